What follows belongs to an exercise in optimizing a design on an open flow for a short achievable clock period and few clock cycles; a production flow would make more cautious choices. The RTL was checked by simulation tests, not by an equivalence proof against the original design. The runs stand in the order in which they began. Some may have run side by side, so a run need not build on the results above it, and the first need not be the original design. Not every run is shown, and edits may drop behaviour that the tests do not exercise. Power is estimated from default activity; no workload was simulated.

## flow/run.sh

```bash
#!/bin/bash
# synth_recipe.tcl (not shown) runs the flow's synth.tcl, then flattens the netlist and writes it again
# the make line also repeats each setting of config.mk as NAME=value (left out here)
make -C /OpenROAD-flow-scripts/flow DESIGN_CONFIG=/design/flow/config.mk WORK_HOME=/design/flow/orfs CLKGATE_MAP_FILE= SYNTH_SCRIPT=/design/flow/synth_recipe.tcl finish
```

## flow/config.mk

```make
export PLATFORM = sky130hd
export DESIGN_NAME = main
export DESIGN_NICKNAME = main
export VERILOG_FILES = /design/flow/design.v
export SDC_FILE = /design/flow/constraint.sdc
export NUM_CORES = 4
export LEC_CHECK = 0
export CAP_MARGIN = 20
export CORE_MARGIN = 2
export CORE_UTILIZATION = 40
export PLACE_DENSITY = 0.6
export SETUP_SLACK_MARGIN = 0.2
export SLEW_MARGIN = 20
```

## flow/constraint.sdc

```tcl
create_clock -name core_clock -period 11.0 [get_ports {Clock}]
set_input_delay 2.2000 -clock core_clock [delete_from_list [all_inputs] [get_ports {Clock}]]
set_output_delay 2.2000 -clock core_clock [all_outputs]
set_load 0.01 [all_outputs]
```

## flow/design.v

```verilog
module ADD (a,b,sum);
    input[31:0] a,b;
    output [31:0] sum;
    assign sum = a+b;
endmodule
module ALU (a,b,ctrl,out,zero);
	input[width-1:0] a,b;
	input[3-1:0] ctrl;
	output reg[width-1:0] out;
	output reg zero;
	parameter width=32;
	always @(a or b or ctrl) begin
		case(ctrl)
			3'b000: out=a&b;
			3'b001: out=a|b;
			3'b010: out=a^b;
            3'b111: out=~(a|b);
			3'b100: out=a+b;
            3'b110: out=a-b;
			3'b011: begin
				if (a<b)
					out=1;
				else
					out=0;
			end
			default: out=~a; 
		endcase
		if (out==0)
			zero=1;
		else
			zero=0;
	end
endmodule
module ALUCU(inst,aluop,ctrl,opcode);
	input[5:0] inst;
	input[1:0] aluop;
    input[5:0] opcode;
	output reg[3-1:0] ctrl;
    always @(*) begin
        ctrl = 3'b100;
        casex(aluop) 
            2'b00: ctrl = 3'b100;
            2'b01: ctrl = 3'b110;
            2'b10: begin
                case (inst)
                    6'b100000: ctrl = 3'b100; 
                    6'b100001: ctrl = 3'b101; 
                    6'b100010: ctrl = 3'b110; 
                    6'b100100: ctrl = 3'b000; 
                    6'b100101: ctrl = 3'b001; 
                    6'b101010: ctrl = 3'b011; 
                    6'b100110: ctrl = 3'b010; 
                    6'b100111: ctrl = 3'b111; 
                    default:   ctrl = 3'b100;
                endcase
            end
            2'b11: begin
                case(opcode)
                    6'b001100: ctrl = 3'b000; 
                    6'b001101: ctrl = 3'b001; 
                    6'b001010: ctrl = 3'b011; 
                    6'b001110: ctrl = 3'b010; 
                    default:   ctrl = 3'b100;
                endcase
            end
        endcase
    end
endmodule
module AND(br,aluz,mc);
input br,aluz;
output mc;
assign mc = br & aluz;
endmodule
module CU(op_code, RegDst, regw, alusrc, memr, memw, memtoreg, branch, jump, aluop,branch2);
input [5:0] op_code;
output reg RegDst, regw, alusrc, memr, memw, memtoreg, branch, jump, branch2;
output reg [1:0] aluop;
parameter R_type =  6'b000000,
          lw =      6'b100011,
          sw =      6'b101011,
          beq =     6'b000100,
          j =       6'b000010,
          addiu =   6'b001001,
          andi =    6'b001100,
          ori =     6'b001101,
          slti =    6'b001010,
          bne =     6'b000101;
always @(*) begin
    case(op_code)
        R_type:{RegDst, regw, alusrc, memr, memw, memtoreg, branch, jump, aluop,branch2} =  11'b11000000100;
        lw:{RegDst, regw, alusrc, memr, memw, memtoreg, branch, jump, aluop,branch2} =      11'b01110100000;
        sw:{RegDst, regw, alusrc, memr, memw, memtoreg, branch, jump, aluop,branch2} =      11'b00101000000;
        beq:{RegDst, regw, alusrc, memr, memw, memtoreg, branch, jump, aluop,branch2} =     11'b00000010010;
        j:{RegDst, regw, alusrc, memr, memw, memtoreg, branch, jump, aluop,branch2} =       11'b00000001000;
        addiu:{RegDst, regw, alusrc, memr, memw, memtoreg, branch, jump, aluop,branch2} =   11'b01100000000;
        andi:{RegDst, regw, alusrc, memr, memw, memtoreg, branch, jump, aluop,branch2} =    11'b01100000110;
        ori:{RegDst, regw, alusrc, memr, memw, memtoreg, branch, jump, aluop,branch2} =     11'b01100000110;
        slti:{RegDst, regw, alusrc, memr, memw, memtoreg, branch, jump, aluop,branch2} =    11'b01100000110;
        bne:{RegDst, regw, alusrc, memr, memw, memtoreg, branch, jump, aluop,branch2} =     11'b00000000011;
        default:{RegDst, regw, alusrc, memr, memw, memtoreg, branch, jump, aluop,branch2} = 11'b00000000000;
    endcase
end
endmodule
module DM(R,W,Addr,W_data,R_data,clk);
	input clk;
	input R,W;
	input[addr_width-1:0] Addr;
	input[data_width-1:0] W_data;
	output[data_width-1:0] R_data;
	parameter addr_width=5;
	parameter data_width=32;
	reg[data_width-1:0] mem[(1<<addr_width)-1:0];
	assign R_data=mem[Addr];
	always @(posedge clk) begin
		if (W) begin
			mem[Addr]<=W_data;
		end
	end
endmodule
module MUXTWO (I0,I1,ctrl,out);
	input[width-1:0] I0,I1;
	input ctrl;
	output reg[width-1:0] out;
	parameter width=32;
	always @(I0 or I1 or ctrl) begin
		if (ctrl==0)
			out=I0;
		else
			out=I1;
	end
endmodule
module OR(oa,ob,oc);
input oa,ob;
output oc;
assign oc = oa|ob;
endmodule
module PC(Clock,Reset,Address_in,Pc_reg);
    input Clock;
    input Reset;
    input [31:0] Address_in;
    output reg[31:0] Pc_reg;
    always@(posedge Clock or posedge Reset)
    begin
        if (Reset)
        begin  
            Pc_reg <= 0;  
        end  
        else   
        begin
            Pc_reg <= Address_in;  
        end
    end
endmodule
module RF(wd,rr1,rr2,wr,rd1,rd2,clk,regwr);
    input[31:0]wd;
    input[4:0] rr1,rr2,wr;
    input clk,regwr;
    output[31:0] rd1,rd2;
    reg [31:0]RFReg[31:0];
    assign rd1 = RFReg[rr1];
    assign rd2 = RFReg[rr2];
    always @(posedge clk)begin
        if (regwr)
            RFReg[wr] <= wd;
    end
endmodule
module SHL2(src,dst);
    input [31:0]src;
    output [31:0]dst;
    parameter s2 = 2'b00;
    assign dst = {src[29:0], s2};
endmodule
module SIG16_32(in,sext,out);
	input[16-1:0] in;
	input sext;
	output[32-1:0] out;
	assign out={{16{sext & in[15]}},in};
endmodule
module main(Clock,Reset,imem_addr,imem_data,dmem_we,dmem_addr,dmem_wdata);
    input Clock,Reset;
    output [31:0] imem_addr;
    input  [31:0] imem_data;
    output dmem_we;
    output [31:0] dmem_addr,dmem_wdata;
    wire RegDst,Jump,RegWr,Branch,MemtoReg,MemWr,MemRd,ALUSrc,Branch2,And2Out,MuxNewCtrl;
    wire AluZ,MuxCtrl,SExt;
    wire [1:0] ALUOp;
    wire [2:0]AluCtrl;
    wire [4:0]WRi;
    wire [31:0]ShlOut;
    wire [31:0]PcI,PcAddr,Inst,Add1C,TransAddr;
    wire [31:0]Data,RdO,AluC,WdI,AluA,AluB,Sig32,Add2B,Add2C,MuxOut;
    assign Inst=imem_data;
    assign imem_addr=PcAddr;
    assign dmem_we=MemWr;
    assign dmem_addr=AluC;
    assign dmem_wdata=Data;
    assign TransAddr={Add1C[31:28],ShlOut[27:0]};
    assign SExt=~(Inst[31:28]==4'b0011);
    PC Pc(Clock,Reset,PcI,PcAddr);
    CU Cu(Inst[31:26],RegDst, RegWr, ALUSrc, MemRd, MemWr, MemtoReg, Branch, Jump, ALUOp, Branch2);
    ALUCU Alucu(.inst(Inst[5:0]),.aluop(ALUOp),.ctrl(AluCtrl),.opcode(Inst[31:26]));
    MUXTWO #(5) Mt1(Inst[20:16],Inst[15:11],RegDst,WRi);
    MUXTWO Mt2(Data,Sig32,ALUSrc,AluB);
    MUXTWO MT3(AluC,RdO,MemtoReg,WdI);
    MUXTWO MT4(Add1C,Add2C,MuxNewCtrl,MuxOut);
    MUXTWO MT5(MuxOut,TransAddr,Jump,PcI);
    SHL2 Shl21({6'b0,Inst[25:0]},ShlOut);
    SHL2 SHl22(Sig32,Add2B);
    AND And(Branch,AluZ,MuxCtrl);
    AND And2(Branch2,~AluZ,And2Out);
    OR Or(And2Out,MuxCtrl,MuxNewCtrl);
    SIG16_32 Sig1632(Inst[15:0],SExt,Sig32);
    ADD Add1(.a(32'h4),.b(PcAddr),.sum(Add1C));
    ADD Add2(.a(Add1C),.b(Add2B),.sum(Add2C));
    ALU Alu(AluA,AluB,AluCtrl,AluC,AluZ);
    DM Dm(MemRd,MemWr,AluC[4:0],Data,RdO,Clock);
    RF Rf(WdI,Inst[25:21],Inst[20:16],WRi,AluA,Data,Clock,RegWr);
endmodule
```

==> results of run 1 <==
## routing by layer
layer  track usage  up-vias
li1              -    25600
met1         0.344    31900
met2         0.406     2961
met3        0.0373      547
met4        0.0951        0
met5             0        -
## cell type report
| type | count | area share |
|---|---|---|
| flip-flops and latches | 2078 | 0.554 |
| repair buffers | 510 | 0.0471 |
| inverters | 150 | 0.00519 |
| well taps | 3202 | 0.0357 |
| clock inverters | 120 | 0.00948 |
| clock buffers | 269 | 0.0501 |
| multi-input cells | 3613 | 0.298 |
| diodes | 5 | 0.000111 |
## kinds of logic after synthesis
logic type | Yosys count | synth area share
xor gates and xnor gates | 72 | 0.00648
adders and majority gates | 142 | 0.0185
AOI/OAI and AO/OA | 847 | 0.0617
other | 1 | 0.0000385
DFF | 2078 | 0.640
muxes | 859 | 0.170
buffers and inverters | 572 | 0.0246
and+or+nand+nor | 1691 | 0.0788
## path summary, 6_finish.rpt
check                           slack (ns)          endpoint  cells past startpoint
worst max-delay path                  0.30     dmem_addr[26]                     19
worst max register to register        3.05  Rf.RFReg[19][23]                     28
worst min register to register        0.63      Pc.Pc_reg[2]                      1
min in group asynchronous             1.71      Pc.Pc_reg[6]                      3
max in group asynchronous             9.00     Pc.Pc_reg[29]                      3
worst min-delay path                  0.63      Pc.Pc_reg[2]                      1
## cell usage after synthesis, types with 39 or more instances
| cell | number | area, um2 |
|---|---|---|
| edfxtp_1 | 2048 | 61500 |
| nand2_1 | 895 | 3360 |
| mux4_2 | 634 | 14300 |
| clkbuf_1 | 266 | 998 |
| nand3_1 | 242 | 1210 |
| nor2_1 | 204 | 766 |
| mux2i_1 | 194 | 1940 |
| a21oi_1 | 146 | 731 |
| inv_1 | 145 | 544 |
| ha_1 | 139 | 1740 |
| a32oi_1 | 122 | 1070 |
| a31oi_1 | 118 | 738 |
| a211oi_1 | 105 | 788 |
| o21ai_0 | 91 | 455 |
| and2_1 | 84 | 526 |
| buf_2 | 71 | 355 |
| buf_1 | 51 | 191 |
| xnor2_1 | 46 | 403 |
| nor3_1 | 43 | 215 |
| and3_1 | 39 | 244 |
## power breakdown
group	total, mW	switching, mW	leakage (nW)	internal (mW)
Clock	7.02	3.09	3.24	3.93
Combinational	6.02	3.93	15.2	2.09
Sequential	9.46	0.0759	18.8	9.38
Total	22.5	7.10	37.2	15.4
## placed cells by master (no fill, tap or decap), drive strengths merged, types with 88 or more instances in the layout
master	count
edfxtp	2048
nand2	895
mux4	634
buf	393
clkbuf	269
nand3	244
nor2	204
mux2i	194
inv	160
a21oi	147
ha	139
a32oi	122
a31oi	118
clkdlybuf4s50	116
a211oi	106
and2	98
o21ai	98
clkinv	88
## what timing repair did
item	in CTS	in global routing
setup endpoints to repair	0	6
resized for setup	0	12
setup buffers	0	0
hold buffers	0	0
==> summary.md, run 1 <==
| Metric | Value |
|---|---|
| Final Max Slew Viols | `0` |
| 1st-iter DRT viols | `7,544` |
| Slew HR | `0.255` |
| CP Buf/Inv Count | `3` |
| Reg-to-Reg Start | `Rf.RFReg[7][0]` |
| Fin crit share | `0.973` |
| WL per Instance | `31.7 um` |
| Vias in the first global route | `59,500` |
| Data arrival, critical path | `8.50 ns` |
| Synth-to-Final Area Change | `15.3%` |
| # setup viols final | `0` |
| DIE AREA | `0.247 mm2` |
| Yosys warnings | `8` |
| Crit end category | `primary output` |
| H-tree level count | `4` |
| Pwr Total | `22.5 mW` |
| Post-route DRC violation count | `0` |
| Port bufs | `128` |
| Startpoint Class | `primary input` |
| Final worst slack | `0.302 ns` |
| CP Cell Sequence | `clkdlybuf4s50_1 > inv_6 > mux4_2 > nand2_1 > nand2_1 > mux2_2 > ha_1 > fa_1 > a21oi_1 > o22ai_1 > or3_1 > and2_1 > o211ai_1 > a311oi_1 > or3b_2 > a21o_1 > o21a_1 > a21oi_1 > clkdlybuf4s50_1` |
| TritonCTS Sinks | `2,078` |
| GRT overflow | `0` |
| Nets | `6,743` |
| Slowest CP cell | `clkdlybuf4s50_1` |
| EDFF count, synth | `2,048` |
| Hold Path Origin | `Pc.Pc_reg[2]` |
| Clock-pin slew on the worst setup and hold paths | `0.06 ns` |
| Slew at the pin closest to its max-slew limit | `1.12 ns` |
| Synth Cell Area | `0.0973 mm2` |
| Area after DPL | `0.106 mm2` |
| Static leakage | `37.2 nW` |
| CP Data Required Time | `8.80 ns` |
| Critical path's top delay family | `compound AO/OA/AOI/OAI gates` |
| Async S/R FF share, synth | `0.0144` |
| CTS tree | `done` |
| First-pass GRT wire length | `448 mm` |
| Final non-filler cell total | `9,947` |
| Synth Instances | `6,262` |
| Final min period | `10.70 ns` |
| Skew-Pair Late Insertion Delay | `0.89 ns` |
| Cts bufs inserted | `214` |
| Pin count of the biggest net entering global routing | `160` |
| Die Height | `497 um` |
| Core Util, Final | `0.463` |
| Final Wtd Congestion | `0.955` |
| Clock skew | `0.0362 ns` |
| Netlist cell types | `102` |
| Initial antenna violation count | `5` |
| Final Cell Area | `0.112 mm2` |
| Tightest Hold Check Type | `reg -> reg` |
| Critical path origin | `imem_data[18]` |
| I/O pin count | `131` |
| Ys flop type | `edfxtp_1` |
| Total track usage | `0.251` |
| Placed insts | `9,552` |
| Total core area | `0.243 mm2` |
| Cell Pwr Density | `200 mW/mm2` |
| Syn Area/Cell | `15.5 um2` |
| Register Area | `0.0622 mm2` |
| WL final | `315 mm` |
| Cell Rows | `181` |
| Drt via density | `6.13` |
| Top Metal Used | `met4` |
| Worst Setup Slack post-DPL | `0.313 ns` |
| Layout fillers | `20,700` |
| Multi-input logic area | `0.0334 mm2` |
| F_max | `93.5 MHz` |
| Largest stage delay, worst path | `0.64 ns` |
| Kind of critical path | `in -> out` |
| Hpwl dp | `192 mm` |
| Initial Util | `0.401` |
| Via count | `61,000` |
| Max Cap Viol | `0` |
| Share of layout cells above drive strength 1 | `0.223` |
| Drt first pass iters | `6` |
| Post-DRT Antenna Nets | `0` |
| Outcome | `no timing/DRC/antenna violations` |
| Final hold vios | `0` |
| CTS root buffer | `clkbuf_16` |
| #FFs+latches synth | `2,078` |
| WL met2 | `151 mm` |
| Met3 Wirelength | `25.1 mm` |
| Met1 WL | `126 mm` |
| Maximum clock path buffer count | `3` |
| Final setup TNS | `0 ns` |
| Sequential area share after synthesis | `0.640` |
| Crit Path Max Fanout | `13` |
| RSZ-0062 raised after global routing | `yes` |
| Die width | `497 um` |
| WHS | `0.632 ns` |
| Worst vdd ir | `0.160 mV` |
Testbench counts, summed over its fixed seeds: cycles 13,533.
==> inputs of run 2 (changes only) <==
==> flow/design.v (replaced) <==
module main(Clock,Reset,imem_addr,imem_data,dmem_we,dmem_addr,dmem_wdata);
    input Clock,Reset;
    output [31:0] imem_addr;
    input  [31:0] imem_data;
    output dmem_we;
    output [31:0] dmem_addr,dmem_wdata;
    reg [31:0] RFReg [0:31];
    reg [31:0] mem   [0:31];
    reg  [29:0] pc;                       
    wire [29:0] pc4 = pc + 30'd1;
    wire [31:0] ins = imem_data;
    wire [5:0] op = ins[31:26];
    wire [4:0] rs = ins[25:21];
    wire [4:0] rt = ins[20:16];
    wire [4:0] rd = ins[15:11];
    wire [5:0] fn = ins[5:0];
    wire [15:0] imm = ins[15:0];
    wire f_r     = (op == 6'h00);
    wire f_addiu = (op == 6'h09);
    wire f_andi  = (op == 6'h0C);
    wire f_ori   = (op == 6'h0D);
    wire f_slti  = (op == 6'h0A);
    wire f_lw    = (op == 6'h23);
    wire f_sw    = (op == 6'h2B);
    wire f_beq   = (op == 6'h04);
    wire f_bne   = (op == 6'h05);
    wire f_j     = (op == 6'h02);
    wire r_add = f_r & ~(fn == 6'h21 | fn == 6'h22 | fn == 6'h24 | fn == 6'h25 |
                         fn == 6'h26 | fn == 6'h27 | fn == 6'h2A);
    wire r_not = f_r & (fn == 6'h21);
    wire r_sub = f_r & (fn == 6'h22);
    wire r_and = f_r & (fn == 6'h24);
    wire r_or  = f_r & (fn == 6'h25);
    wire r_xor = f_r & (fn == 6'h26);
    wire r_nor = f_r & (fn == 6'h27);
    wire r_slt = f_r & (fn == 6'h2A);
    wire        f_zext = f_andi | f_ori;
    wire [31:0] f_imm  = {{16{imm[15] & ~f_zext}}, imm};
    wire        f_we   = f_r | f_addiu | f_andi | f_ori | f_slti | f_lw;
    wire [4:0]  f_dst  = f_r ? rd : rt;
    wire        same   = (rs == rt);
    wire        f_predt = (f_beq & same) | (f_bne & ~same);
    wire [10:0] tlow   = {1'b0, pc4[9:0]} + {1'b0, imm[9:0]};
    wire        f_exact = tlow[10] ? (imm[15:10] == 6'h3F) : (imm[15:10] == 6'h00);
    wire        f_imm0 = (imm == 16'd0);
    reg         x_valid;
    reg  [31:0] x_a, x_b, x_imm;
    reg         x_fa, x_fb;
    reg         x_useimm;
    reg         x_add, x_sub, x_and, x_or, x_xor, x_nor, x_not, x_slt, x_lw;
    reg         x_sw, x_beq, x_bne, x_we;
    reg  [4:0]  x_dst;
    reg         x_predt, x_exact, x_imm0;
    reg  [29:0] x_pc4;
    reg  [31:0] last_res;
    wire [31:0] a  = x_fa ? last_res : x_a;
    wire [31:0] bv = x_fb ? last_res : x_b;
    wire [31:0] b  = x_useimm ? x_imm : bv;
    wire [31:0] sum  = a + b;
    wire [32:0] diff = {1'b0, a} - {1'b0, b};
    wire        ltu  = diff[32];
    wire [4:0]  didx = a[4:0] + x_imm[4:0];
    wire [31:0] ld   = mem[didx];
    wire [31:0] res = ({32{x_add}} & sum)
                    | ({32{x_sub}} & diff[31:0])
                    | ({32{x_and}} & (a & b))
                    | ({32{x_or}}  & (a | b))
                    | ({32{x_xor}} & (a ^ b))
                    | ({32{x_nor}} & ~(a | b))
                    | ({32{x_not}} & ~a)
                    | {31'd0, x_slt & ltu}
                    | ({32{x_lw}}  & ld);
    wire eq    = (a == bv);
    wire taken = (x_beq & eq) | (x_bne & ~eq);
    wire okt   = x_predt ? x_exact : x_imm0;
    wire oknt  = ~x_predt | x_imm0;
    wire mispredict = x_valid & (x_beq | x_bne) & (taken ? ~okt : ~oknt);
    wire [29:0] btgt  = x_pc4 + {{14{x_imm[15]}}, x_imm[15:0]};
    wire [29:0] fixpc = taken ? btgt : x_pc4;
    always @(posedge Clock or posedge Reset) begin
        if (Reset)
            pc <= 30'd0;
        else if (mispredict)
            pc <= fixpc;
        else if (f_j)
            pc <= {pc4[29:26], ins[25:0]};
        else if (f_predt)
            pc <= {pc4[29:10], tlow[9:0]};
        else
            pc <= pc4;
    end
    assign imem_addr = {pc, 2'b00};
    reg dwe;
    always @(posedge Clock or posedge Reset) begin
        if (Reset) begin
            x_valid <= 1'b0;
            dwe     <= 1'b0;
        end else begin
            x_valid <= ~mispredict;
            dwe     <= x_valid & x_sw;
        end
    end
    always @(posedge Clock) begin
        x_a      <= RFReg[rs];
        x_b      <= RFReg[rt];
        x_imm    <= f_imm;
        x_fa     <= x_valid & x_we & (x_dst == rs);
        x_fb     <= x_valid & x_we & (x_dst == rt);
        x_useimm <= ~f_r;
        x_add    <= r_add | f_addiu | f_sw;
        x_sub    <= r_sub;
        x_and    <= r_and | f_andi;
        x_or     <= r_or | f_ori;
        x_xor    <= r_xor;
        x_nor    <= r_nor;
        x_not    <= r_not;
        x_slt    <= r_slt | f_slti;
        x_lw     <= f_lw;
        x_sw     <= f_sw;
        x_beq    <= f_beq;
        x_bne    <= f_bne;
        x_we     <= f_we;
        x_dst    <= f_dst;
        x_predt  <= f_predt;
        x_exact  <= f_exact;
        x_imm0   <= f_imm0;
        x_pc4    <= pc4;
    end
    reg [31:0] daddr, dwdata;
    always @(posedge Clock) begin
        last_res <= res;
        daddr    <= sum;
        dwdata   <= bv;
        if (x_valid & x_we)
            RFReg[x_dst] <= res;
        if (x_valid & x_sw)
            mem[didx] <= bv;
    end
    assign dmem_we    = dwe;
    assign dmem_addr  = daddr;
    assign dmem_wdata = dwdata;
endmodule
==> run 2 against run 1 <==
Net effect: clock power is 17% higher; critical path depth decreased by 1; flip-flop and latch count is 233 higher; critical path type is now reg -> reg.
==> summary.md, run 2 <==
| Metric | Value |
|---|---|
| Synth Instances | `5,581 (-11%)` |
| Synth cell count leaders | `edfxtp_1 (2,048), mux4_2 (905), nand2_1 (239)` |
| Maximum clock path buffer count | `3 (unchanged)` |
| WL final | `308 mm (-2.2%)` |
| Drt first pass iters | `6 (unchanged)` |
| CP Data Required Time | `11.64 ns (+2.84 ns)` |
| Reg2reg path depth | `18 (-36%)` |
| Cells taking the most area after synthesis | `edfxtp_1 (60%), mux4_2 (20%), dfxtp_1 (4.5%)` |
| EDFF count, synth | `2,048 (unchanged)` |
| Cell Rows | `185 (+2.2%)` |
| Synth-to-Final Area Change | `13.8%` |
| Total core area | `0.254 mm2 (+4.9%)` |
| Area after DPL | `0.108 mm2 (+2.8%)` |
| Vias in the first global route | `57,700 (-3.1%)` |
| Commonest non-fill, non-tap cell in the layout | `edfxtp_1` |
| Busiest grt layer | `met2` |
| Data arrival, critical path | `7.72 ns (-0.78 ns)` |
| Final Cell Area | `0.117 mm2 (+3.8%)` |
| Post-Synth Simple-Gate Area | `0.0322 (-0.0466)` |
| Top-count cell post-synth | `edfxtp_1` |
| Top cell type's share of synthesized area | `0.601 (-0.0311)` |
| Crit end category | `flop` |
| First-pass GRT wire length | `436 mm (-2.6%)` |
| Ys flop type | `edfxtp_1` |
| Post-route DRC violation count | `0 (unchanged)` |
| Max Cap Viol | `0 (unchanged)` |
| Startpoint Class | `flop` |
| I/O pin count | `131 (unchanged)` |
| Crit Path Max Fanout | `39 (+26)` |
| Resize count post-CTS | `0 (unchanged)` |
| Final Max Slew Viols | `0 (unchanged)` |
| Skew-Pair Late Insertion Delay | `0.92 ns (+0.03 ns)` |
| 1st-iter DRT viols | `6,937 (-8.0%)` |
| WL per Instance | `33.0 um (+4.0%)` |
| # setup viols final | `0 (unchanged)` |
| Post-CTS Setup Inserts | `0 (unchanged)` |
| Port bufs | `128 (unchanged)` |
| Outcome | `no timing/DRC/antenna violations` |
| Post-Synth XOR/XNOR Area | `0.0181 (+0.0116)` |
| Cell Pwr Density | `192 mW/mm2 (-4.4%)` |
| Placed insts | `8,879 (-7.0%)` |
| Met3 usage | `0.0357 (-0.00164)` |
| Sequential area share after synthesis | `0.654 (+0.0142)` |
| Share of layout cells above drive strength 1 | `0.284 (+0.0611)` |
| Layout fillers | `21,400 (+3.3%)` |
| Static leakage | `37.7 nW (+1.2%)` |
| Drt via density | `6.13 (about the same)` |
| Initial Util | `0.402 (+0.00112)` |
| Slew HR | `0.178 (-0.0767)` |
| Nets | `5,933 (-12%)` |
| Final worst slack | `3.92 ns (+3.62 ns)` |
| Worst Setup Slack post-DPL | `4.02 ns (+3.70 ns)` |
| Synth Cell Area | `0.102 mm2 (+5.2%)` |
| Post-DRT Antenna Nets | `0 (unchanged)` |
| Clock skew | `0.0658 ns (+0.0296 ns)` |
| Met2 Use GR | `0.389 (-0.0169)` |
| Tightest Hold Check Type | `reg -> reg` |
| Hold buffer count at cts | `0 (unchanged)` |
| Compound-Gate Fraction of Synth Area | `0.0383 (-0.0234)` |
| Kind of critical path | `reg -> reg` |
| #FFs+latches synth | `2,311 (+11%)` |
| CTS tree | `done` |
| Final non-filler cell total | `9,351 (-6.0%)` |
| DIE AREA | `0.260 mm2 (+5.1%)` |
| Hpwl dp | `182 mm (-5.3%)` |
| Yosys warnings | `1 (-7)` |
| RSZ-0062 raised after global routing | `no` |
| GRT overflow | `0 (unchanged)` |
| Final Wtd Congestion | `0.921 (-3.6%)` |
| Die Height | `510 um (+2.5%)` |
| Commonest non-fill, non-tap cells in the layout | `edfxtp_1 (2,048), mux4_2 (905), clkbuf_16 (239), nand2_1 (238), dfxtp_1 (227)` |
| Initial antenna violation count | `17 (+12)` |
| Clock-pin slew on the worst setup and hold paths | `0.06 ns (about the same)` |
| Final min period | `7.08 ns (-3.62 ns)` |
| TritonCTS Sinks | `2,311 (+11%)` |
| Netlist cell types | `79 (-23%)` |
| CTS root buffer | `clkbuf_16` |
| Pin count of the biggest net entering global routing | `135 (-16%)` |
| Met1 Use GR | `0.319 (-0.0252)` |
| Cts bufs inserted | `239 (+12%)` |
| Die width | `510 um (+2.5%)` |
| Final hold vios | `0 (unchanged)` |
| Worst vdd ir | `0.152 mV (-4.7%)` |
| F_max | `141 MHz (+51%)` |
| Largest family of logic cells by synthesized area | `multiplexers` |
| Async S/R FF share, synth | `0.0138 (-0.000590)` |
| H-tree level count | `4 (unchanged)` |
| Total track usage | `0.236 (-0.0148)` |
| Via count | `57,300 (-6.1%)` |
| Post-synthesis adder-cell area fraction | `0.0181 (-0.000396)` |
| Biggest area consumer among synthesized cells | `edfxtp_1` |
| Core Util, Final | `0.458 (-0.00483)` |
| Slew at the pin closest to its max-slew limit | `1.23 ns (+0.118 ns)` |
| Final setup TNS | `0 ns (unchanged)` |
| Fin crit share | `0.644 (-0.329)` |
| Hold Path Depth | `2 (+1)` |
| Mux cell area share after synthesis | `0.221 (+0.0511)` |
| Syn Area/Cell | `18.3 um2 (+18%)` |
[run 2: cell types whose count changed in the layout (fill, tap and decap cells not counted), moves of 79 or more]
cell | previous run | this run
a211oi_1 | 105 | 15
a31oi_1 | 118 | 38
a32oi_1 | 122 | 2
and2_1 | 84 | 2
buf_12 | 87 | 8
buf_4 | 297 | 147
dfxtp_1 | 0 | 227
mux2_2 | 28 | 114
mux2i_1 | 191 | 97
mux4_2 | 634 | 905
nand2_1 | 895 | 238
nand3_1 | 242 | 52
xnor2_1 | 46 | 133
[run 2: path summary, 6_finish.rpt]
| path | startpoint | endpoint | slack (ns) |
|---|---|---|---|
| worst min register to register | x_pc4[29] | pc[29] | 0.48 |
| worst max register to register | x_fa | RFReg[19][24] | 3.92 |
| worst min-delay path | x_pc4[29] | pc[29] | 0.48 |
| max in group asynchronous | Reset | pc[10] | 8.90 |
| worst max-delay path | x_fa | RFReg[19][24] | 3.92 |
| min in group asynchronous | Reset | pc[6] | 1.72 |
[run 2: area by class of cell]
| type | instances | area, um2 | share of cell area |
|---|---|---|---|
| timing repair buffer | 283 | 2560 | 0.0220 |
| tap | 3366 | 4210 | 0.0361 |
| clock buffer | 313 | 6500 | 0.0558 |
| sequential | 2311 | 66900 | 0.574 |
| antenna | 16 | 40.0 | 0.000344 |
| multi-input combinational | 2804 | 34300 | 0.294 |
| clock inverter | 143 | 1540 | 0.0132 |
| inverter | 115 | 432 | 0.00370 |
[run 2: per-stage QoR]
| stage | power, mW | hold WS [ns] |
|---|---|---|
| floorplan | 12.7 | 0.447 |
| global placement | 14.2 | 0.481 |
| detailed placement | 14.2 | 0.473 |
| CTS | 22.4 | 0.482 |
| global route | 23.0 | 0.506 |
| finish | 22.3 | 0.481 |
[run 2: logic make-up (layout without fill, tap and decap cells)]
| group | after synthesis | after routing |
|---|---|---|
| fa+ha+maj | 145 | 145 |
| buf+inv | 467 | 854 |
| xor+xnor | 210 | 210 |
| other cells | 1 | 18 |
| simple gates | 734 | 734 |
| compound gates | 595 | 595 |
| flops | 2311 | 2311 |
| mux | 1118 | 1118 |
[run 2: metal layers]
layer / share of wire / up-vias / routed length, um
met2: 0.49 / 2637 / 152000
met1: 0.39 / 30800 / 121000
met5: 0.000042 / - / 13
met4: 0.038 / 2 / 11800
met3: 0.076 / 468 / 23300
li1: - / 23300 / -
[run 2: power by group]
part,internal [mW],leakage [nW],switching [mW]
registers,9.93,20.9,0.215
clock network,4.68,3.92,3.56
logic,1.51,12.9,2.42
[run 2: critical path, stage by stage, from the launching register on]
cell      delay, ns
dfxtp_2        0.31
buf_4          0.51
mux2i_1        0.57
inv_1          0.19
ha_4           0.21
fa_4           0.54
a21o_1         0.19
a21oi_1        0.62
xnor2_4        0.17
buf_4          0.36
buf_4          0.52
nand3_1        0.57
o21ai_0        0.36
a31oi_1        0.11
a221o_1        0.38
a211oi_1       0.39
mux2_2         0.24
o22ai_2        0.22
buf_6          0.26
Testbench counts for the RTL of run 2, summed over its fixed seeds: cycles 13,711.
==> inputs of run 3 (changes only) <==
==> flow/design.v (replaced) <==
module main(Clock,Reset,imem_addr,imem_data,dmem_we,dmem_addr,dmem_wdata);
    input Clock,Reset;
    output [31:0] imem_addr;
    input  [31:0] imem_data;
    output dmem_we;
    output [31:0] dmem_addr,dmem_wdata;
    reg         d_valid;
    reg  [31:0] d_ins;
    reg  [29:0] d_pc4;
    reg  [31:0] d_rs_oh, d_rt_oh;         
    reg         d_predt, d_exact;
    reg         x_valid;
    reg  [31:0] x_a, x_b, x_bi;
    reg  [15:0] x_imm;
    reg  [31:0] x_doh;                    
    reg         x_add, x_sub, x_and, x_or, x_xor, x_nor, x_not, x_slt, x_lw;
    reg         x_sw, x_beq, x_bne, x_we;
    reg  [4:0]  x_dst;
    reg         x_predt, x_exact, x_imm0;
    reg  [29:0] x_pc4;
    wire [31:0] res;
    wire        rf_we = x_valid & x_we;
    wire        dm_we = x_valid & x_sw;
    reg  [31:0] rf [0:31];
    reg  [31:0] dm [0:31];
    wire [31:0] rs_oh, rt_oh;
    reg  [31:0] rf_a, rf_b, ld;
    integer k;
    genvar gi;
    generate
        for (gi = 0; gi < 32; gi = gi + 1) begin : regs
            always @(posedge Clock) begin
                if (rf_we && x_dst == gi)
                    rf[gi] <= res;
                if (dm_we && x_doh[gi])
                    dm[gi] <= x_b;
            end
        end
    endgenerate
    always @(*) begin
        rf_a = 32'd0;
        rf_b = 32'd0;
        ld   = 32'd0;
        for (k = 0; k < 32; k = k + 1) begin
            rf_a = rf_a | ({32{rs_oh[k]}} & rf[k]);
            rf_b = rf_b | ({32{rt_oh[k]}} & rf[k]);
            ld   = ld   | ({32{x_doh[k]}} & dm[k]);
        end
    end
    reg  [29:0] pc;                       
    reg  [29:0] pc_o;                     
    wire [29:0] pc4 = pc + 30'd1;
    wire [31:0] ins = imem_data;
    wire [5:0]  f_op = ins[31:26];
    wire        f_beq = (f_op == 6'h04);
    wire        f_bne = (f_op == 6'h05);
    wire        f_j   = (f_op == 6'h02);
    wire        same    = (ins[25:21] == ins[20:16]);
    wire        f_predt = (f_beq & same) | (f_bne & ~same);
    wire [10:0] tlow;
    wire [9:0]  tg0 = pc4[9:0] & ins[9:0];
    wire [9:0]  tp0 = pc4[9:0] ^ ins[9:0];
    wire [9:0]  tg1, tp1, tg2, tp2, tg3, tp3, tg4;
    genvar ti;
    generate
        for (ti = 0; ti < 10; ti = ti + 1) begin : tks
            if (ti >= 1) begin : l1
                assign tg1[ti] = tg0[ti] | (tp0[ti] & tg0[ti-1]);
                assign tp1[ti] = tp0[ti] & tp0[ti-1];
            end else begin : l1z
                assign tg1[ti] = tg0[ti];
                assign tp1[ti] = tp0[ti];
            end
            if (ti >= 2) begin : l2
                assign tg2[ti] = tg1[ti] | (tp1[ti] & tg1[ti-2]);
                assign tp2[ti] = tp1[ti] & tp1[ti-2];
            end else begin : l2z
                assign tg2[ti] = tg1[ti];
                assign tp2[ti] = tp1[ti];
            end
            if (ti >= 4) begin : l3
                assign tg3[ti] = tg2[ti] | (tp2[ti] & tg2[ti-4]);
                assign tp3[ti] = tp2[ti] & tp2[ti-4];
            end else begin : l3z
                assign tg3[ti] = tg2[ti];
                assign tp3[ti] = tp2[ti];
            end
            if (ti >= 8) begin : l4
                assign tg4[ti] = tg3[ti] | (tp3[ti] & tg3[ti-8]);
            end else begin : l4z
                assign tg4[ti] = tg3[ti];
            end
        end
    endgenerate
    assign tlow = {tg4[9], tp0 ^ {tg4[8:0], 1'b0}};
    wire        f_exact = tlow[10] ? (ins[15:10] == 6'h3F) : (ins[15:10] == 6'h00);
    wire [5:0]  op  = d_ins[31:26];
    wire [4:0]  rs  = d_ins[25:21];
    wire [4:0]  rt  = d_ins[20:16];
    wire [4:0]  rd  = d_ins[15:11];
    wire [5:0]  fn  = d_ins[5:0];
    wire [15:0] imm = d_ins[15:0];
    assign rs_oh = d_rs_oh;
    assign rt_oh = d_rt_oh;
    wire i_r     = (op == 6'h00);
    wire i_addiu = (op == 6'h09);
    wire i_andi  = (op == 6'h0C);
    wire i_ori   = (op == 6'h0D);
    wire i_slti  = (op == 6'h0A);
    wire i_lw    = (op == 6'h23);
    wire i_sw    = (op == 6'h2B);
    wire i_beq   = (op == 6'h04);
    wire i_bne   = (op == 6'h05);
    wire r_add = i_r & ~(fn == 6'h21 | fn == 6'h22 | fn == 6'h24 | fn == 6'h25 |
                         fn == 6'h26 | fn == 6'h27 | fn == 6'h2A);
    wire r_not = i_r & (fn == 6'h21);
    wire r_sub = i_r & (fn == 6'h22);
    wire r_and = i_r & (fn == 6'h24);
    wire r_or  = i_r & (fn == 6'h25);
    wire r_xor = i_r & (fn == 6'h26);
    wire r_nor = i_r & (fn == 6'h27);
    wire r_slt = i_r & (fn == 6'h2A);
    wire        i_zext = i_andi | i_ori;
    wire [31:0] i_imm  = {{16{imm[15] & ~i_zext}}, imm};
    wire        i_we   = i_r | i_addiu | i_andi | i_ori | i_slti | i_lw;
    wire [4:0]  i_dst  = i_r ? rd : rt;
    wire        fwa  = rf_we & (x_dst == rs);
    wire        fwb  = rf_we & (x_dst == rt);
    wire [31:0] opa  = fwa ? res : rf_a;
    wire [31:0] opb  = fwb ? res : rf_b;
    wire [31:0] bi_early = ~i_r ? i_imm : rf_b;
    wire        bi_fwd   = i_r & fwb;
    wire [31:0] base_oh = 32'd1 << rf_a[4:0];
    wire [31:0] rot0 = imm[0] ? {base_oh[30:0], base_oh[31]}    : base_oh;
    wire [31:0] rot1 = imm[1] ? {rot0[29:0], rot0[31:30]}       : rot0;
    wire [31:0] rot2 = imm[2] ? {rot1[27:0], rot1[31:28]}       : rot1;
    wire [31:0] rot3 = imm[3] ? {rot2[23:0], rot2[31:24]}       : rot2;
    wire [31:0] didx_oh = imm[4] ? {rot3[15:0], rot3[31:16]}    : rot3;
    wire        stall = d_valid & (i_lw | i_sw) & fwa;
    wire [31:0] a  = x_a;
    wire [31:0] bv = x_b;                 
    wire [31:0] b  = x_bi;                
    function [32:0] ks_add;
        input [31:0] x, y;
        input        cin;
        reg   [31:0] g, p, p0;
        begin
            p0 = x ^ y;
            g  = x & y;
            g[0] = g[0] | (p0[0] & cin);
            p  = p0;
            g = g | (p & (g << 1));  p = p & ((p << 1) | 32'h1);
            g = g | (p & (g << 2));  p = p & ((p << 2) | 32'h3);
            g = g | (p & (g << 4));  p = p & ((p << 4) | 32'hF);
            g = g | (p & (g << 8));  p = p & ((p << 8) | 32'hFF);
            g = g | (p & (g << 16));
            ks_add = {g[31], p0 ^ {g[30:0], cin}};
        end
    endfunction
    wire [32:0] sumc = ks_add(a, b, 1'b0);
    wire [32:0] difc = ks_add(a, ~b, 1'b1);
    wire [31:0] sum  = sumc[31:0];
    wire [31:0] diff = difc[31:0];
    wire        ltu  = ~difc[32];             
    assign res = ({32{x_add}} & sum)
               | ({32{x_sub}} & diff[31:0])
               | ({32{x_and}} & (a & b))
               | ({32{x_or}}  & (a | b))
               | ({32{x_xor}} & (a ^ b))
               | ({32{x_nor}} & ~(a | b))
               | ({32{x_not}} & ~a)
               | {31'd0, x_slt & ltu}
               | ({32{x_lw}}  & ld);
    wire eq    = (a == bv);
    wire taken = (x_beq & eq) | (x_bne & ~eq);
    wire okt   = x_predt ? x_exact : x_imm0;
    wire oknt  = ~x_predt | x_imm0;
    wire mispredict = x_valid & (x_beq | x_bne) & (taken ? ~okt : ~oknt);
    wire [29:0] btgt  = x_pc4 + {{14{x_imm[15]}}, x_imm[15:0]};
    wire [29:0] fixpc = taken ? btgt : x_pc4;
    wire [29:0] pred_pc  = stall   ? pc :
                           f_j     ? {pc4[29:26], ins[25:0]} :
                           f_predt ? {pc4[29:10], tlow[9:0]} :
                                     pc4;
    wire [29:0] pc_next  = mispredict ? fixpc : pred_pc;
    always @(posedge Clock or posedge Reset) begin
        if (Reset)
            pc <= 30'd0;
        else
            pc <= pc_next;
    end
    always @(posedge Clock)
        pc_o <= Reset ? 30'd0 : pc_next;
    assign imem_addr = {pc_o, 2'b00};
    always @(posedge Clock or posedge Reset) begin
        if (Reset) begin
            d_valid <= 1'b0;
            x_valid <= 1'b0;
        end else begin
            d_valid <= mispredict ? 1'b0 : stall ? d_valid : 1'b1;
            x_valid <= d_valid & ~mispredict & ~stall;
        end
    end
    always @(posedge Clock) begin
        if (~stall) begin    
            d_ins   <= ins;
            d_rs_oh <= 32'd1 << ins[25:21];
            d_rt_oh <= 32'd1 << ins[20:16];
            d_pc4   <= pc4;
            d_predt <= f_predt;
            d_exact <= f_exact;
        end
    end
    always @(posedge Clock) begin
        x_a      <= opa;
        x_b      <= opb;
        x_bi     <= bi_fwd ? res : bi_early;
        x_imm    <= imm;
        x_doh    <= didx_oh;
        x_add    <= r_add | i_addiu | i_sw;
        x_sub    <= r_sub;
        x_and    <= r_and | i_andi;
        x_or     <= r_or | i_ori;
        x_xor    <= r_xor;
        x_nor    <= r_nor;
        x_not    <= r_not;
        x_slt    <= r_slt | i_slti;
        x_lw     <= i_lw;
        x_sw     <= i_sw;
        x_beq    <= i_beq;
        x_bne    <= i_bne;
        x_we     <= i_we;
        x_dst    <= i_dst;
        x_predt  <= d_predt;
        x_exact  <= d_exact;
        x_imm0   <= (imm == 16'd0);
        x_pc4    <= d_pc4;
    end
    reg        dwe;
    reg [31:0] daddr, dwdata;
    always @(posedge Clock) begin
        dwe    <= dm_we;
        daddr  <= sum;
        dwdata <= x_b;
    end
    assign dmem_we    = dwe;
    assign dmem_addr  = daddr;
    assign dmem_wdata = dwdata;
endmodule
==> flow/flow/run.sh (new file) <==
#!/bin/bash
# The standard layout (standard.sh: the standard synthesis and the ORFS
# steps, unchanged) run in two parts with a larger setup-repair margin, so
# that repair_timing keeps improving paths well past the 11 ns clock. The SDC
# and the clock period are the design's.
#  1. synthesis to clock tree synthesis, with the full repair after CTS;
#  2. global route to the end, with the post-global-route repair limited to
#     the worst 5% of endpoints (with this margin every endpoint is below it,
#     and a full repair there only iterates without gain).
# Each part's output goes to its own log here; ORFS keeps its per-step logs
# under orfs/logs.
set -euo pipefail
bash standard.sh SETUP_SLACK_MARGIN=8 cts > flow_1_to_cts.log 2>&1
bash standard.sh SETUP_SLACK_MARGIN=8 TNS_END_PERCENT=5 finish > flow_2_to_finish.log 2>&1
==> flow/standard.sh (new file) <==
#!/bin/bash
# synth_recipe.tcl (not shown) runs the flow's synth.tcl, then flattens the netlist and writes it again
# the make line also repeats each setting of config.mk as NAME=value (left out here)
make -C /OpenROAD-flow-scripts/flow DESIGN_CONFIG=/design/flow/config.mk WORK_HOME=/design/flow/orfs CLKGATE_MAP_FILE= SYNTH_SCRIPT=/design/flow/synth_recipe.tcl "${@:-finish}"
--- a/flow/config.mk
+++ b/flow/config.mk
@@ -7,7 +7,7 @@
 export LEC_CHECK = 0
 export CAP_MARGIN = 20
 export CORE_MARGIN = 2
-export CORE_UTILIZATION = 40
-export PLACE_DENSITY = 0.6
+export CORE_UTILIZATION = 60
+export PLACE_DENSITY = 0.72
 export SETUP_SLACK_MARGIN = 0.2
 export SLEW_MARGIN = 20
removed: flow/run.sh
==> run 3 against run 2 <==
Net effect: via count is 44% higher; routed wire length up 43%; die area is 34% lower; critical path type is now in -> reg; highest routed layer unchanged.
==> summary.md, run 3 <==
| Metric | Value |
|---|---|
| 1st-iter DRT viols | `20,100 (+190%)` |
| Commonest non-fill, non-tap cell in the layout | `edfxtp_1` |
| Synth Cell Area | `0.102 mm2 (-0.71%)` |
| Pin count of the biggest net entering global routing | `65 (-52%)` |
| Final Max Slew Viols | `0 (unchanged)` |
| Syn Area/Cell | `14.7 um2 (-20%)` |
| CP Cell Sequence | `buf_8 > ha_4 > fa_2 > a21o_1 > a21oi_2 > o21bai_2 > a2111oi_4 > nor3_2 > xor2_1 > mux2i_1 > a211oi_2 > a211oi_1 > a21oi_1 > and2_1` |
| Synth Instances | `6,906 (+24%)` |
| Fin crit share | `0.341 (-0.303)` |
| # setup viols final | `0 (unchanged)` |
| Final hold vios | `0 (unchanged)` |
| Biggest area consumer among synthesized cells | `edfxtp_1` |
| Final min period | `3.75 ns (-3.33 ns)` |
| Initial Util | `0.602 (+0.199)` |
| Drt first pass iters | `15 (+9)` |
| WL per Instance | `44.5 um (+35%)` |
| DIE AREA | `0.173 mm2 (-34%)` |
| F_max | `267 MHz (+89%)` |
| Synth cell count leaders | `edfxtp_1 (2,176), a22oi_1 (991), clkbuf_1 (349)` |
| Data arrival, critical path | `4.54 ns (-3.18 ns)` |
| Ys flop type | `edfxtp_1` |
| Cell Rows | `151 (-18%)` |
| Crit end category | `flop` |
| RSZ-0062 raised after global routing | `yes` |
| CP Data Required Time | `11.79 ns (+0.15 ns)` |
| #FFs+latches synth | `2,498 (+8.1%)` |
| H-tree level count | `4 (unchanged)` |
| Cts bufs inserted | `234 (-2.1%)` |
| Largest stage delay, worst path | `0.36 ns (-0.26 ns)` |
| Final Wtd Congestion | `0.993 (+7.9%)` |
| Worst Setup Slack post-DPL | `5.76 ns (+1.74 ns)` |
| Skew-Pair Late Insertion Delay | `0.92 ns (about the same)` |
| Drt via density | `8.29 (+35%)` |
| Critical path's top delay family | `compound AO/OA/AOI/OAI gates` |
| Cell Pwr Density | `189 mW/mm2 (-1.1%)` |
| GRT overflow | `0 (unchanged)` |
| Slew HR | `0.0593 (-0.119)` |
| Total core area | `0.169 mm2 (-34%)` |
| Slowest CP cell | `fa_2` |
| Final worst slack | `7.25 ns (+3.33 ns)` |
| Post-DRT Antenna Nets | `0 (unchanged)` |
| WL final | `442 mm (+43%)` |
| Total track usage | `0.495 (+0.259)` |
| CTS tree | `done` |
| WHS | `0.340 ns (-0.141 ns)` |
| Netlist cell types | `100 (+27%)` |
| CP Buf/Inv Count | `1 (-4)` |
| Commonest non-fill, non-tap cells in the layout | `edfxtp_1 (2,176), a22oi_1 (970), buf_4 (383), a221oi_1 (281), a22o_1 (279)` |
| Startpoint Class | `primary input` |
| Die Height | `416 um (-18%)` |
| Tightest Hold Check Type | `reg -> reg` |
| Hpwl dp | `215 mm (+18%)` |
| Vias in the first global route | `76,600 (+33%)` |
| Worst vdd ir | `0.194 mV (+27%)` |
| Nets | `7,637 (+29%)` |
| Async S/R FF share, synth | `0.0128 (-0.00104)` |
| Outcome | `no timing/DRC/antenna violations` |
| Pwr Total | `23.3 mW (+4.4%)` |
| Via count | `82,300 (+44%)` |
| EDFF count, synth | `2,176 (+6.3%)` |
| Synth-to-Final Area Change | `20.9%` |
| Post-route DRC violation count | `0 (unchanged)` |
| Final setup TNS | `0 ns (unchanged)` |
| Clock-pin slew on the worst setup and hold paths | `0.06 ns (about the same)` |
| I/O pin count | `131 (unchanged)` |
| CTS root buffer | `clkbuf_16` |
| Share of layout cells above drive strength 1 | `0.238 (-0.0456)` |
| Yosys warnings | `3 (+2)` |
| Cells taking the most area after synthesis | `edfxtp_1 (64%), a22oi_1 (7.3%), dfxtp_1 (5.7%)` |
| Static leakage | `41.9 nW (+11%)` |
| Crit Path Max Fanout | `2 (-95%)` |
| Sequential area share after synthesis | `0.708 (+0.0541)` |
| Core Util, Final | `0.728 (+0.270)` |
| Kind of critical path | `in -> reg` |
| Initial antenna violation count | `34 (+17)` |
| Die width | `416 um (-18%)` |
| Maximum clock path buffer count | `3 (unchanged)` |
| Max Cap Viol | `0 (unchanged)` |
| Top cell type's share of synthesized area | `0.643 (+0.0421)` |
| Port bufs | `128 (unchanged)` |
| Top-count cell post-synth | `edfxtp_1` |
| TritonCTS Sinks | `2,498 (+8.1%)` |
| Clock skew | `0.0471 ns (-0.0186 ns)` |
| First-pass GRT wire length | `592 mm (+36%)` |
| Slew at the pin closest to its max-slew limit | `1.40 ns (+0.165 ns)` |
## run 3: final timing paths
check                        startpoint    endpoint  slack [ns]  cells after the start
setup reg to reg                 x_a[8]  rf[15][19]        7.41                     16
max in group asynchronous         Reset       pc[3]        8.26                      3
min in group asynchronous         Reset      pc[28]        1.88                      2
hold / removal                d_pc4[24]   x_pc4[24]        0.34                      0
hold reg to reg               d_pc4[24]   x_pc4[24]        0.34                      0
setup / recovery           imem_data[0]     pc_o[8]        7.25                     14
## run 3: kinds of logic after synthesis
| kind of cell | after synthesis | synth area share |
|---|---|---|
| AO/OA/AOI/OAI | 2151 | 0.162 |
| multiplexers | 126 | 0.0134 |
| AND/OR/NAND/NOR | 1255 | 0.0645 |
| buffers and inverters | 584 | 0.0219 |
| adder cells (fa/ha/maj) | 140 | 0.0175 |
| XOR/XNOR | 151 | 0.0130 |
| flip-flops | 2498 | 0.708 |
| other | 1 | 0.0000369 |
## run 3: area by class of cell
class                      count  area (um2)
sequential                  2498       72400
tap                         2218        2780
timing repair buffer         729        8180
timing repair inverter        13        97.6
clock inverter               142        1330
multi-input combinational   3850       31200
clock buffer                 297        6230
fill                       10300       46000
antenna                       44         110
inverter                     137         638
## run 3: timing repair
action	4_1_cts	5_1_grt
hold buffers	0	0
pin swaps	232	32
setup buffers	291	42
resized for setup	1524	48
endpoints found under the setup margin	1504	1501
cloned	79	7
## run 3: stage by stage
stage | cell area, um2 | instances
2_1_floorplan | 102000 | 6907
3_3_place_gp | 106000 | 9025
3_5_place_dp | 106000 | 9025
4_1_cts | 122000 | 9834
5_1_grt | 123000 | 9902
6_report | 123000 | 9928
## run 3: power breakdown
part           switching, mW  total [mW]  internal [mW]
Combinational           2.33        3.86           1.53
Clock                   3.69        8.17           4.48
Sequential             0.418        11.3           10.8
## run 3: metal layers
metal | part of all wire | vias up | GRT usage
met2 | 0.41 | 10100 | 0.697
met3 | 0.18 | 3424 | 0.243
met5 | 0.0030 | - | 0.0583
met4 | 0.11 | 52 | 0.381
li1 | - | 29600 | -
met1 | 0.30 | 39100 | 0.575
## run 3: worst reg2reg max path, stage by stage (launching register included)
cell and delay, ns:
dfxtp_4 0.35, inv_1 0.11, ha_4 0.23, a21o_1 0.16, a211o_1 0.34, o21bai_4 0.20
o211ai_4 0.14, buf_6 0.15, buf_6 0.09, o21bai_4 0.07, a221o_1 0.40, mux2i_1 0.16
nor4_2 0.22, o211ai_1 0.18, buf_6 0.22, buf_12 0.17, clkbuf_16 0.14
Testbench counts for the RTL of run 3, summed over its fixed seeds: cycles 13,933.
==> inputs of run 4 (changes only) <==
--- a/flow/design.v
+++ b/flow/design.v
@@ -48,7 +48,6 @@
         end
     end
     reg  [29:0] pc;                       
-    reg  [29:0] pc_o;                     
     wire [29:0] pc4 = pc + 30'd1;
     wire [31:0] ins = imem_data;
     wire [5:0]  f_op = ins[31:26];
@@ -57,42 +56,11 @@
     wire        f_j   = (f_op == 6'h02);
     wire        same    = (ins[25:21] == ins[20:16]);
     wire        f_predt = (f_beq & same) | (f_bne & ~same);
-    wire [10:0] tlow;
-    wire [9:0]  tg0 = pc4[9:0] & ins[9:0];
-    wire [9:0]  tp0 = pc4[9:0] ^ ins[9:0];
-    wire [9:0]  tg1, tp1, tg2, tp2, tg3, tp3, tg4;
-    genvar ti;
-    generate
-        for (ti = 0; ti < 10; ti = ti + 1) begin : tks
-            if (ti >= 1) begin : l1
-                assign tg1[ti] = tg0[ti] | (tp0[ti] & tg0[ti-1]);
-                assign tp1[ti] = tp0[ti] & tp0[ti-1];
-            end else begin : l1z
-                assign tg1[ti] = tg0[ti];
-                assign tp1[ti] = tp0[ti];
-            end
-            if (ti >= 2) begin : l2
-                assign tg2[ti] = tg1[ti] | (tp1[ti] & tg1[ti-2]);
-                assign tp2[ti] = tp1[ti] & tp1[ti-2];
-            end else begin : l2z
-                assign tg2[ti] = tg1[ti];
-                assign tp2[ti] = tp1[ti];
-            end
-            if (ti >= 4) begin : l3
-                assign tg3[ti] = tg2[ti] | (tp2[ti] & tg2[ti-4]);
-                assign tp3[ti] = tp2[ti] & tp2[ti-4];
-            end else begin : l3z
-                assign tg3[ti] = tg2[ti];
-                assign tp3[ti] = tp2[ti];
-            end
-            if (ti >= 8) begin : l4
-                assign tg4[ti] = tg3[ti] | (tp3[ti] & tg3[ti-8]);
-            end else begin : l4z
-                assign tg4[ti] = tg3[ti];
-            end
-        end
-    endgenerate
-    assign tlow = {tg4[9], tp0 ^ {tg4[8:0], 1'b0}};
+    wire [5:0]  tlo  = {1'b0, pc4[4:0]} + {1'b0, ins[4:0]};
+    wire [5:0]  thi0 = {1'b0, pc4[9:5]} + {1'b0, ins[9:5]};
+    wire [5:0]  thi1 = {1'b0, pc4[9:5]} + {1'b0, ins[9:5]} + 6'd1;
+    wire [5:0]  thi  = tlo[5] ? thi1 : thi0;
+    wire [10:0] tlow = {thi, tlo[4:0]};
     wire        f_exact = tlow[10] ? (ins[15:10] == 6'h3F) : (ins[15:10] == 6'h00);
     wire [5:0]  op  = d_ins[31:26];
     wire [4:0]  rs  = d_ins[25:21];
@@ -189,9 +157,7 @@
         else
             pc <= pc_next;
     end
-    always @(posedge Clock)
-        pc_o <= Reset ? 30'd0 : pc_next;
-    assign imem_addr = {pc_o, 2'b00};
+    assign imem_addr = {pc, 2'b00};
     always @(posedge Clock or posedge Reset) begin
         if (Reset) begin
             d_valid <= 1'b0;
--- a/flow/config.mk
+++ b/flow/config.mk
@@ -7,7 +7,7 @@
 export LEC_CHECK = 0
 export CAP_MARGIN = 20
 export CORE_MARGIN = 2
-export CORE_UTILIZATION = 60
-export PLACE_DENSITY = 0.72
+export CORE_UTILIZATION = 50
+export PLACE_DENSITY = 0.65
 export SETUP_SLACK_MARGIN = 0.2
 export SLEW_MARGIN = 20
==> run 4 against run 3 <==
Net effect: still clean; synthesized cell count down 0.56%; via count up 1.9%; sequential power about the same; global-route usage down 3.2 points; fmax about the same; critical path depth down 13; die area up 19%; synthesized area down 0.73%; register-to-register slack worse by 0.08 ns; non-clock buffer count up 263; cell count up 6.8%.
==> summary.md, run 4 <==
| Metric | Value |
|---|---|
| Largest stage delay, worst path | `0.46 ns (+0.10 ns)` |
| Crit end category | `primary output` |
| CP Cell Sequence | `buf_6` |
| Biggest area consumer among synthesized cells | `edfxtp_1` |
| Vias in the first global route | `77,700 (+1.5%)` |
| Maximum clock path buffer count | `3 (unchanged)` |
| Hold buffer count at cts | `0 (unchanged)` |
| Cell Rows | `164 (+8.6%)` |
| Die Height | `453 um (+9.1%)` |
| First-pass GRT wire length | `648 mm (+9.4%)` |
| Kind of critical path | `reg -> out` |
| Sequential area share after synthesis | `0.707 (-0.000712)` |
| Initial antenna violation count | `43 (+26%)` |
| Startpoint Class | `flop` |
| Port bufs | `128 (unchanged)` |
| Synth Cell Area | `0.101 mm2 (-0.73%)` |
| Top-count cell post-synth | `edfxtp_1` |
| Fin crit share | `0.341 (about the same)` |
| Syn Area/Cell | `14.7 um2 (-0.17%)` |
| Critical path's top delay family | `flip-flops` |
| Drt via density | `7.91 (-4.5%)` |
| Core Util, Final | `0.640 (-0.0880)` |
| Slew HR | `0.132 (+0.0731)` |
| Share of layout cells above drive strength 1 | `0.271 (+0.0333)` |
| Max Cap Viol | `0 (unchanged)` |
| Ys flop type | `edfxtp_1` |
| Hpwl dp | `241 mm (+12%)` |
| WL per Instance | `45.7 um (+2.7%)` |
| Total core area | `0.200 mm2 (+18%)` |
| Final hold vios | `0 (unchanged)` |
| F_max | `267 MHz (about the same)` |
| Reg-to-Reg Start | `d_rt_oh[15]` |
| Initial Util | `0.504 (-0.0975)` |
| Seq pwr share | `0.457 (-0.026)` |
| H-tree level count | `4 (unchanged)` |
| Commonest non-fill, non-tap cells in the layout | `edfxtp_1 (2,176), a22oi_1 (1,087), buf_4 (475), clkbuf_16 (245), nand4_1 (239)` |
| Cells taking the most area after synthesis | `edfxtp_1 (65%), a22oi_1 (8.3%), dfxtp_1 (5.2%)` |
| 1st-iter DRT viols | `19,700 (-1.9%)` |
| Synth Instances | `6,867 (-0.56%)` |
| DIE AREA | `0.205 mm2 (+19%)` |
| Cts bufs inserted | `240 (+2.6%)` |
| Commonest non-fill, non-tap cell in the layout | `edfxtp_1` |
| EDFF count, synth | `2,176 (unchanged)` |
| #FFs+latches synth | `2,468 (-1.2%)` |
| Drt first pass iters | `15 (unchanged)` |
| # setup viols final | `0 (unchanged)` |
| Total track usage | `0.463 (-0.0321)` |
| Final min period | `3.75 ns (-0.00291 ns)` |
| Tightest Hold Check Type | `reg -> reg` |
| CP Data Required Time | `8.80 ns (-2.99 ns)` |
| Final Wtd Congestion | `0.994 (about the same)` |
| Data arrival, critical path | `1.55 ns (-2.99 ns)` |
| Netlist cell types | `100 (unchanged)` |
| Final Max Slew Viols | `0 (unchanged)` |
| WL final | `485 mm (+9.7%)` |
| CTS root buffer | `clkbuf_16` |
| Synth-to-Final Area Change | `26.9%` |
| Die width | `453 um (+9.1%)` |
| CP Buf/Inv Count | `1 (unchanged)` |
| Layout fillers | `14,000 (+35%)` |
| Slowest CP cell | `dfrtp_2` |
| Clock-pin slew on the worst setup and hold paths | `0.07 ns (about the same)` |
| Clock skew | `0.117 ns (+0.0703 ns)` |
| Synth cell count leaders | `edfxtp_1 (2,176), a22oi_1 (1,109), clkbuf_1 (327)` |
| Clock power frac | `0.351 (about the same)` |
| Critical path origin | `pc[9]` |
| Post-route DRC violation count | `0 (unchanged)` |
| TritonCTS Sinks | `2,468 (-1.2%)` |
| Slew at the pin closest to its max-slew limit | `1.29 ns (-0.107 ns)` |
| Final setup TNS | `0 ns (unchanged)` |
| GRT overflow | `0 (unchanged)` |
| Pin count of the biggest net entering global routing | `60 (-7.7%)` |
| Async S/R FF share, synth | `0.0130 (+0.000156)` |
| Static leakage | `43.7 nW (+4.4%)` |
| Worst vdd ir | `0.167 mV (-13%)` |
| Skew-Pair Late Insertion Delay | `0.98 ns (+0.06 ns)` |
| Via count | `83,900 (+1.9%)` |
| Hold Path Origin | `d_pc4[22]` |
| Cell Pwr Density | `189 mW/mm2 (-0.38%)` |
| Top cell type's share of synthesized area | `0.648 (+0.00476)` |
| P_sw | `6.84 mW (+6.3%)` |
| I/O pin count | `131 (unchanged)` |
| Post-DRT Antenna Nets | `0 (unchanged)` |
| CTS tree | `done` |
| Outcome | `no timing/DRC/antenna violations` |
| Nets | `7,873 (+3.1%)` |
| Int Power | `17.3 mW (+2.7%)` |
| Combinational share of power | `0.192 (+0.026)` |
| Yosys warnings | `3 (unchanged)` |
| Crit Path Max Fanout | `2 (unchanged)` |
| Switching Share | `0.283 (+0.00691)` |
| RSZ-0062 raised after global routing | `yes` |
==> run 4: cell count changes after synthesis, sizes merged, moves of 30 or more <==
| cell | change |
|---|---|
| a22o | -59 |
| a221oi | -58 |
| dfxtp | -30 |
| nand3 | +56 |
| a22oi | +118 |
==> run 4: what timing repair did <==
action                     4_1_cts  5_1_grt
setup buffers                  508       21
pin swaps                      304       21
cloned                         101        0
resized for setup             1896       11
setup endpoints to repair     1920     1460
==> run 4: final cells by class <==
| class | count | area, um2 | area share |
|---|---|---|---|
| tap | 2656 | 3320 | 0.0260 |
| antenna | 32 | 80.1 | 0.000626 |
| multi-input combinational | 3848 | 32100 | 0.251 |
| clock buffer | 319 | 6530 | 0.0510 |
| sequential | 2468 | 71800 | 0.561 |
| clock inverter | 138 | 1470 | 0.0115 |
| inverter | 138 | 602 | 0.00470 |
| timing repair buffer | 992 | 12100 | 0.0945 |
| timing repair inverter | 9 | 78.8 | 0.000616 |
==> run 4: path summary, 6_finish.rpt <==
check / slack (ns) / cells past startpoint / to
setup / recovery: 7.25 / 1 / imem_addr[11]
hold / removal: 0.33 / 0 / x_pc4[22]
setup reg to reg: 7.33 / 6 / x_bi[27]
hold reg to reg: 0.33 / 0 / x_pc4[22]
max in group asynchronous: 8.91 / 3 / pc[13]
min in group asynchronous: 1.69 / 3 / pc[24]
==> run 4: power by group through the flow <==
stage / combinational [mW] / clock, mW / sequential (mW)
final: 4.64 / 8.47 / 11.1
after global placement: 2.82 / 0 / 11.3
after global routing: 4.72 / 8.76 / 11.1
after CTS: 4.33 / 8.39 / 11.0
after detailed placement: 2.84 / 0 / 11.3
after floorplan: 1.63 / 0 / 11.2
==> run 4: cell families after synthesis <==
group	count (synthesis)	share of synthesized area
flip-flops	2468	0.707
AO/OA/AOI/OAI	2161	0.163
AND/OR/NAND/NOR	1251	0.0644
buffers and inverters	577	0.0218
XOR/XNOR	151	0.0131
adder cells (fa/ha/maj)	142	0.0180
multiplexers	116	0.0124
other	1	0.0000372
==> run 4: layer usage <==
layer  share of wire  wire (um)  track usage
met3            0.19      90500        0.231
met1            0.30     147000        0.547
met4            0.11      53800        0.366
met5         0.00079        381      0.00233
met2            0.40     193000        0.637
==> run 4: per-stage QoR <==
step / setup slack [ns] / area, um2 / power [mW] / hold slack (ns) / cells
2_1_floorplan: 6.94 / 102000 / 12.8 / 0.323 / 6868
5_1_grt: 7.24 / 128000 / 24.5 / 0.342 / 10600
3_3_place_gp: 4.91 / 107000 / 14.1 / 0.325 / 9476
6_report: 7.25 / 128000 / 24.2 / 0.333 / 10600
3_5_place_dp: 4.89 / 107000 / 14.2 / 0.327 / 9477
4_1_cts: 7.22 / 128000 / 23.7 / 0.319 / 10500
Testbench counts for the RTL of run 4, summed over its fixed seeds: cycles 13,933.
==> inputs of run 5 (changes only) <==
--- a/flow/design.v
+++ b/flow/design.v
@@ -48,6 +48,7 @@
         end
     end
     reg  [29:0] pc;                       
+    reg  [29:0] pc_o;                     
     wire [29:0] pc4 = pc + 30'd1;
     wire [31:0] ins = imem_data;
     wire [5:0]  f_op = ins[31:26];
@@ -146,7 +147,7 @@
     wire mispredict = x_valid & (x_beq | x_bne) & (taken ? ~okt : ~oknt);
     wire [29:0] btgt  = x_pc4 + {{14{x_imm[15]}}, x_imm[15:0]};
     wire [29:0] fixpc = taken ? btgt : x_pc4;
-    wire [29:0] pred_pc  = stall   ? pc :
+    wire [29:0] pred_pc  = (stall | Reset) ? pc :
                            f_j     ? {pc4[29:26], ins[25:0]} :
                            f_predt ? {pc4[29:10], tlow[9:0]} :
                                      pc4;
@@ -157,7 +158,9 @@
         else
             pc <= pc_next;
     end
-    assign imem_addr = {pc, 2'b00};
+    always @(posedge Clock)
+        pc_o <= pc_next;
+    assign imem_addr = {pc_o, 2'b00};
     always @(posedge Clock or posedge Reset) begin
         if (Reset) begin
             d_valid <= 1'b0;
--- a/flow/config.mk
+++ b/flow/config.mk
@@ -5,9 +5,9 @@
 export SDC_FILE = /design/flow/constraint.sdc
 export NUM_CORES = 4
 export LEC_CHECK = 0
-export CAP_MARGIN = 20
+export CAP_MARGIN = 40
 export CORE_MARGIN = 2
 export CORE_UTILIZATION = 50
 export PLACE_DENSITY = 0.65
 export SETUP_SLACK_MARGIN = 0.2
-export SLEW_MARGIN = 20
+export SLEW_MARGIN = 30
==> run 5 against run 4 <==
Net effect: total power decreased by 1.3%; register-to-register slack lost 0.22 ns; non-clock buffer count down 141; clock skew down 0.048 ns; sequential share of layout area grew 1.2 points; largest cell class unchanged; final area is 1.3% lower; clock power increased by 5.9%; fmax down 3.6%; routed wire length decreased by 3.0%; global-route usage fell by 1.5 points; highest routed layer unchanged; sequential power about the same; clock-buffer cell count up 33.
==> summary.md, run 5 <==
| Metric | Value |
|---|---|
| # setup viols final | `0 (unchanged)` |
| Port bufs | `128 (unchanged)` |
| DIE AREA | `0.206 mm2 (+0.38%)` |
| Cell Rows | `165 (+0.61%)` |
| Outcome | `no timing/DRC/antenna violations` |
| Crit Path Max Fanout | `9 (+7)` |
| Top-count cell post-synth | `edfxtp_1` |
| Post-Synth Simple-Gate Area | `0.0620 (-0.00242)` |
| Vias in the first global route | `76,600 (-1.5%)` |
| Die width | `454 um (+0.19%)` |
| TritonCTS Sinks | `2,498 (+1.2%)` |
| Reg-to-Reg Start | `x_a[0]` |
| Post-route DRC violation count | `0 (unchanged)` |
| Cts bufs inserted | `275 (+15%)` |
| Post-DRT Antenna Nets | `0 (unchanged)` |
| Hpwl dp | `243 mm (+0.79%)` |
| Pin count of the biggest net entering global routing | `84 (+40%)` |
| Netlist cell types | `102 (+2.0%)` |
| Drt first pass iters | `14 (-1)` |
| Slowest CP cell | `and2_4` |
| Synth Instances | `6,839 (-0.41%)` |
| WL final | `470 mm (-3.0%)` |
| Total track usage | `0.448 (-0.0147)` |
| EDFF count, synth | `2,176 (unchanged)` |
| Compound-Gate Fraction of Synth Area | `0.160 (-0.00285)` |
| Maximum clock path buffer count | `4 (+1)` |
| Biggest area consumer among synthesized cells | `edfxtp_1` |
| Tightest Hold Check Type | `reg -> reg` |
| Post-synthesis adder-cell area fraction | `0.0179 (-0.0000695)` |
| Worst vdd ir | `0.181 mV (+7.8%)` |
| Critical path origin | `x_a[0]` |
| Initial antenna violation count | `44 (+2.3%)` |
| Fin crit share | `0.353 (+0.0126)` |
| WHS | `0.329 ns (-0.00406 ns)` |
| First-pass GRT wire length | `630 mm (-2.7%)` |
| Syn Area/Cell | `14.8 um2 (+0.80%)` |
| Total core area | `0.202 mm2 (+0.82%)` |
| R2R setup slack | `7.11 ns (-0.22 ns)` |
| CP Data Required Time | `11.71 ns (+2.91 ns)` |
| Final min period | `3.89 ns (+0.138 ns)` |
| CP Cell Sequence | `inv_4 > ha_4 > fa_2 > o21ba_4 > o41a_1 > a31oi_4 > buf_12 > a221oi_4 > o221ai_2 > nand2_2 > o22ai_4 > nor4_2 > o32ai_2 > and2_4 > clkinvlp_4 > buf_6` |
| I/O pin count | `131 (unchanged)` |
| Layout fillers | `14,300 (+2.2%)` |
| Post-Synth XOR/XNOR Area | `0.0143 (+0.00116)` |
| Static leakage | `43.2 nW (-1.3%)` |
| Clock skew | `0.0694 ns (-0.0481 ns)` |
| Final setup TNS | `0 ns (unchanged)` |
| Multi-input logic area | `0.0309 mm2 (-3.5%)` |
| Slew HR | `0.258 (+0.126)` |
| Ys flop type | `edfxtp_1` |
| Async S/R FF share, synth | `0.0128 (-0.000156)` |
| Synth Cell Area | `0.101 mm2 (+0.39%)` |
| Final Max Slew Viols | `0 (unchanged)` |
| Drt via density | `7.80 (-1.4%)` |
| Skew-Pair Late Insertion Delay | `0.98 ns (about the same)` |
| Final Cell Area | `0.126 mm2 (-1.3%)` |
| Commonest non-fill, non-tap cell in the layout | `edfxtp_1` |
| Cell Pwr Density | `189 mW/mm2 (about the same)` |
| CTS root buffer | `clkbuf_16` |
| Synth-to-Final Area Change | `24.7%` |
| Final Wtd Congestion | `1.00 (+1.1%)` |
| Kind of critical path | `reg -> reg` |
| RSZ-0062 raised after global routing | `yes` |
| Hold Path Origin | `d_pc4[14]` |
| Top cell type's share of synthesized area | `0.645 (-0.00250)` |
| Nets | `7,739 (-1.7%)` |
| Die Height | `454 um (+0.19%)` |
| Max Cap Viol | `0 (unchanged)` |
| H-tree level count | `5 (+1)` |
| Hold buffer count at cts | `0 (unchanged)` |
| WL per Instance | `44.9 um (-1.8%)` |
| Largest family of logic cells by synthesized area | `compound AO/OA/AOI/OAI gates` |
| GRT overflow | `0 (unchanged)` |
| Area after DPL | `0.108 mm2 (+1.2%)` |
| Largest stage delay, worst path | `0.39 ns (-0.07 ns)` |
| Crit end category | `flop` |
| #FFs+latches synth | `2,498 (+1.2%)` |
| Via count | `81,700 (-2.7%)` |
| Slew at the pin closest to its max-slew limit | `1.11 ns (-0.178 ns)` |
| Register Area | `0.0724 mm2 (+0.85%)` |
| Commonest non-fill, non-tap cells in the layout | `edfxtp_1 (2,176), a22oi_1 (957), buf_4 (380), a22o_1 (285), clkbuf_16 (284)` |
| Cells taking the most area after synthesis | `edfxtp_1 (65%), a22oi_1 (7.3%), dfxtp_1 (5.7%)` |
| Synth cell count leaders | `edfxtp_1 (2,176), a22oi_1 (983), clkbuf_1 (336)` |
| Data arrival, critical path | `4.60 ns (+3.05 ns)` |
| Mux cell area share after synthesis | `0.0134 (+0.000965)` |
| Startpoint Class | `flop` |
| Clock-pin slew on the worst setup and hold paths | `0.07 ns (about the same)` |
| Final hold vios | `0 (unchanged)` |
| Initial Util | `0.502 (-0.00214)` |
| Sequential area share after synthesis | `0.710 (+0.00320)` |
| 1st-iter DRT viols | `18,900 (-4.1%)` |
| F_max | `257 MHz (-3.6%)` |
| Share of layout cells above drive strength 1 | `0.257 (-0.0147)` |
| CTS tree | `done` |
| Yosys warnings | `3 (unchanged)` |
## run 5: cell count changes in the layout (fill, tap and decap cells not counted), sizes merged, moves of 14 or more
cell	change
clkinv	-23
a22oi	-126
clkbuf	+34
nand3	-44
nor2	+21
a22o	+65
a221oi	+61
nor3	-15
o21a	-14
dfxtp	+30
buf	-150
## run 5: cell families (layout without fill, tap and decap cells)
family                     count (synthesis)  after routing
AOI/OAI and AO/OA                       2110           2116
xor gates and xnor gates                 165            165
other                                      1             45
muxes                                    126            126
adders and majority gates                142            142
DFF                                     2498           2498
buffers and inverters                    583           1476
and+or+nand+nor                         1214           1227
## run 5: final timing paths
kind	to	depth (start not counted)
min in group asynchronous	pc[16]	3
max in group asynchronous	pc[2]	3
min reg2reg	x_pc4[14]	0
max	rf[23][30]	16
min	x_pc4[14]	0
max reg2reg	rf[23][30]	16
## run 5: final cells by class
cell class	count	share of cell area
flip-flops and latches	2498	0.573
repair inverters	13	0.000773
clock inverters	114	0.00771
repair buffers	851	0.0819
diodes	43	0.000852
multi-input cells	3778	0.245
clock buffers	352	0.0595
well taps	2672	0.0265
inverters	146	0.00517
## run 5: report_power, final
group / internal, mW / switching [mW]
combinational: 1.44 / 2.21
sequential: 10.8 / 0.403
clock: 5.18 / 3.79
total: 17.4 / 6.40
## run 5: through the flow
step | util | setup WS (ns) | cells | power, mW
after floorplan | - | 6.93 | 6840 | 12.6
after global placement | 0.531 | 5.26 | 9426 | 13.9
after detailed placement | 0.537 | 5.57 | 9510 | 14.0
after CTS | 0.624 | 7.26 | 10400 | 23.5
after global routing | 0.626 | 7.07 | 10400 | 24.2
final | 0.626 | 7.11 | 10500 | 23.8
## run 5: worst max-delay path, delay by kind of cell, from the launching register on
family | cells | cell delay (ns)
buf+inv | 4 | 0.54
compound gates | 7 | 1.59
flops | 1 | 0.37
fa+ha+maj | 2 | 0.50
simple gates | 3 | 0.60
## run 5: repair_timing
item                                    in CTS  in global routing
pin swaps                                  223                  7
resized for setup                         1611                  3
endpoints found under the setup margin    1442               1488
setup buffers                              346                  8
gates cloned                                76                  0
## run 5: layer usage
metal  vias up  track usage  wire, um
li1      29700            -         -
met1     39500        0.520    145000
met2      9318        0.630    191000
met3      3069        0.219     82500
met4        54        0.351     50400
met5         -       0.0373      1380
Testbench counts for the RTL of run 5, summed over its fixed seeds: cycles 13,933.

==> static timing again, ports no longer ideal <==
In the flow no input, the clock included, has a driving cell. The finished layouts below were timed again as built, in two steps. Step 1: set_driving_cell puts a clkbuf_16 on Clock and a buf_2 on each other input, an assumption about the parent block. Step 2 moves the port delays by t, midway between the first and last clock arrival at a register: inputs arrive t later, outputs are due t later. That takes back most of the time a late clock gives input paths. a / b / c = ideal ports / drivers / drivers and shift; a / b = the first two.
run | t, ns | setup WS [ns] | worst setup path after step 2 | slew at the worst register clock pin (ns)
run 1 | 0.960 | 0.302 / 0.267 / 0.267 | input to output | 0.07 / 0.07
run 2 | 0.976 | 3.917 / 3.917 / 3.917 | register to register | 0.07 / 0.07
run 3 | 0.990 | 7.248 / 7.276 / 6.307 | input to register | 0.08 / 0.08
run 4 | 1.016 | 7.251 / 7.152 / 6.654 | input to register | 0.07 / 0.07
run 5 | 1.046 | 7.113 / 7.113 / 6.551 | input to register | 0.07 / 0.07
After both steps every run listed still meets setup and hold. For run 3, which loses most, drivers alone change the setup slack by +0.028 ns; drivers and shift together by -0.941 ns.
